This is an optimization exercise on Yosys and OpenROAD, whose aim is small area, not a production implementation. The RTL was checked by simulation tests, not by an equivalence proof against the original design. Order is by start time. A run may have started before the one above it ended, and the first run may already hold edits. The series may have gaps, and a smaller design here may also do less where the tests do not look. The flow treats the clock pin as an ideal source, which a real chip does not have. Power figures rest on the tool's default switching activity, not on a simulated workload.

==> design/flow/design.v <==
module timelogger
 (
  rst,
  clk,
  sw,
  rw,
  rs,
  en,
  data,
  key1,key2,key3,key4,
  HEX0,HEX1,HEX2,HEX3,
  Led_out,
  Led_Out1,
  RST_CLK1,RST_CLK2,
  SW2,SW3,
  HEX4,HEX5,HEX6,HEX7
 );
 input clk,rst,sw;
 input key1,key2,key3,key4;
 output rs,en,rw;
 output [7:0] data;
 output [6:0] HEX0;
 output [6:0] HEX1;
 output [6:0] HEX2;
 output [6:0] HEX3;
 output Led_out,Led_Out1;
 input RST_CLK1,RST_CLK2;
 input SW2,SW3;
 output [6:0] HEX4;
 output [6:0] HEX5;
 output [6:0] HEX6;
 output [6:0] HEX7;
 reg [8:0] cnt;
 wire cnt_wrap = cnt[8] & cnt[7] & (&cnt[3:0]);               
 always @(posedge clk or negedge rst)
  if (!rst) cnt <= 9'd0;
  else cnt <= cnt_wrap ? 9'd0 : cnt + 9'd1;
 wire lcd_tick = ~cnt[1] & cnt[0];                             
 wire key_ph   = (cnt[2:0] == 3'd1);                           
 wire smp_ph   = (cnt[2:0] == 3'd7);                           
 wire dtick    = (cnt[8:3] == 6'd25) & (cnt[2:0] == 3'd0);
 reg [6:0] cnt2;
 always @(posedge clk or negedge rst)
  if (!rst) cnt2 <= 7'd0;
  else cnt2 <= (cnt2[6] & cnt2[4]) ? 7'd0 : cnt2 + 7'd1;
 wire scan_flag = cnt[0] ^ cnt2[0];
 wire scan_prev = ~cnt2[0] & (|cnt2[6:1]);
 reg k1_s, k2_s, k3_s, k1_e, k2_e, k3_e;
 always @(posedge clk or negedge rst)
  if (!rst) begin
   k1_s <= 1'b1; k2_s <= 1'b1; k3_s <= 1'b1;
   k1_e <= 1'b0; k2_e <= 1'b0; k3_e <= 1'b0;
  end else if (smp_ph) begin
   k1_s <= key1; k2_s <= key2; k3_s <= key3;
   k1_e <= k1_s & ~key1; k2_e <= k2_s & ~key2; k3_e <= k3_s & ~key3;
  end
 wire p1 = key_ph & k1_e;
 wire p2 = key_ph & k2_e;
 wire p3 = key_ph & k3_e;
 reg [3:0] flag;
 always @(posedge clk or negedge rst)
  if (!rst) flag <= 4'd0;
  else if (p1) flag <= flag[3] ? 4'd0 : flag + 4'd1;
 wire m0 = (flag == 4'd0);
 wire m2 = (flag == 4'd2);
 wire m3 = (flag == 4'd3);
 wire m4 = (flag == 4'd4);
 wire m5 = (flag == 4'd5);
 wire m6 = (flag == 4'd6);
 wire m7 = (flag == 4'd7);
 wire m8 = (flag == 4'd8);
 reg [5:0] c1hi;
 reg c1off;
 wire c1lo7 = c1off ? (cnt[2:0] == 3'd1) : (cnt[2:0] == 3'd7);
 wire c1hi49 = (c1hi[5] & c1hi[4] & c1hi[0]);                 
 always @(posedge clk or negedge rst)
  if (!rst) begin
   c1hi <= 6'd0; c1off <= 1'b0;
  end else if (!m0) begin
   c1hi <= 6'd0; c1off <= 1'b1;
  end else if (c1lo7)
   c1hi <= c1hi49 ? 6'd0 : c1hi + 6'd1;
 wire sec = m0 & c1lo7 & c1hi49;
 reg [2:0] st_; reg [3:0] su;    
 reg [2:0] ft; reg [3:0] fu;     
 reg [1:0] ht; reg [3:0] hu;     
 wire s59 = (st_ == 3'd5) & (su == 4'd9);
 wire f59 = (ft == 3'd5) & (fu == 4'd9);
 wire h23 = (ht == 2'd2) & (hu == 4'd3);
 wire s00 = (st_ == 3'd0) & (su == 4'd0);
 wire f00 = (ft == 3'd0) & (fu == 4'd0);
 wire h00 = (ht == 2'd0) & (hu == 4'd0);
 wire [6:0] s_inc = s59 ? 7'd0 : (su == 4'd9) ? {st_ + 3'd1, 4'd0} : {st_, su + 4'd1};
 wire [6:0] s_dec = s00 ? {3'd5, 4'd9} : (su == 4'd0) ? {st_ - 3'd1, 4'd9} : {st_, su - 4'd1};
 wire [6:0] f_inc = f59 ? 7'd0 : (fu == 4'd9) ? {ft + 3'd1, 4'd0} : {ft, fu + 4'd1};
 wire [6:0] f_dec = f00 ? {3'd5, 4'd9} : (fu == 4'd0) ? {ft - 3'd1, 4'd9} : {ft, fu - 4'd1};
 wire [5:0] h_inc = h23 ? 6'd0 : (hu == 4'd9) ? {ht + 2'd1, 4'd0} : {ht, hu + 4'd1};
 wire [5:0] h_dec = h00 ? {2'd2, 4'd3} : (hu == 4'd0) ? {ht - 2'd1, 4'd9} : {ht, hu - 4'd1};
 wire up = p2 & ~p3;
 wire s_up = sec | (m8 & up);
 wire s_dn = m8 & p3;
 wire f_up = (sec & s59) | (m7 & up);
 wire f_dn = m7 & p3;
 wire h_up = (sec & s59 & f59) | (m6 & up);
 wire h_dn = m6 & p3;
 wire day = sec & s59 & f59 & h23;
 always @(posedge clk or negedge rst)
  if (!rst) begin
   st_ <= 3'd0; su <= 4'd0; ft <= 3'd0; fu <= 4'd0; ht <= 2'd0; hu <= 4'd0;
  end else begin
   if (s_dn) {st_, su} <= s_dec; else if (s_up) {st_, su} <= s_inc;
   if (f_dn) {ft, fu} <= f_dec; else if (f_up) {ft, fu} <= f_inc;
   if (h_dn) {ht, hu} <= h_dec; else if (h_up) {ht, hu} <= h_inc;
  end
 reg [4:0] dt; reg [3:0] du;     
 reg [3:0] month;                
 reg [3:0] y3, y2, y1, y0;       
 reg [3:0] week;
 wire leap4   = ~y0[0] & ~(y0[1] ^ y1[0]);
 wire y00     = (y1 == 4'd0) & (y0 == 4'd0);
 wire leap400 = ~y2[0] & ~(y2[1] ^ y3[0]);
 wire leap    = y00 ? leap400 : leap4;
 wire mon30   = (month == 4'd4) | (month == 4'd6) | (month == 4'd9) | (month == 4'd11);
 wire mon2    = (month == 4'd2);
 wire [4:0] dft = 5'd2 | {4'd0, ~mon2};                       
 wire [3:0] dfu = mon2 ? (leap ? 4'd8 : 4'd7) : (mon30 ? 4'd0 : 4'd1);
 wire d_eq = (dt == dft) & (du == dfu);
 wire d00  = (dt == 5'd0) & (du == 4'd0);
 wire [8:0] d_inc = ((dt == 5'd25) & (du == 4'd5)) ? 9'd0 :
                    (du == 4'd9) ? {dt + 5'd1, 4'd0} : {dt, du + 4'd1};
 wire [8:0] d_dec = (du == 4'd0) ? {dt - 5'd1, 4'd9} : {dt, du - 4'd1};
 wire m12 = (month == 4'd12);
 wire mon_roll = day & d_eq;
 wire [3:0] mon_inc = month + 4'd1;
 wire [3:0] y0i = (y0 == 4'd9) ? 4'd0 : y0 + 4'd1;
 wire [3:0] y1i = (y1 == 4'd9) ? 4'd0 : y1 + 4'd1;
 wire [3:0] y2i = (y2 == 4'd9) ? 4'd0 : y2 + 4'd1;
 wire [3:0] y3i = (y3 == 4'd9) ? 4'd0 : y3 + 4'd1;
 wire c0 = (y0 == 4'd9), c1 = c0 & (y1 == 4'd9), c2 = c1 & (y2 == 4'd9);
 wire [3:0] y0d = (y0 == 4'd0) ? 4'd9 : y0 - 4'd1;
 wire [3:0] y1d = (y1 == 4'd0) ? 4'd9 : y1 - 4'd1;
 wire [3:0] y2d = (y2 == 4'd0) ? 4'd9 : y2 - 4'd1;
 wire [3:0] y3d = (y3 == 4'd0) ? 4'd9 : y3 - 4'd1;
 wire b0 = (y0 == 4'd0), b1 = b0 & (y1 == 4'd0), b2 = b1 & (y2 == 4'd0);
 wire y_up = (mon_roll & m12) | (m2 & up);
 wire y_dn = m2 & p3;
 always @(posedge clk or negedge rst)
  if (!rst) begin
   dt <= 5'd1; du <= 4'd1; month <= 4'd7;
   y3 <= 4'd2; y2 <= 4'd0; y1 <= 4'd2; y0 <= 4'd0;
   week <= 4'd5;
  end else begin
   if (day) {dt, du} <= d_eq ? 9'd1 : d_inc;
   else if (m4 & p3) {dt, du} <= d00 ? {dft, dfu} : d_dec;
   else if (m4 & p2) {dt, du} <= d_eq ? 9'd0 : d_inc;
   if (day) week <= (week == 4'd6) ? 4'd1 : week + 4'd1;
   else if (m5 & p3) week <= (week == 4'd0) ? 4'd7 : week - 4'd1;
   else if (m5 & p2) week <= (week == 4'd6) ? 4'd0 : week + 4'd1;
   if (mon_roll) month <= m12 ? 4'd1 : mon_inc;
   else if (m3 & p3) month <= (month == 4'd0) ? 4'd12 : month - 4'd1;
   else if (m3 & p2) month <= m12 ? 4'd0 : mon_inc;
   if (y_dn) begin
    y0 <= y0d;
    if (b0) y1 <= y1d;
    if (b1) y2 <= y2d;
    if (b2) y3 <= y3d;
   end else if (y_up) begin
    y0 <= y0i;
    if (c0) y1 <= y1i;
    if (c1) y2 <= y2i;
    if (c2) y3 <= y3i;
   end
  end
 reg wk_blank;
 wire wk_named = ~week[3] & ~(week[2] & week[1] & week[0]);
 always @(posedge clk)
  wk_blank <= (m5 & ~scan_flag) | (~wk_named & wk_blank);
 reg [5:0] lst;
 reg [7:0] data;
 wire lD = lst[4];
 wire lL = lst[5];
 wire [3:0] lp = lst[3:0];
 assign rs = lD ? (|lp) : lp[3];
 always @(posedge clk or negedge rst)
  if (!rst) lst <= 6'd0;
  else if (lcd_tick) begin
   if (lD)
    lst <= (&lp) ? {1'b1, 1'b0, 3'b100, lL} : lst + 6'd1;
   else if (lL)
    lst <= lp[0] ? 6'b001100 : 6'b110000;
   else if (lp[2])
    lst <= 6'b010000;
   else
    lst <= lst + 6'd1;
  end
 reg [4:0] dg;       
 reg       dgb;      
 always @* begin
  dg = 5'd0; dgb = 1'b0;
  case ({lL, lp})
   5'h00: begin dg = {1'b0, y3}; dgb = m2; end
   5'h01: begin dg = {1'b0, y2}; dgb = m2; end
   5'h02: begin dg = {1'b0, y1}; dgb = m2; end
   5'h03: begin dg = {1'b0, y0}; dgb = m2; end
   5'h05: begin dg = {4'd0, month[3] & (month[2] | month[1])}; dgb = m3; end
   5'h06: begin dg = (month[3] & (month[2] | month[1])) ? {3'd0, month[2], month[0]} : {1'b0, month}; dgb = m3; end
   5'h08: begin dg = dt; dgb = m4; end
   5'h09: begin dg = {1'b0, du}; dgb = m4; end
   5'h16: begin dg = {3'd0, ht}; dgb = m6; end
   5'h17: begin dg = {1'b0, hu}; dgb = m6; end
   5'h19: begin dg = {2'd0, ft}; dgb = m7; end
   5'h1a: begin dg = {1'b0, fu}; dgb = m7; end
   5'h1c: begin dg = {2'd0, st_}; dgb = m8; end
   5'h1d: begin dg = {1'b0, su}; dgb = m8; end
   default: ;
  endcase
 end
 wire [7:0] dchar = (dgb & ~scan_prev) ? 8'h14 : {1'b0, dg[4], ~dg[4], ~dg[4], dg[3:0]};
 wire [2:0] wn = wk_named ? week[2:0] : 3'd0;
 reg [7:0] n1, n2, n3;
 always @* begin
  case (wn)
   3'd0: begin n1 = "M"; n2 = "o"; n3 = "n"; end
   3'd1: begin n1 = "T"; n2 = "u"; n3 = "e"; end
   3'd2: begin n1 = "W"; n2 = "e"; n3 = "d"; end
   3'd3: begin n1 = "T"; n2 = "h"; n3 = "u"; end
   3'd4: begin n1 = "F"; n2 = "r"; n3 = "i"; end
   3'd5: begin n1 = "S"; n2 = "a"; n3 = "t"; end
   default: begin n1 = "S"; n2 = "u"; n3 = "n"; end
  endcase
 end
 reg [7:0] ch;
 always @* begin
  if (lD) begin
   case ({lL, lp})
    5'h04, 5'h07, 5'h18, 5'h1b: ch = "-";
    5'h0c: ch = wk_blank ? 8'h14 : n1;
    5'h0d: ch = wk_blank ? 8'h14 : n2;
    5'h0e: ch = wk_blank ? 8'h14 : n3;
    5'h0a, 5'h0b, 5'h0f, 5'h1e, 5'h1f: ch = " ";
    5'h10: ch = "C";
    5'h11: ch = "l";
    5'h12: ch = "o";
    5'h13: ch = "c";
    5'h14: ch = "k";
    5'h15: ch = ":";
    default: ch = dchar;
   endcase
  end else begin
   case ({lL, lp})
    5'h00: ch = 8'h38;
    5'h01: ch = 8'h0e;
    5'h02: ch = 8'h06;
    5'h03: ch = 8'h01;
    5'h10, 5'h11, 5'h18: ch = 8'hC0;
    default: ch = 8'h80;
   endcase
  end
 end
 always @(posedge clk or negedge rst)
  if (!rst) data <= 8'h00;
  else if (lcd_tick & ~(lL & ~lD & lp[0])) data <= ch;
 assign en = cnt[1];
 assign rw = 1'b0;
 reg Led_out;
 always @(posedge clk or negedge rst)
  if (!rst) Led_out <= 1'b0;
  else Led_out <= f00 & (st_ == 3'd0) & (su[3:2] == 2'd0) & ~(su[1] & su[0]);
 reg kd1, kd2;       
 reg swd;            
 reg st1;            
 reg [3:0] wsl, wml; reg [2:0] wsh, wmh;
 always @(posedge clk or negedge rst)
  if (!rst) begin kd1 <= 1'b1; kd2 <= 1'b1; end
  else begin kd1 <= key4; kd2 <= kd1; end
 always @(posedge clk) swd <= sw;
 wire w_s9 = (wsl == 4'd9), w_s59 = w_s9 & (wsh == 3'd5);
 wire w_m9 = (wml == 4'd9);
 always @(posedge clk or negedge rst)
  if (!rst) begin
   st1 <= 1'b0; wsl <= 4'd0; wsh <= 3'd0; wml <= 4'd0; wmh <= 3'd0;
  end else if (!swd) begin
   st1 <= 1'b0; wsl <= 4'd0; wsh <= 3'd0; wml <= 4'd0; wmh <= 3'd0;
  end else begin
   if (kd2 & ~kd1) st1 <= ~st1;
   if (dtick & ~st1) begin
    wsl <= w_s9 ? 4'd0 : wsl + 4'd1;
    if (w_s9) wsh <= (wsh == 3'd5) ? 3'd0 : wsh + 3'd1;
    if (w_s59) wml <= w_m9 ? 4'd0 : wml + 4'd1;
    if (w_s59 & w_m9) wmh <= (wmh == 3'd5) ? 3'd0 : wmh + 3'd1;
   end
  end
 reg r1d, r2d, s2d, s3d;
 always @(posedge clk) begin r1d <= RST_CLK1; r2d <= RST_CLK2; s2d <= SW2; s3d <= SW3; end
 reg [3:0] aml, ahl; reg [2:0] amh; reg [1:0] ahh;
 wire a_m9 = (aml == 4'd9);
 wire a_h9 = (ahl == 4'd9);
 wire a_h23 = (ahl == 4'd3) & (ahh == 2'd2);
 wire [3:0] aml_n = !r1d ? 4'd0 : (dtick & ~s2d) ? (a_m9 ? 4'd0 : aml + 4'd1) : aml;
 wire [2:0] amh_n = !r1d ? 3'd0 : (dtick & ~s2d & a_m9) ? ((amh == 3'd5) ? 3'd0 : amh + 3'd1) : amh;
 wire [3:0] ahl_n = !r2d ? 4'd0 : (dtick & ~s3d) ? ((a_h9 | a_h23) ? 4'd0 : ahl + 4'd1) : ahl;
 wire [1:0] ahh_n = !r2d ? 2'd0 : (dtick & ~s3d) ? (a_h9 ? ahh + 2'd1 : a_h23 ? 2'd0 : ahh) : ahh;
 always @(posedge clk or negedge rst)
  if (!rst) begin
   aml <= 4'd0; amh <= 3'd0; ahl <= 4'd0; ahh <= 2'd0;
  end else begin
   aml <= aml_n; amh <= amh_n; ahl <= ahl_n; ahh <= ahh_n;
  end
 reg Led_Out1;
 always @(posedge clk or negedge rst)
  if (!rst) Led_Out1 <= 1'b0;
  else Led_Out1 <= (aml_n == fu) & (amh_n == ft) & (ahl_n == hu) & (ahh_n == ht);
 function [6:0] seg;
  input [3:0] v;
  case (v)
   4'd0: seg = 7'b1000000;
   4'd1: seg = 7'b1111001;
   4'd2: seg = 7'b0100100;
   4'd3: seg = 7'b0110000;
   4'd4: seg = 7'b0011001;
   4'd5: seg = 7'b0010010;
   4'd6: seg = 7'b0000010;
   4'd7: seg = 7'b1111000;
   4'd8: seg = 7'b0000000;
   4'd9: seg = 7'b0010000;
   default: seg = 7'bxxxxxxx;
  endcase
 endfunction
 assign HEX0 = seg(wsl);
 assign HEX1 = seg({1'b0, wsh});
 assign HEX2 = seg(wml);
 assign HEX3 = seg({1'b0, wmh});
 assign HEX4 = seg(aml);
 assign HEX5 = seg({1'b0, amh});
 assign HEX6 = seg(ahl);
 assign HEX7 = seg({2'b0, ahh});
endmodule
==> design/flow/run.sh <==
#!/bin/bash
# synth_recipe.tcl (not shown) runs the flow's synth.tcl, then flattens the netlist and writes it again
# the make line also repeats each setting of config.mk as NAME=value (left out here)
make -C /OpenROAD-flow-scripts/flow DESIGN_CONFIG=/design/flow/config.mk WORK_HOME=/design/flow/orfs CLKGATE_MAP_FILE= SYNTH_SCRIPT=/design/flow/synth_recipe.tcl finish
==> design/flow/config.mk <==
export PLATFORM = sky130hd
export DESIGN_NAME = timelogger
export DESIGN_NICKNAME = timelogger
export VERILOG_FILES = /design/flow/design.v
export SDC_FILE = /design/flow/constraint.sdc
export NUM_CORES = 4
export LEC_CHECK = 0
export ABC_AREA = 1
export CAP_MARGIN = 20
export CORE_MARGIN = 2
export CORE_UTILIZATION = 40
export SLEW_MARGIN = 20
==> design/flow/constraint.sdc <==
create_clock -name core_clock -period 12.0 [get_ports {clk}]
set_input_delay 2.4000 -clock core_clock [delete_from_list [all_inputs] [get_ports {clk}]]
set_output_delay 2.4000 -clock core_clock [all_outputs]
set_load 0.01 [all_outputs]
==> results of run 1 <==
==> layer usage <==
| layer | GRT usage (%) | vias to the layer above | wire, um |
|---|---|---|---|
| li1 | - | 5442 | - |
| met3 | 3.125 | 30 | 1058 |
| met4 | 5.425 | 0 | 385 |
| met1 | 27.63 | 4804 | 13790 |
| met5 | 0 | - | 0 |
| met2 | 32.88 | 228 | 12690 |
==> cell type report <==
type / instances / area, um^2 / share of cell area [%]
Multi-Input combinational cell: 1189 / 6420 / 50.71
Sequential cell: 138 / 3441 / 27.18
Inverter: 256 / 962.2 / 7.600
Timing Repair Buffer: 79 / 787.0 / 6.216
Tap cell: 341 / 426.7 / 3.370
Clock buffer: 17 / 425.4 / 3.360
Clock inverter: 15 / 198.9 / 1.571
==> cells in the final DEF, fill, tap and decap left out, types with 3 or more instances in the layout <==
master           count
nor2_4               8
a21oi_1             75
o211ai_1            13
clkdlybuf4s50_1     76
a211oi_1             3
or2_2                7
nor2_1             174
nor4_1               9
clkinv_2             5
nand3_1            121
o221ai_1             5
ha_1                81
bufinv_16            4
clkinv_4             3
xor2_1              24
nand2_1            350
inv_1              244
clkbuf_16           17
nor3_2               3
nand2_2              4
dfxtp_1              6
o31ai_1             10
nand3_2              6
nor3_1              34
o21ai_0            149
o21ai_1              6
nor2_2               8
inv_2               10
dfstp_2             14
a31oi_1             15
o22ai_1             25
nand4_1             26
dfrtp_1            118
nor3b_1              3
xnor2_1              5
==> final timing paths <==
kind / startpoint / endpoint / slack (ns)
max: lst[0] / rs / 7.39
min: kd1 / kd2 / 0.37
max reg2reg: cnt[1] / y1[2] / 9.10
min reg2reg: kd1 / kd2 / 0.37
max in group asynchronous: rst / y0[0] / 8.71
min in group asynchronous: rst / aml[3] / 1.96
==> worst register-to-register path, cell delays in order (launching register included) <==
cell and delay [ns]:
dfrtp_1 0.40, inv_1 0.10, ha_1 0.35, nand2_2 0.21, nor2_4 0.07, nand2_1 0.33, clkinv_1 0.50, a21oi_1 0.51
nand2_1 0.19, nand2_1 0.09, nand2_1 0.05
==> power by group through the flow <==
stage,sequential [mW],combinational (mW),clock [mW]
final,0.511,0.229,0.570
after global routing,0.515,0.261,0.606
after CTS,0.511,0.232,0.584
after detailed placement,0.520,0.231,0
after global placement,0.519,0.229,0
after floorplan,0.512,0.139,0
==> flip-flops by register name, indices dropped and copies added, names as in the netlist, 5 cells and up <==
| register | count |
|---|---|
| data | 8 |
| cnt2 | 7 |
| cnt | 9 |
| lst | 6 |
| dt | 5 |
| c1hi | 6 |
==> cell families (layout without fill, tap and decap cells) <==
group / after synthesis / after routing
AO/OA/AOI/OAI: 319 / 319
XOR/XNOR: 29 / 29
adder cells (fa/ha/maj): 81 / 81
buffers and inverters: 287 / 367
flip-flops: 138 / 138
other: 1 / 2
AND/OR/NAND/NOR: 758 / 758
==> out/results.txt, run 1 <==
Syn Inst Count - 1613
Fin. Hold Viols - 0
share of cells above drive strength 1 - 6.021%
largest net degree at the start of global routing - 69
crit path launch type - register
crit-path leading delay family - buffers and inverters
DP HPWL - 21390 um
Die Area - 28770 um^2
Seq pwr share - 39.0%
crit-path cells - inv_1 -> ha_1 -> nand2_1 -> inv_1 -> a21oi_1 -> clkdlybuf4s50_1
Pwr Total - 1.311 mW
hold path depth - 0
slowest cell on the critical path - clkdlybuf4s50_1
final setup TNS - 0 ns
Post-Syn Area - 10970 um^2
clock root buffer master - clkbuf_16
mux cell area share after synthesis - 0%
WL final - 27930 um
diode count - 0
initial antenna violation count - 0
Final GP Congestion - 0.9238
fin crit share - 38.43%
Psw - 0.3768 mW
Via-to-Cell Ratio - 5.162
Setup Viol. Count Final - 0
Max Fclk - 216.8 MHz
CTS sink count - 138
Initial Util - 40.71%
CTS tree - done
Yosys warning count - 1
Worst path max stage delay - 0.57 ns
post-place setup slack - 7.857 ns
clock-pin slew on the worst setup and hold paths - 0.06 ns
Final min period - 4.612 ns
Skew-Pair Late Insertion Delay - 0.44 ns
post-DR wirelength/cell - 13.72 um
die height - 169.6 um
outcome - timing/DRC/antenna clean
Setup Buffers After CTS - 0
Clock Power Share - 43.5%
H-tree depth - 4
Internal - 0.9345 mW
# hold bufs at CTS - 0
Worst IR Drop VDD - 0.07700 mV
RSZ-0062 raised after global routing - false
Synth Area in Adders - 9.237%
crit-path most repeated cell - inv_1
worst setup slack after layout - 7.388 ns
total gr overflow - 0
Yosys top cell by area - dfrtp_1
# DRC - 0
Worst R2R Path Depth - 10
worst hold margin - 0.3659 ns
vias in the first global route - 9949
vias after detailed routing - 10500
Core Box Area - 26950 um^2
Post-DP Area - 12040 um^2
CTS Buf Count - 17
final instance area - 12660 um^2
first-pass GRT wire length - 47710 um
Port Buffer Count - 77
pwr/cell area - 103.6 nW/um^2
Post-synth EDFFs - 0
FP Rows - 60
gr usage total - 20.09%
Synth area leaders - dfrtp_1 27%, nand2_1 12%, ha_1 9.2%, inv_1 8.3%, o21ai_0 6.8%
Synth Area in XOR/XNOR - 2.315%
Die Wd - 169.6 um
compound-gate portion of the synthesized area - 16.43%
switching share of power - 28.73%
Seq/Total Area, Yosys - 31.36%
Non-Filler Instances - 2035
DR pass1 iterations - 5
synth cell count leaders - 350 x nand2_1, 244 x inv_1, 174 x nor2_1
largest family of logic cells by synthesized area - simple AND/OR/NAND/NOR gates
WP depth - 6
maximum root-to-sink buffer count - 2
IO Pins - 80
Post-synth top flop - dfrtp_1
antenna-violating nets left - 0
clock skew - 0.01091 ns
largest fanout on the critical path - 8
post-CTS sizing - 0
nets@finish - 1773
Pins Over Slew Limit - 0
final core occ - 46.98%
WP buf/inv - 3
Worst EP arrival - 2.21 ns
Async SR Flop Fraction - 95.65%
Worst slew margin - 41.28%
syn_area_per_cell - 6.802 um^2
Yosys cell types - 53
leakage - 6.210 nW
Worst Hold Class - reg2reg
drt first-iter violations - 759
placed insts - 2003
max-cap violations - 0
fillcell total - 2676
Synth Register Bits - 138
Crit Path Category - reg2out
Combinational Power Share - 17.5%
top-area cell type share of the netlist area - 26.91%
area grow syn2layout - 15.40%
Simple-Gate Fraction of Synth Area - 30.46%
Crit path required time - 9.60 ns
Setup crit end kind - output pin
worst-margin pin slew - 0.8808 ns
count leader, synth - nand2_1
==> run 2, diff against run 1 <==
--- a/design/flow/design.v
+++ b/design/flow/design.v
@@ -45,14 +45,14 @@
   else cnt2 <= (cnt2[6] & cnt2[4]) ? 7'd0 : cnt2 + 7'd1;
  wire scan_flag = cnt[0] ^ cnt2[0];
  wire scan_prev = ~cnt2[0] & (|cnt2[6:1]);
- reg k1_s, k2_s, k3_s, k1_e, k2_e, k3_e;
+ reg k1_sn, k2_sn, k3_sn, k1_e, k2_e, k3_e;
  always @(posedge clk or negedge rst)
   if (!rst) begin
-   k1_s <= 1'b1; k2_s <= 1'b1; k3_s <= 1'b1;
+   k1_sn <= 1'b0; k2_sn <= 1'b0; k3_sn <= 1'b0;
    k1_e <= 1'b0; k2_e <= 1'b0; k3_e <= 1'b0;
   end else if (smp_ph) begin
-   k1_s <= key1; k2_s <= key2; k3_s <= key3;
-   k1_e <= k1_s & ~key1; k2_e <= k2_s & ~key2; k3_e <= k3_s & ~key3;
+   k1_sn <= ~key1; k2_sn <= ~key2; k3_sn <= ~key3;
+   k1_e <= ~k1_sn & ~key1; k2_e <= ~k2_sn & ~key2; k3_e <= ~k3_sn & ~key3;
   end
  wire p1 = key_ph & k1_e;
  wire p2 = key_ph & k2_e;
@@ -112,10 +112,16 @@
    if (f_dn) {ft, fu} <= f_dec; else if (f_up) {ft, fu} <= f_inc;
    if (h_dn) {ht, hu} <= h_dec; else if (h_up) {ht, hu} <= h_inc;
   end
- reg [4:0] dt; reg [3:0] du;     
- reg [3:0] month;                
- reg [3:0] y3, y2, y1, y0;       
- reg [3:0] week;
+ reg [4:0] dt_q; reg [3:0] du_q;     
+ reg [3:0] month_q;                  
+ reg [3:0] y3_q, y2, y1_q, y0;       
+ reg [3:0] week_q;
+ wire [4:0] dt = dt_q ^ 5'd1;
+ wire [3:0] du = du_q ^ 4'd1;
+ wire [3:0] month = month_q ^ 4'd7;
+ wire [3:0] y3 = y3_q ^ 4'd2;
+ wire [3:0] y1 = y1_q ^ 4'd2;
+ wire [3:0] week = week_q ^ 4'd5;
  wire leap4   = ~y0[0] & ~(y0[1] ^ y1[0]);
  wire y00     = (y1 == 4'd0) & (y0 == 4'd0);
  wire leap400 = ~y2[0] & ~(y2[1] ^ y3[0]);
@@ -144,39 +150,47 @@
  wire b0 = (y0 == 4'd0), b1 = b0 & (y1 == 4'd0), b2 = b1 & (y2 == 4'd0);
  wire y_up = (mon_roll & m12) | (m2 & up);
  wire y_dn = m2 & p3;
+ reg [4:0] dt_n; reg [3:0] du_n, month_n, y3_n, y2_n, y1_n, y0_n, week_n;
+ always @* begin
+  {dt_n, du_n} = {dt, du}; week_n = week; month_n = month;
+  {y3_n, y2_n, y1_n, y0_n} = {y3, y2, y1, y0};
+  if (day) {dt_n, du_n} = d_eq ? 9'd1 : d_inc;
+  else if (m4 & p3) {dt_n, du_n} = d00 ? {dft, dfu} : d_dec;
+  else if (m4 & p2) {dt_n, du_n} = d_eq ? 9'd0 : d_inc;
+  if (day) week_n = (week == 4'd6) ? 4'd1 : week + 4'd1;
+  else if (m5 & p3) week_n = (week == 4'd0) ? 4'd7 : week - 4'd1;
+  else if (m5 & p2) week_n = (week == 4'd6) ? 4'd0 : week + 4'd1;
+  if (mon_roll) month_n = m12 ? 4'd1 : mon_inc;
+  else if (m3 & p3) month_n = (month == 4'd0) ? 4'd12 : month - 4'd1;
+  else if (m3 & p2) month_n = m12 ? 4'd0 : mon_inc;
+  if (y_dn) begin
+   y0_n = y0d;
+   if (b0) y1_n = y1d;
+   if (b1) y2_n = y2d;
+   if (b2) y3_n = y3d;
+  end else if (y_up) begin
+   y0_n = y0i;
+   if (c0) y1_n = y1i;
+   if (c1) y2_n = y2i;
+   if (c2) y3_n = y3i;
+  end
+ end
  always @(posedge clk or negedge rst)
   if (!rst) begin
-   dt <= 5'd1; du <= 4'd1; month <= 4'd7;
-   y3 <= 4'd2; y2 <= 4'd0; y1 <= 4'd2; y0 <= 4'd0;
-   week <= 4'd5;
+   dt_q <= 5'd0; du_q <= 4'd0; month_q <= 4'd0;
+   y3_q <= 4'd0; y2 <= 4'd0; y1_q <= 4'd0; y0 <= 4'd0;
+   week_q <= 4'd0;
   end else begin
-   if (day) {dt, du} <= d_eq ? 9'd1 : d_inc;
-   else if (m4 & p3) {dt, du} <= d00 ? {dft, dfu} : d_dec;
-   else if (m4 & p2) {dt, du} <= d_eq ? 9'd0 : d_inc;
-   if (day) week <= (week == 4'd6) ? 4'd1 : week + 4'd1;
-   else if (m5 & p3) week <= (week == 4'd0) ? 4'd7 : week - 4'd1;
-   else if (m5 & p2) week <= (week == 4'd6) ? 4'd0 : week + 4'd1;
-   if (mon_roll) month <= m12 ? 4'd1 : mon_inc;
-   else if (m3 & p3) month <= (month == 4'd0) ? 4'd12 : month - 4'd1;
-   else if (m3 & p2) month <= m12 ? 4'd0 : mon_inc;
-   if (y_dn) begin
-    y0 <= y0d;
-    if (b0) y1 <= y1d;
-    if (b1) y2 <= y2d;
-    if (b2) y3 <= y3d;
-   end else if (y_up) begin
-    y0 <= y0i;
-    if (c0) y1 <= y1i;
-    if (c1) y2 <= y2i;
-    if (c2) y3 <= y3i;
-   end
+   dt_q <= dt_n ^ 5'd1; du_q <= du_n ^ 4'd1; month_q <= month_n ^ 4'd7;
+   y3_q <= y3_n ^ 4'd2; y2 <= y2_n; y1_q <= y1_n ^ 4'd2; y0 <= y0_n;
+   week_q <= week_n ^ 4'd5;
   end
  reg wk_blank;
  wire wk_named = ~week[3] & ~(week[2] & week[1] & week[0]);
  always @(posedge clk)
   wk_blank <= (m5 & ~scan_flag) | (~wk_named & wk_blank);
  reg [5:0] lst;
- reg [7:0] data;
+ reg [6:0] data_q;    
  wire lD = lst[4];
  wire lL = lst[5];
  wire [3:0] lp = lst[3:0];
@@ -258,21 +272,22 @@
   end
  end
  always @(posedge clk or negedge rst)
-  if (!rst) data <= 8'h00;
-  else if (lcd_tick & ~(lL & ~lD & lp[0])) data <= ch;
+  if (!rst) data_q <= 7'h00;
+  else if (lcd_tick & ~(lL & ~lD & lp[0])) data_q <= ch[6:0];
+ assign data = {lD & (lp == 4'd0), data_q};
  assign en = cnt[1];
  assign rw = 1'b0;
  reg Led_out;
  always @(posedge clk or negedge rst)
   if (!rst) Led_out <= 1'b0;
   else Led_out <= f00 & (st_ == 3'd0) & (su[3:2] == 2'd0) & ~(su[1] & su[0]);
- reg kd1, kd2;       
+ reg kd1n, kd2n;     
  reg swd;            
  reg st1;            
  reg [3:0] wsl, wml; reg [2:0] wsh, wmh;
  always @(posedge clk or negedge rst)
-  if (!rst) begin kd1 <= 1'b1; kd2 <= 1'b1; end
-  else begin kd1 <= key4; kd2 <= kd1; end
+  if (!rst) begin kd1n <= 1'b0; kd2n <= 1'b0; end
+  else begin kd1n <= ~key4; kd2n <= kd1n; end
  always @(posedge clk) swd <= sw;
  wire w_s9 = (wsl == 4'd9), w_s59 = w_s9 & (wsh == 3'd5);
  wire w_m9 = (wml == 4'd9);
@@ -282,7 +297,7 @@
   end else if (!swd) begin
    st1 <= 1'b0; wsl <= 4'd0; wsh <= 3'd0; wml <= 4'd0; wmh <= 3'd0;
   end else begin
-   if (kd2 & ~kd1) st1 <= ~st1;
+   if (~kd2n & kd1n) st1 <= ~st1;
    if (dtick & ~st1) begin
     wsl <= w_s9 ? 4'd0 : wsl + 4'd1;
     if (w_s9) wsh <= (wsh == 3'd5) ? 3'd0 : wsh + 3'd1;
@@ -323,15 +338,28 @@
    4'd7: seg = 7'b1111000;
    4'd8: seg = 7'b0000000;
    4'd9: seg = 7'b0010000;
-   default: seg = 7'bxxxxxxx;
+   4'd10, 4'd12, 4'd14: seg = 7'b0000000;    
+   default: seg = 7'b0010000;                
+  endcase
+ endfunction
+ function [6:0] seg6;
+  input [2:0] v;
+  case (v)
+   3'd0: seg6 = 7'b1000000;
+   3'd1: seg6 = 7'b1111001;
+   3'd2: seg6 = 7'b0100100;
+   3'd3: seg6 = 7'b0110000;
+   3'd4: seg6 = 7'b0011001;
+   3'd5: seg6 = 7'b0010010;
+   default: seg6 = 7'b1000000;
   endcase
  endfunction
  assign HEX0 = seg(wsl);
- assign HEX1 = seg({1'b0, wsh});
+ assign HEX1 = seg6(wsh);
  assign HEX2 = seg(wml);
- assign HEX3 = seg({1'b0, wmh});
+ assign HEX3 = seg6(wmh);
  assign HEX4 = seg(aml);
- assign HEX5 = seg({1'b0, amh});
+ assign HEX5 = seg6(amh);
  assign HEX6 = seg(ahl);
  assign HEX7 = seg({2'b0, ahh});
 endmodule
==> design/flow/flow/run.sh (new file) <==
#!/bin/bash
# Own layout flow: the standard synthesis, then the combinational logic
# between the (unchanged) registers is re-mapped by ABC for area, then the
# standard ORFS layout from floorplan to finish.
set -euo pipefail
W=$(pwd)
FLOWDIR=$W/flow
RES=$W/orfs/results/${FLOW_PLATFORM}/timelogger/base
LIB=$FLOW_HOME/platforms/${FLOW_PLATFORM}/lib/sky130_fd_sc_hd__tt_025C_1v80.lib

# 1. standard synthesis
bash standard.sh synth > $W/log_1_standard_synth.log 2>&1

# 2. re-map the logic between the registers for area
cp $RES/1_2_yosys.v $W/std_synth.v
DU=$(sed -n '/DONT_USE_CELLS/,/^$/p' $FLOW_HOME/platforms/${FLOW_PLATFORM}/config.mk \
     | grep -o 'sky130_fd_sc_hd__[a-z0-9_]*' | sed 's/^/-dont_use /' | tr '\n' ' ')
cat > $W/reopt.ys <<EOY
read_liberty -ignore_miss_func $LIB
read_verilog $W/std_synth.v
hierarchy -top $FLOW_TOP
setattr -mod -set keep_hierarchy 1 sky130_fd_sc_hd__df*
flatten
hierarchy -top $FLOW_TOP
opt_clean -purge
tee -o $W/reopt_before.stat stat -liberty $LIB
abc -liberty $LIB $DU -script $FLOWDIR/area.abc
opt_clean -purge
hilomap -singleton -hicell sky130_fd_sc_hd__conb_1 HI -locell sky130_fd_sc_hd__conb_1 LO
splitnets
opt_clean -purge
read_liberty -overwrite -lib $LIB
hierarchy -top $FLOW_TOP
tee -o $W/reopt_after.stat stat -liberty $LIB
check -assert
write_verilog -noattr -noexpr -nohex -nodec $W/reopt.v
EOY
yosys -s $W/reopt.ys > $W/log_2_reopt_yosys.log 2>&1
cp $W/reopt.v $RES/1_2_yosys.v
rm -f $RES/1_synth.odb $RES/1_synth.sdc

# 3. standard layout from the new netlist
bash standard.sh > $W/log_3_standard_layout.log 2>&1
test -f $W/out/final.def
==> design/flow/flow/area.abc (new file) <==
strash; &get -n; &deepsyn -T 60; &put; balance -l; resub -K 6 -l; rewrite -l; resub -K 6 -N 2 -l; refactor -l; resub -K 8 -l; balance -l; resub -K 8 -N 2 -l; rewrite -l; resub -K 10 -l; rewrite -z -l; resub -K 10 -N 2 -l; balance -l; resub -K 12 -l; refactor -z -l; resub -K 12 -N 2 -l; rewrite -z -l; balance -l; dch -f; map -a; topo
==> design/flow/standard.sh (new file) <==
#!/bin/bash
# synth_recipe.tcl (not shown) runs the flow's synth.tcl, then flattens the netlist and writes it again
# the make line also repeats each setting of config.mk as NAME=value (left out here)
make -C /OpenROAD-flow-scripts/flow DESIGN_CONFIG=/design/flow/config.mk WORK_HOME=/design/flow/orfs CLKGATE_MAP_FILE= SYNTH_SCRIPT=/design/flow/synth_recipe.tcl "${@:-finish}"
removed: design/flow/run.sh
==> run 2 against run 1 <==
Highest routed layer unchanged. First-iteration DRC count shrank 17%. Still clean. Die area shrank 24%. Sequential cell count shrank 1.
==> out/results.txt, run 2 <==
H-tree depth - 4 (unchanged)
Yosys warning count - 1 (unchanged)
Pwr Total - 1.112 mW (was 1.311 mW)
commonest cells after routing, fill and taps aside - 230 x clkinv_1, 226 x nor2_1, 143 x nand2_1, 131 x dfrtp_1, 92 x a21oi_1 (was 350 x nand2_1, 244 x inv_1, 174 x nor2_1, 149 x o21ai_0, 121 x nand3_1)
maximum root-to-sink buffer count - 2 (unchanged)
Regs by FF count - cnt: 9 flops, cnt2: 7 flops, data_q: 7 flops (was cnt: 9 flops, data: 8 flops, cnt2: 7 flops)
Pins Over Slew Limit - 0 (unchanged)
# hold bufs at CTS - 0 (unchanged)
worst r2r dst - y3_q[2] (was y1[2])
switching share of power - 23.98% (was 28.73%)
Clock Power Share - 50.6% (was 43.5%)
Die Wd - 148.3 um (was 169.6 um)
max-cap violations - 0 (unchanged)
RSZ-0062 raised after global routing - false (unchanged)
Max Fclk - 181.1 MHz (was 216.8 MHz)
crit path launch type - register (unchanged)
fin crit share - 46.01% (was 38.43%)
Setup crit end kind - register (was output pin)
antenna-violating nets left - 0 (unchanged)
Initial Util - 41.01% (was 40.71%)
Met3 Routed Length - 1202 um (was 1058 um)
Seq pwr share - 43.5% (was 39.0%)
Worst IR Drop VDD - 0.09945 mV (was 0.07700 mV)
clock-pin slew on the worst setup and hold paths - 0.06 ns (about the same)
hold path depth - 0 (unchanged)
clock root buffer master - clkbuf_16 (unchanged)
leakage - 4.117 nW (was 6.210 nW)
CTS Buf Count - 17 (unchanged)
first-pass GRT wire length - 39000 um (was 47710 um)
Post-DP Area - 9442 um^2 (was 12040 um^2)
drt first-iter violations - 631 (was 759)
Setup Buffers After CTS - 0 (unchanged)
largest net degree at the start of global routing - 77 (was 69)
gr usage total - 21.87% (was 20.09%)
Internal - 0.8449 mW (was 0.9345 mW)
Post-Syn Area - 8324 um^2 (was 10970 um^2)
DP HPWL - 18090 um (was 21390 um)
crit-path leading delay family - simple AND/OR/NAND/NOR gates (was buffers and inverters)
initial antenna violation count - 0 (unchanged)
Final GP Congestion - 0.9586 (was 0.9238)
Syn Inst Count - 1187 (was 1613)
clock skew - 0.01569 ns (was 0.01091 ns)
largest fanout on the critical path - 7 (was 8)
Worst slew margin - 51.11% (was 41.28%)
Worst EP arrival - 5.82 ns (was 2.21 ns)
Min-Delay Startpoint - kd1n (was kd1)
share of cells above drive strength 1 - 3.547% (was 6.021%)
most common cell after layout, fill and taps aside - clkinv_1 (was nand2_1)
Via-to-Cell Ratio - 5.404 (was 5.162)
FP Rows - 52 (was 60)
Die Area - 21980 um^2 (was 28770 um^2)
reg2reg setup slack - 6.48 ns (was 9.10 ns)
Skew-Pair Late Insertion Delay - 0.44 ns (about the same)
syn_area_per_cell - 7.013 um^2 (was 6.802 um^2)
placed insts - 1535 (was 2003)
Hold Path Sink - kd2n (was kd2)
final core occ - 49.60% (was 46.98%)
slowest cell on the critical path - or4_2 (was clkdlybuf4s50_1)
Non-Filler Instances - 1567 (was 2035)
Crit Path Category - reg2reg (was reg2out)
final setup TNS - 0 ns (unchanged)
total gr overflow - 0 (unchanged)
outcome - timing/DRC/antenna clean (unchanged)
Worst R2R Path Depth - 25 (was 10)
worst-margin pin slew - 0.7333 ns (was 0.8808 ns)
final instance area - 10070 um^2 (was 12660 um^2)
fillcell total - 2066 (was 2676)
Worst path max stage delay - 0.60 ns (was 0.57 ns)
Psw - 0.2666 mW (was 0.3768 mW)
CTS sink count - 137 (was 138)
Post-Route M1 WL - 11030 um (was 13790 um)
vias after detailed routing - 8468 (was 10500)
Port Buffer Count - 77 (unchanged)
diode count - 0 (unchanged)
CTS tree - done (unchanged)
area grow syn2layout - 20.95% (was 15.40%)
WL final - 23470 um (was 27930 um)
metal2 WL - 10850 um (was 12690 um)
crit-path most repeated cell - clkinv_1 (was inv_1)
# DRC - 0 (unchanged)
r2r startpoint - cnt[0] (was cnt[1])
Crit path required time - 12.30 ns (was 9.60 ns)
post-CTS sizing - 0 (unchanged)
nets@finish - 1295 (was 1773)
DR top layer - met4 (unchanged)
die height - 148.3 um (was 169.6 um)
Final min period - 5.521 ns (was 4.612 ns)
IO Pins - 80 (unchanged)
Setup Viol. Count Final - 0 (unchanged)
Fin. Hold Viols - 0 (unchanged)
Worst Hold Class - reg2reg (unchanged)
Core Box Area - 20300 um^2 (was 26950 um^2)
max reg flops - 9 (unchanged)
Combinational Power Share - 5.9% (was 17.5%)
post-DR wirelength/cell - 14.98 um (was 13.72 um)
vias in the first global route - 7923 (was 9949)
pwr/cell area - 110.4 nW/um^2 (was 103.6 nW/um^2)
DR pass1 iterations - 6 (was 5)
WP buf/inv - 6 (was 3)
WP depth - 25 (was 6)
Biggest register - cnt (unchanged)
run 2: worst reg2reg max path: cells and delay by family (launching register included):
kind | cells | cell delay, ns
simple gates | 13 | 3.15
compound gates | 5 | 0.88
buf+inv | 6 | 0.84
flops | 1 | 0.37
xor+xnor | 1 | 0.17
run 2: worst max-delay path by stage:
stage,slack [ns],start,end
after global placement,6.76,cnt[0],y3_q[2]
after floorplan,7.48,cnt[0],y3_q[2]
after global routing,5.69,cnt[0],y3_q[2]
final,6.48,cnt[0],y3_q[2]
after detailed placement,6.58,cnt[0],y3_q[2]
after CTS,6.54,cnt[0],y3_q[2]
run 2: power groups by stage:
stage / Sequential [mW] / Clock [mW] / Combinational, mW
2_1_floorplan: 0.491 / 0 / 0.0346
3_5_place_dp: 0.492 / 0 / 0.0655
5_1_grt: 0.485 / 0.596 / 0.0738
3_3_place_gp: 0.493 / 0 / 0.0649
6_report: 0.484 / 0.563 / 0.0650
4_1_cts: 0.484 / 0.573 / 0.0658
run 2: cell type report:
class,count,area (um^2),share of cell area (%)
multi-input cells,820,4063,40.35
clock buffers,18,429.2,4.262
inverters,230,863.3,8.575
clock inverters,14,197.7,1.963
well taps,270,337.8,3.355
repair buffers,78,779.5,7.742
flip-flops and latches,137,3398,33.75
run 2: per-stage QoR:
stage	setup slack, ns	hold slack [ns]
2_1_floorplan	7.480	0.3669
3_3_place_gp	6.764	0.3787
3_5_place_dp	6.584	0.3778
4_1_cts	6.545	0.3935
5_1_grt	5.688	0.4072
6_report	6.479	0.3917
run 2: layer usage:
| metal | global-route usage [%] | up-vias |
|---|---|---|
| li1 | - | 4232 |
| met1 | 29.54 | 3936 |
| met2 | 36.23 | 262 |
| met3 | 4.141 | 38 |
| met4 | 5.810 | 0 |
| met5 | 0 | - |
==> run 3, diff against run 2 <==
--- a/design/flow/flow/run.sh
+++ b/design/flow/flow/run.sh
@@ -39,6 +39,10 @@
 cp $W/reopt.v $RES/1_2_yosys.v
 rm -f $RES/1_synth.odb $RES/1_synth.sdc
 
-# 3. standard layout from the new netlist
-bash standard.sh > $W/log_3_standard_layout.log 2>&1
+# 3. standard layout from the new netlist, with the ports buffered by the
+#    smallest buffer and a clock tree of small buffers without dummy loads
+bash standard.sh \
+  "BUFFER_PORTS_ARGS=-buffer_cell sky130_fd_sc_hd__buf_1" \
+  "CTS_ARGS=-sink_clustering_enable -repair_clock_nets -dont_use_dummy_load -buf_list sky130_fd_sc_hd__clkbuf_4" \
+  finish > $W/log_3_standard_layout.log 2>&1
 test -f $W/out/final.def
==> design/flow/flow/area.abc (replaced) <==
strash; &get -n; &deepsyn -J 100 -T 600; &put; balance -l; resub -K 6 -l; rewrite -l; resub -K 6 -N 2 -l; refactor -l; resub -K 8 -l; balance -l; resub -K 8 -N 2 -l; rewrite -l; resub -K 10 -l; rewrite -z -l; resub -K 10 -N 2 -l; balance -l; resub -K 12 -l; refactor -z -l; resub -K 12 -N 2 -l; rewrite -z -l; balance -l; dch -f; amap; strash; dch -f; amap; topo
--- a/design/flow/config.mk
+++ b/design/flow/config.mk
@@ -8,5 +8,6 @@
 export ABC_AREA = 1
 export CAP_MARGIN = 20
 export CORE_MARGIN = 2
-export CORE_UTILIZATION = 40
+export CORE_UTILIZATION = 65
+export PLACE_DENSITY = 0.8
 export SLEW_MARGIN = 20
==> run 3 against run 2 <==
Synthesized cell count decreased by 6.2%. First-iteration DRC count increased by 40%. Sequential cell count unchanged. Maximum frequency decreased by 4.3%. Sequential power about the same. Clock skew increased by 0.023 ns. Total power decreased by 32%. Cell area decreased by 13%. Setup slack got worse by 0.25 ns. Largest cell class unchanged.
==> out/results.txt, run 3 <==
Worst IR Drop VDD - 0.1126 mV (was 0.09945 mV)
RSZ-0062 raised after global routing - false (unchanged)
clock-pin slew on the worst setup and hold paths - 0.11 ns (was 0.06 ns)
Yosys warning count - 1 (unchanged)
commonest cells after routing, fill and taps aside - 233 x nor2_1, 178 x clkinv_1, 131 x dfrtp_1, 109 x nand2_1, 76 x buf_1 (was 230 x clkinv_1, 226 x nor2_1, 143 x nand2_1, 131 x dfrtp_1, 92 x a21oi_1)
first-pass GRT wire length - 34800 um (was 39000 um)
Port Buffer Count - 77 (unchanged)
Max Fclk - 173.4 MHz (was 181.1 MHz)
vias after detailed routing - 8347 (was 8468)
clock root buffer master - clkbuf_4 (was clkbuf_16)
antenna-violating nets left - 0 (unchanged)
Pins Over Slew Limit - 0 (unchanged)
metal2 WL - 9425 um (was 10850 um)
largest fanout on the critical path - 6 (was 7)
Post-Syn Area - 8132 um^2 (was 8324 um^2)
Initial Util - 67.14% (was 41.01%)
Worst Hold Class - reg2reg (unchanged)
area of the multi-input gates - 4065 um^2 (was 4063 um^2)
maximum root-to-sink buffer count - 2 (unchanged)
clock skew - 0.03896 ns (was 0.01569 ns)
Setup crit end kind - register (unchanged)
post-DR wirelength/cell - 15.24 um (was 14.98 um)
area grow syn2layout - 7.940% (was 20.95%)
Regs by FF count - cnt: 9 flops, cnt2: 7 flops, data_q: 7 flops (unchanged)
crit path launch type - register (unchanged)
IO Pins - 80 (unchanged)
DP HPWL - 16060 um (was 18090 um)
diode count - 0 (unchanged)
Min-Delay Startpoint - kd1n (unchanged)
Biggest register - cnt (unchanged)
Setup Viol. Count Final - 0 (unchanged)
WL final - 20980 um (was 23470 um)
CTS sink count - 137 (unchanged)
post-CTS sizing - 0 (unchanged)
total gr overflow - 0 (unchanged)
Syn Inst Count - 1113 (was 1187)
largest net degree at the start of global routing - 67 (was 77)
outcome - timing/DRC/antenna clean (unchanged)
Reg area - 3398 um^2 (unchanged)
Setup Buffers After CTS - 0 (unchanged)
initial antenna violation count - 0 (unchanged)
Die Wd - 115.9 um (was 148.3 um)
Final min period - 5.768 ns (was 5.521 ns)
placed insts - 1360 (was 1535)
# hold bufs at CTS - 0 (unchanged)
CTS tree - done (unchanged)
most common cell after layout, fill and taps aside - nor2_1 (was clkinv_1)
nets@finish - 1222 (was 1295)
FP Rows - 40 (was 52)
worst-margin pin slew - 0.8993 ns (was 0.7333 ns)
Die Area - 13420 um^2 (was 21980 um^2)
Core Box Area - 12110 um^2 (was 20300 um^2)
drt first-iter violations - 885 (was 631)
# DRC - 0 (unchanged)
die height - 115.9 um (was 148.3 um)
DR pass1 iterations - 5 (was 6)
final setup TNS - 0 ns (unchanged)
H-tree depth - 4 (unchanged)
Crit Path Category - reg2reg (unchanged)
CTS Buf Count - 17 (unchanged)
Skew-Pair Late Insertion Delay - 0.55 ns (was 0.44 ns)
gr usage total - 32.60% (was 21.87%)
Crit path required time - 12.41 ns (was 12.30 ns)
pwr/cell area - 85.72 nW/um^2 (was 110.4 nW/um^2)
Met3 Routed Length - 1827 um (was 1202 um)
max reg flops - 9 (unchanged)
Post-Route M1 WL - 9083 um (was 11030 um)
leakage - 3.457 nW (was 4.117 nW)
Fin. Hold Viols - 0 (unchanged)
r2r startpoint - cnt[0] (unchanged)
fillcell total - 1028 (was 2066)
share of cells above drive strength 1 - 1.654% (was 3.547%)
Worst EP arrival - 6.18 ns (was 5.82 ns)
syn_area_per_cell - 7.306 um^2 (was 7.013 um^2)
Via-to-Cell Ratio - 6.062 (was 5.404)
Non-Filler Instances - 1377 (was 1567)
fin crit share - 48.06% (was 46.01%)
Worst Setup SP - cnt[0] (unchanged)
Worst slew margin - 40.05% (was 51.11%)
vias in the first global route - 7524 (was 7923)
DR top layer - met4 (unchanged)
Final GP Congestion - 0.9927 (was 0.9586)
max-cap violations - 0 (unchanged)
## run 3: final cells by class
cell class                      count  area share, %
Clock buffer                       17          1.454
Inverter                          178          7.612
Sequential cell                   137          38.72
Multi-Input combinational cell    798          46.32
Timing Repair Buffer               79          3.507
Tap cell                          168          2.395
## run 3: final timing paths
check	endpoint	slack (ns)	cells past startpoint
max	y3_q[2]	6.23	26
min	kd2n	0.35	0
max reg2reg	y3_q[2]	6.23	26
min reg2reg	kd2n	0.35	0
max in group asynchronous	amh[0]	8.65	2
min in group asynchronous	cnt[8]	1.98	1
## run 3: where the power goes
part	internal (mW)	total, mW	switching [mW]
combinational	0.0191	0.0639	0.0448
sequential	0.472	0.483	0.0106
clock	0.0646	0.205	0.141
total	0.556	0.752	0.196
## run 3: layer usage
metal	GRT usage [%]	vias up
li1	-	4106
met4	11.27	0
met3	8.525	61
met5	0	-
met2	51.85	370
met1	43.69	3810
## run 3: metrics by stage
stage / area (um^2) / hold slack, ns / power (mW) / utilization [%] / worst slack [ns]
after floorplan: 8135 / 0.3465 / 0.5293 / - / 7.329
after global placement: 8650 / 0.3585 / 0.5540 / 71.42 / 6.685
after detailed placement: 8650 / 0.3542 / 0.5553 / 71.42 / 6.465
after CTS: 8777 / 0.3506 / 0.7570 / 72.47 / 6.392
after global routing: 8777 / 0.3717 / 0.7909 / 72.47 / 5.703
final: 8777 / 0.3470 / 0.7524 / 72.47 / 6.232
## run 3: critical path, stage by stage, from the launching register on
cell,delay [ns]
dfrtp_1,0.39
clkinv_1,0.12
nor2_1,0.25
clkinv_1,0.23
or2_0,0.32
nand2_1,0.10
o21ai_0,0.10
nor2_1,0.22
nand2_1,0.13
or4_1,0.43
nand3b_1,0.19
or2_0,0.29
nor2b_1,0.36
a32oi_1,0.25
or3_1,0.41
nor4_1,0.41
clkinv_1,0.19
nor2_1,0.17
nand4_1,0.20
nor2_1,0.13
nor2_1,0.06
nor2_1,0.13
a21oi_1,0.06
a31oi_1,0.20
a21oi_1,0.12
nor2_1,0.11
a21oi_1,0.05
==> run 4, diff against run 3 <==
--- a/design/flow/flow/run.sh
+++ b/design/flow/flow/run.sh
@@ -43,6 +43,6 @@
 #    smallest buffer and a clock tree of small buffers without dummy loads
 bash standard.sh \
   "BUFFER_PORTS_ARGS=-buffer_cell sky130_fd_sc_hd__buf_1" \
-  "CTS_ARGS=-sink_clustering_enable -repair_clock_nets -dont_use_dummy_load -buf_list sky130_fd_sc_hd__clkbuf_4" \
+  "CTS_ARGS=-sink_clustering_enable -repair_clock_nets -dont_use_dummy_load -buf_list sky130_fd_sc_hd__clkbuf_4 -sink_clustering_size 10" \
   finish > $W/log_3_standard_layout.log 2>&1
 test -f $W/out/final.def
==> run 4 against run 3 <==
Register-to-register slack about the same. Clock skew is the same. Wire length unchanged. Critical endpoint unchanged.
==> out/results.txt, run 4 <==
Pins Over Slew Limit - 0 (unchanged)
worst hold margin - 0.3470 ns (unchanged)
IO Pins - 80 (unchanged)
Crit Path Category - reg2reg (unchanged)
gr usage total - 32.60% (unchanged)
Core Box Area - 12110 um^2 (unchanged)
CTS tree - done (unchanged)
FP Rows - 40 (unchanged)
vias after detailed routing - 8347 (unchanged)
reg2reg setup slack - 6.23 ns (about the same)
Syn Inst Count - 1113 (unchanged)
Final min period - 5.768 ns (unchanged)
Max Fclk - 173.4 MHz (unchanged)
CTS sink count - 137 (unchanged)
clock-pin slew on the worst setup and hold paths - 0.11 ns (about the same)
Biggest register - cnt (unchanged)
# DRC - 0 (unchanged)
CTS Buf Count - 17 (unchanged)
antenna-violating nets left - 0 (unchanged)
Fin. Hold Viols - 0 (unchanged)
Die Wd - 115.9 um (unchanged)
DP HPWL - 16060 um (unchanged)
WL final - 20980 um (unchanged)
post-place setup slack - 6.465 ns (unchanged)
pwr/cell area - 85.72 nW/um^2 (unchanged)
nets@finish - 1222 (unchanged)
vias in the first global route - 7524 (unchanged)
max-cap violations - 0 (unchanged)
initial antenna violation count - 0 (unchanged)
Port Buffer Count - 77 (unchanged)
post-DR wirelength/cell - 15.24 um (unchanged)
Min-Delay Startpoint - kd1n (unchanged)
syn_area_per_cell - 7.306 um^2 (unchanged)
Worst EP arrival - 6.18 ns (about the same)
r2r startpoint - cnt[0] (unchanged)
largest fanout on the critical path - 6 (unchanged)
Die Area - 13420 um^2 (unchanged)
area grow syn2layout - 7.940% (unchanged)
Worst Hold Class - reg2reg (unchanged)
worst-margin pin slew - 0.8993 ns (unchanged)
Regs by FF count - cnt: 9 flops, cnt2: 7 flops, data_q: 7 flops (unchanged)
Setup crit end kind - register (unchanged)
Skew-Pair Late Insertion Delay - 0.55 ns (about the same)
share of cells above drive strength 1 - 1.654% (unchanged)
H-tree depth - 4 (unchanged)
total gr overflow - 0 (unchanged)
outcome - timing/DRC/antenna clean (unchanged)
DR pass1 iterations - 5 (unchanged)
crit-path leading delay family - simple AND/OR/NAND/NOR gates (unchanged)
Worst slew margin - 40.05% (unchanged)
largest net degree at the start of global routing - 67 (unchanged)
max reg flops - 9 (unchanged)
die height - 115.9 um (unchanged)
hold path depth - 0 (unchanged)
leakage - 3.457 nW (unchanged)
slowest cell on the critical path - or4_1 (unchanged)
fillcell total - 1028 (unchanged)
Crit path required time - 12.41 ns (about the same)
maximum root-to-sink buffer count - 2 (unchanged)
Yosys warning count - 1 (unchanged)
Hold Path Sink - kd2n (unchanged)
Final GP Congestion - 0.9927 (unchanged)
clock root buffer master - clkbuf_4 (unchanged)
Post-Syn Area - 8132 um^2 (unchanged)
crit-path most repeated cell - nor2_1 (unchanged)
Worst IR Drop VDD - 0.1126 mV (unchanged)
# hold bufs at CTS - 0 (unchanged)
worst setup slack after layout - 6.232 ns (unchanged)
fin crit share - 48.06% (unchanged)
clock skew - 0.03896 ns (unchanged)
first-pass GRT wire length - 34800 um (unchanged)
worst r2r dst - y3_q[2] (unchanged)
Setup Viol. Count Final - 0 (unchanged)
Pwr Total - 0.7524 mW (unchanged)
crit path launch type - register (unchanged)
post-CTS sizing - 0 (unchanged)
Initial Util - 67.14% (unchanged)
most common cell after layout, fill and taps aside - nor2_1 (unchanged)
final setup TNS - 0 ns (unchanged)
Worst R2R Path Depth - 26 (unchanged)
RSZ-0062 raised after global routing - false (unchanged)
WP buf/inv - 3 (unchanged)
Worst path max stage delay - 0.43 ns (about the same)
Via-to-Cell Ratio - 6.062 (unchanged)
commonest cells after routing, fill and taps aside - 233 x nor2_1, 178 x clkinv_1, 131 x dfrtp_1, 109 x nand2_1, 76 x buf_1 (unchanged)
Setup Buffers After CTS - 0 (unchanged)
drt first-iter violations - 885 (unchanged)
diode count - 0 (unchanged)
run 4: worst max-delay path by stage:
stage | startpoint | to | slack [ns] | depth (start not counted)
6_report | cnt[0] | y3_q[2] | 6.23 | 26
3_3_place_gp | cnt[0] | y3_q[2] | 6.68 | 26
5_1_grt | y2[1] | y3_q[2] | 5.70 | 27
3_5_place_dp | cnt[0] | y3_q[2] | 6.47 | 26
2_1_floorplan | cnt[0] | y3_q[2] | 7.33 | 26
4_1_cts | cnt[0] | y3_q[2] | 6.39 | 26
run 4: metal layers:
metal	share of wire [%]	wire (um)	vias to the layer above	track usage, %
met5	0	0	-	0
li1	-	-	4106	-
met4	3.1	648	0	11.27
met1	43	9083	3810	43.69
met3	8.7	1827	61	8.525
met2	45	9425	370	51.85
run 4: metrics by stage:
stage,cell area [um^2],util (%),instances
floorplan,8135,-,1114
global placement,8650,71.42,1360
detailed placement,8650,71.42,1360
CTS,8777,72.47,1377
global route,8777,72.47,1377
finish,8777,72.47,1377
run 4: report_power, final:
part           total [mW]  leakage (nW)  internal [mW]  switching (mW)
sequential          0.483          1.77          0.472          0.0106
combinational      0.0639          1.61         0.0191          0.0448
clock               0.205        0.0782         0.0646           0.141
run 4: final cells by class:
type	count	area [um^2]	share of cell area [%]
Multi-Input combinational cell	798	4065	46.32
Sequential cell	137	3398	38.72
Inverter	178	668.1	7.612
Timing Repair Buffer	79	307.8	3.507
Tap cell	168	210.2	2.395
Clock buffer	17	127.6	1.454
==> run 5, diff against run 4 <==
--- a/design/flow/flow/run.sh
+++ b/design/flow/flow/run.sh
@@ -43,6 +43,6 @@
 #    smallest buffer and a clock tree of small buffers without dummy loads
 bash standard.sh \
   "BUFFER_PORTS_ARGS=-buffer_cell sky130_fd_sc_hd__buf_1" \
-  "CTS_ARGS=-sink_clustering_enable -repair_clock_nets -dont_use_dummy_load -buf_list sky130_fd_sc_hd__clkbuf_4 -sink_clustering_size 10" \
+  "CTS_ARGS=-sink_clustering_enable -repair_clock_nets -dont_use_dummy_load -buf_list sky130_fd_sc_hd__clkbuf_4 -root_buf sky130_fd_sc_hd__clkbuf_8" \
   finish > $W/log_3_standard_layout.log 2>&1
 test -f $W/out/final.def
==> run 5 against run 4 <==
Clock skew is 0.0013 ns lower. Global-route usage stayed put. Largest cell class unchanged. Sequential power hardly changed. Cell area hardly changed. Highest routed layer unchanged. Clock power is 2% higher. Total power is 0.46% higher. Still clean. Hold slack hardly changed. Cell count stayed put. Non-clock buffer count stayed put.
==> out/results.txt, run 5 <==
Die Wd - 115.9 um (unchanged)
Regs by FF count - cnt: 9 flops, cnt2: 7 flops, data_q: 7 flops (unchanged)
worst hold margin - 0.3472 ns (was 0.3470 ns)
post-CTS sizing - 0 (unchanged)
Via-to-Cell Ratio - 6.090 (was 6.062)
Worst IR Drop VDD - 0.1129 mV (was 0.1126 mV)
Setup crit end kind - register (unchanged)
Post-Syn Area - 8132 um^2 (unchanged)
crit path launch type - register (unchanged)
syn_area_per_cell - 7.306 um^2 (unchanged)
Setup Viol. Count Final - 0 (unchanged)
initial antenna violation count - 0 (unchanged)
Non-Filler Instances - 1377 (unchanged)
clock-pin slew on the worst setup and hold paths - 0.11 ns (about the same)
share of cells above drive strength 1 - 1.654% (unchanged)
maximum root-to-sink buffer count - 2 (unchanged)
vias after detailed routing - 8386 (was 8347)
Fin. Hold Viols - 0 (unchanged)
outcome - timing/DRC/antenna clean (unchanged)
final instance area - 8783 um^2 (was 8777 um^2)
placed insts - 1360 (unchanged)
die height - 115.9 um (unchanged)
fin crit share - 47.91% (was 48.06%)
Core Box Area - 12110 um^2 (unchanged)
drt first-iter violations - 897 (was 885)
IO Pins - 80 (unchanged)
hold path depth - 0 (unchanged)
clock skew - 0.03766 ns (was 0.03896 ns)
Initial Util - 67.14% (unchanged)
Port Buffer Count - 77 (unchanged)
Worst Hold Class - reg2reg (unchanged)
largest fanout on the critical path - 6 (unchanged)
CTS tree - done (unchanged)
WL final - 20910 um (was 20980 um)
Worst Setup SP - cnt[0] (unchanged)
Worst EP arrival - 6.04 ns (was 6.18 ns)
RSZ-0062 raised after global routing - false (unchanged)
first-pass GRT wire length - 34800 um (about the same)
Yosys warning count - 1 (unchanged)
reg2reg setup slack - 6.25 ns (was 6.23 ns)
DR pass1 iterations - 5 (unchanged)
pwr/cell area - 86.05 nW/um^2 (was 85.72 nW/um^2)
leakage - 3.460 nW (was 3.457 nW)
post-DR wirelength/cell - 15.18 um (was 15.24 um)
vias in the first global route - 7522 (was 7524)
CTS sink count - 137 (unchanged)
met3 GRT Util - 8.525% (unchanged)
Final min period - 5.750 ns (was 5.768 ns)
# DRC - 0 (unchanged)
Post-DP Area - 8650 um^2 (unchanged)
Skew-Pair Late Insertion Delay - 0.43 ns (was 0.55 ns)
total gr overflow - 0 (unchanged)
largest net degree at the start of global routing - 67 (unchanged)
Biggest register - cnt (unchanged)
DP HPWL - 16060 um (unchanged)
GR peak layer - met2 (unchanged)
clock root buffer master - clkbuf_8 (was clkbuf_4)
Setup Buffers After CTS - 0 (unchanged)
# hold bufs at CTS - 0 (unchanged)
Syn Inst Count - 1113 (unchanged)
most common cell after layout, fill and taps aside - nor2_1 (unchanged)
Die Area - 13420 um^2 (unchanged)
Worst slew margin - 40.41% (was 40.05%)
area grow syn2layout - 8.017% (was 7.940%)
commonest cells after routing, fill and taps aside - 233 x nor2_1, 178 x clkinv_1, 131 x dfrtp_1, 109 x nand2_1, 76 x buf_1 (unchanged)
CTS Buf Count - 17 (unchanged)
final core occ - 72.52% (was 72.47%)
Worst R2R Path Depth - 26 (unchanged)
global routing usage on met1 - 43.69% (unchanged)
gr usage total - 32.60% (unchanged)
Worst Setup EP - y3_q[2] (unchanged)
H-tree depth - 4 (unchanged)
Crit Path Category - reg2reg (unchanged)
Final GP Congestion - 0.9927 (unchanged)
worst r2r dst - y3_q[2] (unchanged)
worst-margin pin slew - 0.8939 ns (was 0.8993 ns)
nets@finish - 1222 (unchanged)
max reg flops - 9 (unchanged)
r2r startpoint - cnt[0] (unchanged)
Pins Over Slew Limit - 0 (unchanged)
final setup TNS - 0 ns (unchanged)
FP Rows - 40 (unchanged)
max-cap violations - 0 (unchanged)
diode count - 0 (unchanged)
Max Fclk - 173.9 MHz (was 173.4 MHz)
Crit path required time - 12.29 ns (was 12.41 ns)
met2 Usage GRT - 51.85% (unchanged)
antenna-violating nets left - 0 (unchanged)
-- run 5: cell types whose count changed in the layout (fill, tap and decap cells not counted) --
cell / previous run / this run
clkbuf_4: 18 / 17
clkbuf_8: 0 / 1
-- run 5: per-stage QoR --
stage	setup slack [ns]	power (mW)
floorplan	7.329	0.5293
CTS	6.392	0.7618
finish	6.250	0.7558
detailed placement	6.465	0.5553
global route	5.703	0.7957
global placement	6.685	0.5540
-- run 5: layout make-up --
| class | instances | area [um^2] |
|---|---|---|
| clock buffer | 17 | 133.9 |
| timing repair buffer | 79 | 307.8 |
| tap | 168 | 210.2 |
| fill | 1029 | 3328 |
| multi-input combinational | 798 | 4065 |
| sequential | 137 | 3398 |
| inverter | 178 | 668.1 |
-- run 5: per-layer routing --
layer	up-vias	share of wire, %
met4	0	3.1
met2	377	45
met3	55	8.2
li1	4111	-
met5	-	0
met1	3843	43
-- run 5: worst min path at each step --
stage | to | start | slack [ns]
after floorplan | kd2n | kd1n | 0.35
after global placement | kd2n | kd1n | 0.36
after CTS | kd2n | kd1n | 0.35
after global routing | kd2n | kd1n | 0.37
after detailed placement | kd2n | kd1n | 0.35
final | kd2n | kd1n | 0.35
-- run 5: report_power, final --
part           total, mW  internal, mW  switching [mW]  leakage (nW)
clock              0.209        0.0695           0.139        0.0808
sequential         0.483         0.472          0.0105          1.77
combinational     0.0640        0.0191          0.0449          1.61
-- run 5: worst max-delay path, stage by stage, from the launching register on --
cell and delay (ns):
dfrtp_1 0.39, clkinv_1 0.13, nor2_1 0.25, clkinv_1 0.23
or2_0 0.32, nand2_1 0.10, o21ai_0 0.10, nor2_1 0.23
nand2_1 0.13, or4_1 0.43, nand3b_1 0.19, or2_0 0.29
nor2b_1 0.36, a32oi_1 0.25, or3_1 0.41, nor4_1 0.41
clkinv_1 0.19, nor2_1 0.17, nand4_1 0.20, nor2_1 0.13
nor2_1 0.06, nor2_1 0.14, a21oi_1 0.06, a31oi_1 0.20
a21oi_1 0.12, nor2_1 0.11, a21oi_1 0.05
==> run 6, diff against run 5 <==
==> design/flow/flow/run.sh (replaced) <==
#!/bin/bash
# Own layout flow: the standard synthesis, then the combinational logic
# between the (unchanged) registers is re-mapped by ABC for area (several
# seeds of ABC's &deepsyn, the smallest result kept), then the standard ORFS
# layout from floorplan to finish, with the ports buffered by the smallest
# buffer and a clock tree of small buffers.
set -euo pipefail
W=$(pwd)
FLOWDIR=$W/flow
RES=$W/orfs/results/${FLOW_PLATFORM}/timelogger/base
LIB=$FLOW_HOME/platforms/${FLOW_PLATFORM}/lib/sky130_fd_sc_hd__tt_025C_1v80.lib

# 1. standard synthesis
bash standard.sh synth > $W/log_1_standard_synth.log 2>&1

# 2. re-map the logic between the registers for area
cp $RES/1_2_yosys.v $W/std_synth.v
DU=$(sed -n '/DONT_USE_CELLS/,/^$/p' $FLOW_HOME/platforms/${FLOW_PLATFORM}/config.mk \
     | grep -o 'sky130_fd_sc_hd__[a-z0-9_]*' | sed 's/^/-dont_use /' | tr '\n' ' ')
C2="balance -l; resub -K 6 -l; rewrite -l; resub -K 6 -N 2 -l; refactor -l; resub -K 8 -l; balance -l; resub -K 8 -N 2 -l; rewrite -l; resub -K 10 -l; rewrite -z -l; resub -K 10 -N 2 -l; balance -l; resub -K 12 -l; refactor -z -l; resub -K 12 -N 2 -l; rewrite -z -l; balance -l"
reopt() {
  local S=$1
  echo "strash; &get -n; &deepsyn -J 100 -T 900 -S $S; &put; $C2; dch -f; amap; strash; dch -f; amap; topo" > $W/area_$S.abc
  cat > $W/reopt_$S.ys <<EOY
read_liberty -ignore_miss_func $LIB
read_verilog $W/std_synth.v
hierarchy -top $FLOW_TOP
setattr -mod -set keep_hierarchy 1 sky130_fd_sc_hd__df*
flatten
hierarchy -top $FLOW_TOP
opt_clean -purge
abc -liberty $LIB $DU -script $W/area_$S.abc
opt_clean -purge
hilomap -singleton -hicell sky130_fd_sc_hd__conb_1 HI -locell sky130_fd_sc_hd__conb_1 LO
splitnets
opt_clean -purge
read_liberty -overwrite -lib $LIB
hierarchy -top $FLOW_TOP
tee -o $W/reopt_$S.stat stat -liberty $LIB
check -assert
write_verilog -noattr -noexpr -nohex -nodec $W/reopt_$S.v
EOY
  yosys -s $W/reopt_$S.ys > $W/log_2_reopt_yosys_$S.log 2>&1 || true
}
SEEDS="0 7 13 21 34 55 77 99"
n=0
for S in $SEEDS; do
  reopt $S &
  n=$((n+1))
  if (( n % ${NUM_CORES:-4} == 0 )); then wait; fi
done
wait
best=""; besta=""
for S in $SEEDS; do
  [[ -s $W/reopt_$S.v && -s $W/reopt_$S.stat ]] || continue
  a=$(grep -m1 "Chip area for module" $W/reopt_$S.stat | grep -o '[0-9.]*$')
  echo "seed $S area $a" >> $W/log_2_reopt_choice.log
  if [[ -z "$besta" ]] || awk "BEGIN{exit !($a < $besta)}"; then best=$S; besta=$a; fi
done
echo "chosen seed $best area $besta" >> $W/log_2_reopt_choice.log
cp $W/reopt_$best.v $W/reopt.v
cp $W/reopt.v $RES/1_2_yosys.v
rm -f $RES/1_synth.odb $RES/1_synth.sdc

# 3. standard layout from the new netlist
bash standard.sh \
  "BUFFER_PORTS_ARGS=-buffer_cell sky130_fd_sc_hd__buf_1" \
  "CTS_ARGS=-sink_clustering_enable -repair_clock_nets -dont_use_dummy_load -buf_list sky130_fd_sc_hd__clkbuf_4" \
  "POST_CTS_TCL=$FLOWDIR/post_cts.tcl" \
  finish > $W/log_3_standard_layout.log 2>&1
test -f $W/out/final.def
==> design/flow/flow/post_cts.tcl (new file) <==
estimate_parasitics -placement
set upsized 0
foreach inst [get_cells -filter "ref_name == sky130_fd_sc_hd__clkbuf_4"] {
  if {![string match "clkbuf_*" [get_full_name $inst]]} { continue }
  set out [get_pins -of_objects $inst -filter "direction == output"]
  set net [get_nets -of_objects $out]
  set worst 0
  foreach p [get_pins -of_objects $net -filter "direction == input"] {
    set s [get_property $p slew_max_rise]
    if {$s > $worst} { set worst $s }
  }
  if {$worst > 0.100} {
    puts "post_cts: [get_full_name $inst] sink slew $worst -> clkbuf_8"
    replace_cell $inst sky130_fd_sc_hd__clkbuf_8
    incr upsized
  }
}
puts "post_cts: upsized $upsized clock buffers"
if {$upsized > 0} {
  detailed_placement
  check_placement -verbose
  estimate_parasitics -placement
}
removed: design/flow/flow/area.abc
==> run 6 against run 5 <==
Clock-buffer cell count unchanged. Critical path depth decreased by 2. Non-clock buffer count decreased by 1. Sequential cell count unchanged.
==> out/results.txt, run 6 <==
Port Buffer Count - 77 (unchanged)
Setup crit end kind - register (unchanged)
vias in the first global route - 7298 (was 7522)
largest fanout on the critical path - 7 (was 6)
clock skew - 0.02907 ns (was 0.03766 ns)
CTS sink count - 137 (unchanged)
leakage - 3.421 nW (was 3.460 nW)
Reg area - 3398 um^2 (unchanged)
die height - 115.2 um (was 115.9 um)
Final GP Congestion - 0.9930 (was 0.9927)
Crit path required time - 12.32 ns (was 12.29 ns)
Post-Syn Area - 8038 um^2 (was 8132 um^2)
max reg flops - 9 (unchanged)
DR pass1 iterations - 5 (unchanged)
clock-pin slew on the worst setup and hold paths - 0.09 ns (was 0.11 ns)
Combinational Power Share - 11.3% (was 8.5%)
Skew-Pair Late Insertion Delay - 0.45 ns (was 0.43 ns)
Clock Power Share - 28.2% (was 27.6%)
antenna-violating nets left - 0 (unchanged)
outcome - timing/DRC/antenna clean (unchanged)
IO Pins - 80 (unchanged)
# DRC - 0 (unchanged)
Worst path max stage delay - 0.56 ns (was 0.43 ns)
post-DR wirelength/cell - 15.43 um (was 15.18 um)
crit path launch type - register (unchanged)
fin crit share - 49.69% (was 47.91%)
Via-to-Cell Ratio - 6.164 (was 6.090)
Max Fclk - 167.7 MHz (was 173.9 MHz)
final setup TNS - 0 ns (unchanged)
hold path depth - 0 (unchanged)
crit-path cells - clkinv_1 -> nor2_1 -> clkinv_1 -> or2_0 -> a21oi_1 -> nand4_1 -> nand4b_1 -> or4_1 -> nor4_1 -> nand2_1 -> o32ai_1 -> nand4_1 -> nor4_1 -> clkinv_1 -> nor3_1 -> nand2_1 -> nor4_1 -> clkinv_1 -> nor2_1 -> a221oi_1 -> nor2_1 -> a21oi_1 -> nand2_1 -> o21ai_0
gr usage total - 32.64% (was 32.60%)
r2r startpoint - cnt[0] (unchanged)
nets@finish - 1186 (was 1222)
area of the multi-input gates - 4009 um^2 (was 4065 um^2)
CTS tree - done (unchanged)
drt first-iter violations - 787 (was 897)
worst-margin pin slew - 0.9455 ns (was 0.8939 ns)
largest net degree at the start of global routing - 77 (was 67)
slowest cell on the critical path - nor4_1 (was or4_1)
initial antenna violation count - 0 (unchanged)
share of cells above drive strength 1 - 1.620% (was 1.654%)
most common cell after layout, fill and taps aside - nor2_1 (unchanged)
final core occ - 72.24% (was 72.52%)
switching share of power - 27.87% (was 25.77%)
Setup Viol. Count Final - 0 (unchanged)
syn_area_per_cell - 7.456 um^2 (was 7.306 um^2)
Min-Delay Startpoint - kd1n (unchanged)
Worst Hold Class - reg2reg (unchanged)
Pins Over Slew Limit - 0 (unchanged)
RSZ-0062 raised after global routing - false (unchanged)
reg2reg setup slack - 6.04 ns (was 6.25 ns)
Biggest register - cnt (unchanged)
commonest cells after routing, fill and taps aside - 223 x nor2_1, 168 x clkinv_1, 131 x dfrtp_1, 112 x nand2_1, 78 x o21ai_0 (was 233 x nor2_1, 178 x clkinv_1, 131 x dfrtp_1, 109 x nand2_1, 76 x buf_1)
Worst R2R Path Depth - 24 (was 26)
Syn Inst Count - 1078 (was 1113)
Crit Path Category - reg2reg (unchanged)
Die Area - 13270 um^2 (was 13420 um^2)
worst r2r dst - y3_q[2] (unchanged)
Worst Setup SP - cnt[0] (unchanged)
Worst slew margin - 36.97% (was 40.41%)
WL final - 20690 um (was 20910 um)
DP HPWL - 15840 um (was 16060 um)
FP Rows - 40 (unchanged)
diode count - 0 (unchanged)
Yosys warning count - 1 (unchanged)
crit-path most repeated cell - clkinv_1 (was nor2_1)
total gr overflow - 0 (unchanged)
pwr/cell area - 94.33 nW/um^2 (was 86.05 nW/um^2)
Regs by FF count - cnt: 9 flops, cnt2: 7 flops, data_q: 7 flops (unchanged)
Psw - 0.2291 mW (was 0.1947 mW)
Die Wd - 115.2 um (was 115.9 um)
Final min period - 5.963 ns (was 5.750 ns)
Initial Util - 66.64% (was 67.14%)
Seq pwr share - 60.5% (was 63.9%)
fillcell total - 1000 (was 1029)
area grow syn2layout - 8.406% (was 8.017%)
first-pass GRT wire length - 34090 um (was 34800 um)
Core Box Area - 12060 um^2 (was 12110 um^2)
max-cap violations - 0 (unchanged)
Worst IR Drop VDD - 0.09046 mV (was 0.1129 mV)
Hold Path Sink - kd2n (unchanged)
vias after detailed routing - 8266 (was 8386)
Internal - 0.5928 mW (was 0.5610 mW)
Fin. Hold Viols - 0 (unchanged)
Worst EP arrival - 6.29 ns (was 6.04 ns)
==> run 6: worst max-delay path by stage <==
| stage | slack (ns) | to |
|---|---|---|
| after floorplan | 7.27 | y3_q[2] |
| after global placement | 6.39 | y3_q[2] |
| after detailed placement | 6.11 | y3_q[2] |
| after global routing | 5.35 | y3_q[2] |
| final | 6.04 | y3_q[2] |
==> run 6: per-stage QoR <==
step           hold slack [ns]  setup slack [ns]  cell area (um^2)  power [mW]  cells
2_1_floorplan           0.3465             7.271              8041      0.5635   1079
3_3_place_gp            0.3514             6.393              8548      0.5954   1324
3_5_place_dp            0.3529             6.106              8548      0.5968   1324
5_1_grt                 0.3941             5.347              8713      0.8587   1341
6_report                0.3717             6.037              8713      0.8219   1341
==> run 6: final cells by class <==
type                       count  area share, %
multi-input combinational    773          46.01
sequential                   137          39.00
inverter                     168          7.237
timing repair buffer          78          3.446
tap                          168          2.412
clock buffer                  17          1.895
==> run 6: power groups by stage <==
stage                     Combinational, mW  Sequential (mW)  Clock, mW
after floorplan                      0.0595            0.504          0
after global placement               0.0899            0.505          0
after detailed placement             0.0909            0.506          0
after global routing                  0.104            0.500      0.255
final                                0.0926            0.497      0.232
==> run 6: metal layers <==
metal | global-route usage, % | vias up | share of wire, %
li1 | - | 4042 | -
met1 | 43.03 | 3804 | 43
met2 | 53.02 | 361 | 47
met3 | 6.589 | 59 | 6.9
met4 | 13.65 | 0 | 3.3
met5 | 0 | - | 0
==> run 6: critical path: cells and delay by family (launching register included) <==
kind / cells / cell delay, ns
AO/OA/AOI/OAI: 5 / 0.78
buffers and inverters: 4 / 0.73
flip-flops: 1 / 0.36
AND/OR/NAND/NOR: 15 / 3.97
==> run 7, diff against run 6 <==
--- a/design/flow/flow/run.sh
+++ b/design/flow/flow/run.sh
@@ -42,7 +42,7 @@
 EOY
   yosys -s $W/reopt_$S.ys > $W/log_2_reopt_yosys_$S.log 2>&1 || true
 }
-SEEDS="0 7 13 21 34 55 77 99"
+SEEDS="0 7 13 21 34 55 77 99 3 11 42 63 70 85 91 100"
 n=0
 for S in $SEEDS; do
   reopt $S &
--- a/design/flow/flow/post_cts.tcl
+++ b/design/flow/flow/post_cts.tcl
@@ -9,7 +9,7 @@
     set s [get_property $p slew_max_rise]
     if {$s > $worst} { set worst $s }
   }
-  if {$worst > 0.100} {
+  if {$worst > 0.110} {
     puts "post_cts: [get_full_name $inst] sink slew $worst -> clkbuf_8"
     replace_cell $inst sky130_fd_sc_hd__clkbuf_8
     incr upsized
==> run 7 against run 6 <==
Clock power shrank 8%. Via count is 1.3% lower. Hold slack improved by 0.013 ns. Die area is 0.30% lower. Cell count fell by 1.6%. Global-route usage shrank 1.2 points. Critical endpoint is now y3_q[3]. Largest power group unchanged. Highest routed layer unchanged.
==> out/results.txt, run 7 <==
Crit path required time - 12.32 ns (about the same)
final setup TNS - 0 ns (unchanged)
Pins Over Slew Limit - 0 (unchanged)
WL final - 20150 um (was 20690 um)
Worst IR Drop VDD - 0.07412 mV (was 0.09046 mV)
Syn Inst Count - 1077 (was 1078)
total gr overflow - 0 (unchanged)
IO Pins - 80 (unchanged)
area grow syn2layout - 7.839% (was 8.406%)
Biggest register - cnt (unchanged)
Yosys warning count - 1 (unchanged)
crit path launch type - register (unchanged)
fillcell total - 1040 (was 1000)
hold path depth - 0 (unchanged)
max-cap violations - 0 (unchanged)
share of cells above drive strength 1 - 1.621% (was 1.620%)
CTS tree - done (unchanged)
first-pass GRT wire length - 32920 um (was 34090 um)
CTS sink count - 137 (unchanged)
Worst slew margin - 33.90% (was 36.97%)
Min-Delay Startpoint - kd1n (unchanged)
DR pass1 iterations - 7 (was 5)
Final GP Congestion - 0.9777 (was 0.9930)
largest net degree at the start of global routing - 82 (was 77)
Regs by FF count - cnt: 9 flops, cnt2: 7 flops, data_q: 7 flops (unchanged)
area of the multi-input gates - 3935 um^2 (was 4009 um^2)
Skew-Pair Late Insertion Delay - 0.44 ns (was 0.45 ns)
clock skew - 0.04223 ns (was 0.02907 ns)
FP Rows - 40 (unchanged)
worst hold margin - 0.3851 ns (was 0.3717 ns)
worst r2r dst - y3_q[3] (was y3_q[2])
outcome - timing/DRC/antenna clean (unchanged)
max reg flops - 9 (unchanged)
reg2reg setup slack - 6.28 ns (was 6.04 ns)
Non-Filler Instances - 1319 (was 1341)
Reg area - 3398 um^2 (unchanged)
most common cell after layout, fill and taps aside - nor2_1 (unchanged)
drt first-iter violations - 676 (was 787)
post-DR wirelength/cell - 15.28 um (was 15.43 um)
nets@finish - 1185 (was 1186)
gr usage total - 31.39% (was 32.64%)
vias in the first global route - 7079 (was 7298)
syn_area_per_cell - 7.440 um^2 (was 7.456 um^2)
DP HPWL - 15350 um (was 15840 um)
Crit Path Category - reg2reg (unchanged)
clock-pin slew on the worst setup and hold paths - 0.10 ns (was 0.09 ns)
Worst R2R Path Depth - 27 (was 24)
fin crit share - 47.66% (was 49.69%)
worst-margin pin slew - 0.9879 ns (was 0.9455 ns)
antenna-violating nets left - 0 (unchanged)
vias after detailed routing - 8155 (was 8266)
initial antenna violation count - 0 (unchanged)
Core Box Area - 12010 um^2 (was 12060 um^2)
r2r startpoint - cnt[0] (unchanged)
Worst EP arrival - 6.04 ns (was 6.29 ns)
post-place setup slack - 6.373 ns (was 6.106 ns)
pwr/cell area - 90.69 nW/um^2 (was 94.33 nW/um^2)
largest fanout on the critical path - 8 (was 7)
Pwr Total - 0.7837 mW (was 0.8219 mW)
worst setup slack after layout - 6.281 ns (was 6.037 ns)
Max Fclk - 174.9 MHz (was 167.7 MHz)
Port Buffer Count - 77 (unchanged)
Setup crit end kind - register (unchanged)
Via-to-Cell Ratio - 6.183 (was 6.164)
Hold Path Sink - kd2n (unchanged)
Initial Util - 66.71% (was 66.64%)
placed insts - 1302 (was 1324)
Worst Hold Class - reg2reg (unchanged)
Final min period - 5.719 ns (was 5.963 ns)
Die Area - 13230 um^2 (was 13270 um^2)
Die Wd - 115.0 um (was 115.2 um)
Fin. Hold Viols - 0 (unchanged)
# DRC - 0 (unchanged)
diode count - 0 (unchanged)
Setup Viol. Count Final - 0 (unchanged)
commonest cells after routing, fill and taps aside - 225 x nor2_1, 181 x clkinv_1, 131 x dfrtp_1, 97 x nand2_1, 87 x o21ai_0 (was 223 x nor2_1, 168 x clkinv_1, 131 x dfrtp_1, 112 x nand2_1, 78 x o21ai_0)
leakage - 3.397 nW (was 3.421 nW)
die height - 115.0 um (was 115.2 um)
Post-Syn Area - 8013 um^2 (was 8038 um^2)
RSZ-0062 raised after global routing - false (unchanged)
-- run 7: per-layer routing --
metal / track usage (%) / routed length (um)
met2: 49.37 / 9024
met5: 0 / 0
met3: 9.172 / 1671
met1: 42.11 / 8959
met4: 10.52 / 498
-- run 7: cell type report --
cell class	instances	area share (%)
inverters	181	7.863
clock buffers	17	1.622
flip-flops and latches	137	39.33
well taps	147	2.129
multi-input cells	759	45.54
repair buffers	78	3.519
-- run 7: worst max-delay path, cell delays in order, from the launching register on --
cell and delay (ns):
dfrtp_1 0.39, clkinv_1 0.13, nor2_1 0.20, clkinv_1 0.24, or2_0 0.33, nand2_1 0.09, o21ai_0 0.10, nor2_1 0.15
nand2_1 0.10, or4_1 0.45, or3_1 0.37, nor3_1 0.40, nand2_1 0.18, o32ai_1 0.34, nand2_1 0.19, nor3_1 0.22
nand2_1 0.16, clkinv_1 0.09, nand2_1 0.09, nor3_1 0.22, nand2_1 0.11, clkinv_1 0.10, nand2_1 0.07, nor3_1 0.38
and3_1 0.25, a21o_1 0.11, nor2_1 0.05, o32a_1 0.14
-- run 7: worst max path at each step --
stage | to | slack (ns) | start | cells after the start
2_1_floorplan | y3_q[3] | 7.25 | cnt[0] | 27
3_3_place_gp | y3_q[3] | 6.64 | cnt[0] | 27
3_5_place_dp | y3_q[3] | 6.37 | cnt[0] | 27
5_1_grt | y3_q[3] | 5.65 | cnt[0] | 27
6_report | y3_q[3] | 6.28 | cnt[0] | 27
-- run 7: stage by stage --
stage               util (%)  cell area, um^2
finish                 71.94             8641
global route           71.94             8641
detailed placement     70.74             8497
global placement       70.74             8497
floorplan                  -             8016
-- run 7: power breakdown --
part,internal [mW],leakage (nW),switching [mW]
sequential,0.475,1.77,0.0139
combinational,0.0262,1.55,0.0562
clock,0.0728,0.0834,0.140
total,0.574,3.40,0.210
==> run 8, diff against run 7 <==
--- a/design/flow/design.v
+++ b/design/flow/design.v
@@ -116,12 +116,12 @@
  reg [3:0] month_q;                  
  reg [3:0] y3_q, y2, y1_q, y0;       
  reg [3:0] week_q;
- wire [4:0] dt = dt_q ^ 5'd1;
- wire [3:0] du = du_q ^ 4'd1;
- wire [3:0] month = month_q ^ 4'd7;
- wire [3:0] y3 = y3_q ^ 4'd2;
- wire [3:0] y1 = y1_q ^ 4'd2;
- wire [3:0] week = week_q ^ 4'd5;
+ wire [4:0] dt = dt_q;
+ wire [3:0] du = du_q;
+ wire [3:0] month = month_q;
+ wire [3:0] y3 = y3_q;
+ wire [3:0] y1 = y1_q;
+ wire [3:0] week = week_q;
  wire leap4   = ~y0[0] & ~(y0[1] ^ y1[0]);
  wire y00     = (y1 == 4'd0) & (y0 == 4'd0);
  wire leap400 = ~y2[0] & ~(y2[1] ^ y3[0]);
@@ -177,13 +177,13 @@
  end
  always @(posedge clk or negedge rst)
   if (!rst) begin
-   dt_q <= 5'd0; du_q <= 4'd0; month_q <= 4'd0;
-   y3_q <= 4'd0; y2 <= 4'd0; y1_q <= 4'd0; y0 <= 4'd0;
-   week_q <= 4'd0;
+   dt_q <= 5'd1; du_q <= 4'd1; month_q <= 4'd7;
+   y3_q <= 4'd2; y2 <= 4'd0; y1_q <= 4'd2; y0 <= 4'd0;
+   week_q <= 4'd5;
   end else begin
-   dt_q <= dt_n ^ 5'd1; du_q <= du_n ^ 4'd1; month_q <= month_n ^ 4'd7;
-   y3_q <= y3_n ^ 4'd2; y2 <= y2_n; y1_q <= y1_n ^ 4'd2; y0 <= y0_n;
-   week_q <= week_n ^ 4'd5;
+   dt_q <= dt_n; du_q <= du_n; month_q <= month_n;
+   y3_q <= y3_n; y2 <= y2_n; y1_q <= y1_n; y0 <= y0_n;
+   week_q <= week_n;
   end
  reg wk_blank;
  wire wk_named = ~week[3] & ~(week[2] & week[1] & week[0]);
==> run 8 against run 7 <==
Clock skew down 0.0052 ns. Clock power about the same. Sequential share of layout area up 0.39 points. Synthesized area down 0.81%. Non-clock buffer count up 1. Via count down 1.9%. Utilization down 0.17 points. Wire length down 0.64%. Cell count down 1.4%. Clock-buffer cell count unchanged. Combinational power down 32%.
==> out/results.txt, run 8 <==
Initial Util - 66.44% (was 66.71%)
antenna-violating nets left - 0 (unchanged)
outcome - timing/DRC/antenna clean (unchanged)
Worst IR Drop VDD - 0.09324 mV (was 0.07412 mV)
vias in the first global route - 7023 (was 7079)
most common cell after layout, fill and taps aside - nor2_1 (unchanged)
Final GP Congestion - 0.9927 (was 0.9777)
Via-to-Cell Ratio - 6.151 (was 6.183)
Worst Hold Class - reg2reg (unchanged)
fillcell total - 1020 (was 1040)
final setup TNS - 0 ns (unchanged)
Biggest register - cnt (unchanged)
Worst slew margin - 33.21% (was 33.90%)
# DRC - 0 (unchanged)
first-pass GRT wire length - 33070 um (was 32920 um)
crit-path most repeated cell - clkinv_1 (was nand2_1)
Setup crit end kind - register (unchanged)
leakage - 3.302 nW (was 3.397 nW)
clock-pin slew on the worst setup and hold paths - 0.11 ns (was 0.10 ns)
worst setup slack after layout - 5.451 ns (was 6.281 ns)
clock skew - 0.03708 ns (was 0.04223 ns)
Final min period - 6.549 ns (was 5.719 ns)
Die Area - 13130 um^2 (was 13230 um^2)
CTS sink count - 137 (unchanged)
die height - 114.6 um (was 115.0 um)
Syn Inst Count - 1058 (was 1077)
Setup Viol. Count Final - 0 (unchanged)
Skew-Pair Late Insertion Delay - 0.45 ns (was 0.44 ns)
gr usage total - 31.79% (was 31.39%)
Regs by FF count - cnt: 9 flops, cnt2: 7 flops, data_q: 7 flops (unchanged)
initial antenna violation count - 0 (unchanged)
DR pass1 iterations - 5 (was 7)
Crit path required time - 12.35 ns (was 12.32 ns)
area grow syn2layout - 8.013% (was 7.839%)
diode count - 0 (unchanged)
IO Pins - 80 (unchanged)
CTS tree - done (unchanged)
Pins Over Slew Limit - 0 (unchanged)
Fin. Hold Viols - 0 (unchanged)
crit-path leading delay family - compound AO/OA/AOI/OAI gates (was simple AND/OR/NAND/NOR gates)
commonest cells after routing, fill and taps aside - 213 x nor2_1, 183 x clkinv_1, 122 x dfrtp_1, 91 x o21ai_0, 85 x nand2_1 (was 225 x nor2_1, 181 x clkinv_1, 131 x dfrtp_1, 97 x nand2_1, 87 x o21ai_0)
post-place setup slack - 5.611 ns (was 6.373 ns)
max-cap violations - 0 (unchanged)
crit path launch type - register (unchanged)
FP Rows - 40 (unchanged)
post-DR wirelength/cell - 15.39 um (was 15.28 um)
WL final - 20030 um (was 20150 um)
crit-path cells - clkinv_1 -> nand2_1 -> o21ai_0 -> nor3_1 -> o211ai_1 -> a21oi_1 -> o22ai_1 -> a2111oi_0 -> nand2_1 -> o22ai_1 -> o221ai_1 -> clkinv_1 -> o21ai_0 -> nor2_1 -> clkinv_1 -> nor3_1 -> clkinv_1 -> o32ai_1 -> clkinv_1 -> a2111oi_0 -> o221ai_1 -> a221oi_1 -> nand3_1 -> o21ai_0
Reg area - 3410 um^2 (was 3398 um^2)
fin crit share - 54.58% (was 47.66%)
Worst EP arrival - 6.90 ns (was 6.04 ns)
Port Buffer Count - 77 (unchanged)
drt first-iter violations - 821 (was 676)
RSZ-0062 raised after global routing - false (unchanged)
nets@finish - 1167 (was 1185)
max reg flops - 9 (unchanged)
Yosys warning count - 1 (unchanged)
Post-Syn Area - 7948 um^2 (was 8013 um^2)
syn_area_per_cell - 7.512 um^2 (was 7.440 um^2)
WP buf/inv - 5 (was 4)
slowest cell on the critical path - a2111oi_0 (was or4_1)
share of cells above drive strength 1 - 2.513% (was 1.621%)
pwr/cell area - 87.44 nW/um^2 (was 90.69 nW/um^2)
Crit Path Category - reg2reg (unchanged)
DP HPWL - 15250 um (was 15350 um)
area of the multi-input gates - 3852 um^2 (was 3935 um^2)
Die Wd - 114.6 um (was 115.0 um)
Worst path max stage delay - 0.71 ns (was 0.45 ns)
worst-margin pin slew - 0.9981 ns (was 0.9879 ns)
Core Box Area - 11960 um^2 (was 12010 um^2)
largest fanout on the critical path - 5 (was 8)
vias after detailed routing - 8002 (was 8155)
Pwr Total - 0.7506 mW (was 0.7837 mW)
largest net degree at the start of global routing - 82 (unchanged)
total gr overflow - 0 (unchanged)
Max Fclk - 152.7 MHz (was 174.9 MHz)
final core occ - 71.77% (was 71.94%)
## run 8: cell types whose count changed in the layout (fill, tap and decap cells not counted), moves of 5 or more
cell	change
or2_0	+5
a21oi_1	+22
o22ai_1	-11
dfrtp_1	-9
nand2_1	-12
dfstp_2	+9
nor3_1	-14
nor2_1	-12
## run 8: metal layers
metal / track usage [%] / vias up / routed length [um]
li1: - / 3950 / -
met1: 44.91 / 3597 / 9179
met2: 48.84 / 380 / 8815
met3: 5.982 / 75 / 1449
met4: 12.36 / 0 / 581
met5: 0 / - / 0
## run 8: through the flow
step                      cell area, um^2  hold WS [ns]  std cells
after floorplan                      7951        0.3465       1059
after global placement               8439        0.3612       1284
after detailed placement             8439        0.3827       1284
after global routing                 8584        0.3833       1301
final                                8584        0.3604       1301
## run 8: final cells by class
cell class | count | share of cell area (%)
clock buffers | 17 | 1.632
inverters | 183 | 8.002
repair buffers | 79 | 3.629
multi-input cells | 738 | 44.88
flip-flops and latches | 137 | 39.72
well taps | 147 | 2.143
## run 8: worst paths after layout
path                            start       to  slack (ns)  cells past startpoint
max                        month_q[2]  y3_q[2]        5.45                     24
min                              kd1n     kd2n        0.36                      0
max reg2reg                month_q[2]  y3_q[2]        5.45                     24
min reg2reg                      kd1n     kd2n        0.36                      0
max in group asynchronous         rst  dt_q[3]        8.84                      2
min in group asynchronous         rst  cnt2[4]        2.00                      1
## run 8: power by group
| group | switching [mW] | leakage (nW) | internal [mW] | total, mW |
|---|---|---|---|---|
| registers | 0.0105 | 1.75 | 0.472 | 0.483 |
| logic | 0.0407 | 1.46 | 0.0156 | 0.0564 |
| clock network | 0.139 | 0.0834 | 0.0727 | 0.212 |
==> run 9, diff against run 8 <==
--- a/design/flow/flow/run.sh
+++ b/design/flow/flow/run.sh
@@ -20,7 +20,12 @@
 C2="balance -l; resub -K 6 -l; rewrite -l; resub -K 6 -N 2 -l; refactor -l; resub -K 8 -l; balance -l; resub -K 8 -N 2 -l; rewrite -l; resub -K 10 -l; rewrite -z -l; resub -K 10 -N 2 -l; balance -l; resub -K 12 -l; refactor -z -l; resub -K 12 -N 2 -l; rewrite -z -l; balance -l"
 reopt() {
   local S=$1
-  echo "strash; &get -n; &deepsyn -J 100 -T 900 -S $S; &put; $C2; dch -f; amap; strash; dch -f; amap; topo" > $W/area_$S.abc
+  # seeds above 100 use a dc2 pass before &deepsyn (seed S-100)
+  if (( S > 100 )); then
+    echo "strash; dc2; &get -n; &deepsyn -J 100 -T 900 -S $((S-100)); &put; $C2; dch -f; amap; strash; dch -f; amap; topo" > $W/area_$S.abc
+  else
+    echo "strash; &get -n; &deepsyn -J 100 -T 900 -S $S; &put; $C2; dch -f; amap; strash; dch -f; amap; topo" > $W/area_$S.abc
+  fi
   cat > $W/reopt_$S.ys <<EOY
 read_liberty -ignore_miss_func $LIB
 read_verilog $W/std_synth.v
@@ -42,7 +47,7 @@
 EOY
   yosys -s $W/reopt_$S.ys > $W/log_2_reopt_yosys_$S.log 2>&1 || true
 }
-SEEDS="0 7 13 21 34 55 77 99 3 11 42 63 70 85 91 100"
+SEEDS="0 7 13 21 34 55 77 99 3 11 42 63 70 85 91 100 101 107 113 121 134 155 177 199"
 n=0
 for S in $SEEDS; do
   reopt $S &
==> run 9 against run 8 <==
Utilization is 0.31 points lower. Die area is 0.49% lower. Clock-buffer cell count stayed put. Critical endpoint unchanged. Sequential power is 1% lower.
==> out/results.txt, run 9 <==
Port Buffer Count - 77 (unchanged)
vias in the first global route - 7187 (was 7023)
Biggest register - cnt (unchanged)
Worst IR Drop VDD - 0.07813 mV (was 0.09324 mV)
leakage - 3.350 nW (was 3.302 nW)
Psw - 0.1841 mW (was 0.1902 mW)
Combinational Power Share - 6.4% (was 7.5%)
FP Rows - 40 (unchanged)
Pins Over Slew Limit - 0 (unchanged)
final setup TNS - 0 ns (unchanged)
Yosys warning count - 1 (unchanged)
worst setup slack after layout - 6.116 ns (was 5.451 ns)
Worst EP arrival - 6.21 ns (was 6.90 ns)
WL final - 20400 um (was 20030 um)
first-pass GRT wire length - 33890 um (was 33070 um)
Syn Inst Count - 1032 (was 1058)
Pwr Total - 0.7390 mW (was 0.7506 mW)
worst-margin pin slew - 0.9027 ns (was 0.9981 ns)
largest fanout on the critical path - 6 (was 5)
Setup crit end kind - register (unchanged)
DR pass1 iterations - 8 (was 5)
# DRC - 0 (unchanged)
gr usage total - 32.72% (was 31.79%)
pwr/cell area - 86.46 nW/um^2 (was 87.44 nW/um^2)
Crit Path Category - reg2reg (unchanged)
max-cap violations - 0 (unchanged)
diode count - 0 (unchanged)
fillcell total - 1017 (was 1020)
global routing usage on met1 - 44.52% (was 44.91%)
outcome - timing/DRC/antenna clean (unchanged)
area grow syn2layout - 8.085% (was 8.013%)
Final GP Congestion - 1.012 (was 0.9927)
clock skew - 0.02882 ns (was 0.03708 ns)
drt first-iter violations - 647 (was 821)
die height - 114.3 um (was 114.6 um)
Regs by FF count - cnt: 9 flops, cnt2: 7 flops, data_q: 7 flops (unchanged)
total gr overflow - 0 (unchanged)
Final min period - 5.884 ns (was 6.549 ns)
initial antenna violation count - 0 (unchanged)
Fin. Hold Viols - 0 (unchanged)
Die Area - 13060 um^2 (was 13130 um^2)
antenna-violating nets left - 0 (unchanged)
Post-Syn Area - 7908 um^2 (was 7948 um^2)
clock-pin slew on the worst setup and hold paths - 0.11 ns (about the same)
max reg flops - 9 (unchanged)
Internal - 0.5548 mW (was 0.5604 mW)
Initial Util - 66.11% (was 66.44%)
crit path launch type - register (unchanged)
Worst path max stage delay - 0.43 ns (was 0.71 ns)
Seq pwr share - 64.4% (was 64.3%)
post-place setup slack - 6.242 ns (was 5.611 ns)
GR peak layer - met2 (unchanged)
met3 GRT Util - 7.094% (was 5.982%)
post-DR wirelength/cell - 15.99 um (was 15.39 um)
largest net degree at the start of global routing - 69 (was 82)
Max Fclk - 170.0 MHz (was 152.7 MHz)
share of cells above drive strength 1 - 2.657% (was 2.513%)
Crit path required time - 12.33 ns (was 12.35 ns)
crit-path most repeated cell - nor2_1 (was clkinv_1)
Worst Hold Class - reg2reg (unchanged)
Core Box Area - 11960 um^2 (unchanged)
Skew-Pair Late Insertion Delay - 0.44 ns (was 0.45 ns)
Die Wd - 114.3 um (was 114.6 um)
RSZ-0062 raised after global routing - false (unchanged)
CTS sink count - 137 (unchanged)
DP HPWL - 15620 um (was 15250 um)
commonest cells after routing, fill and taps aside - 214 x nor2_1, 167 x clkinv_1, 122 x dfrtp_1, 76 x o21ai_0, 76 x buf_1 (was 213 x nor2_1, 183 x clkinv_1, 122 x dfrtp_1, 91 x o21ai_0, 85 x nand2_1)
IO Pins - 80 (unchanged)
Clock Power Share - 29.2% (was 28.2%)
slowest cell on the critical path - dfrtp_1 (was a2111oi_0)
crit-path leading delay family - simple AND/OR/NAND/NOR gates (was compound AO/OA/AOI/OAI gates)
most common cell after layout, fill and taps aside - nor2_1 (unchanged)
CTS tree - done (unchanged)
Via-to-Cell Ratio - 6.230 (was 6.151)
reg2reg setup slack - 6.12 ns (was 5.45 ns)
nets@finish - 1142 (was 1167)
WP buf/inv - 4 (was 5)
worst hold margin - 0.3803 ns (was 0.3604 ns)
met2 Usage GRT - 50.99% (was 48.84%)
vias after detailed routing - 7950 (was 8002)
syn_area_per_cell - 7.662 um^2 (was 7.512 um^2)
Setup Viol. Count Final - 0 (unchanged)
Worst slew margin - 39.82% (was 33.21%)
fin crit share - 49.03% (was 54.58%)
switching share of power - 24.92% (was 25.34%)
-- run 9: final timing paths --
path / startpoint / end / cells past startpoint
min: kd1n / kd2n / 0
max in group asynchronous: rst / y0[2] / 2
max reg2reg: cnt[0] / y3_q[2] / 26
max: cnt[0] / y3_q[2] / 26
min reg2reg: kd1n / kd2n / 0
min in group asynchronous: rst / cnt[0] / 1
-- run 9: metrics by stage --
step | area [um^2] | util [%] | cells
2_1_floorplan | 7911 | - | 1033
3_5_place_dp | 8407 | 70.28 | 1259
3_3_place_gp | 8407 | 70.28 | 1259
6_report | 8547 | 71.45 | 1276
5_1_grt | 8547 | 71.45 | 1276
-- run 9: per-layer routing --
layer	vias up	part of all wire [%]	routed length [um]
li1	3902	-	-
met1	3626	44	8935
met2	360	44	9050
met3	62	8.1	1644
met4	0	3.8	772
met5	-	0	0
-- run 9: area by class of cell --
| cell class | count | area, um^2 | area share (%) |
|---|---|---|---|
| sequential | 137 | 3410 | 39.89 |
| multi-input combinational | 728 | 3871 | 45.29 |
| inverter | 167 | 626.9 | 7.334 |
| tap | 147 | 183.9 | 2.152 |
| clock buffer | 17 | 140.1 | 1.640 |
| timing repair buffer | 80 | 315.3 | 3.689 |
-- run 9: worst reg2reg max path: stages, from the launching register on --
cell and delay, ns:
dfrtp_1 0.43, clkinv_1 0.15, nor2_1 0.20, clkinv_1 0.21
nor2_1 0.16, nand2_1 0.06, o21ai_0 0.11, nand4_1 0.18
nor4_1 0.35, nand4_1 0.16, or4_1 0.42, nand4b_1 0.28
nor2_1 0.21, clkinv_1 0.12, o22ai_1 0.29, o221ai_1 0.30
nor2_1 0.25, o221ai_1 0.17, clkinv_1 0.11, nand2_1 0.07
nor2_1 0.16, o221ai_1 0.23, nor2_1 0.30, o221ai_1 0.25
nor3_1 0.25, a21oi_1 0.09, o32ai_1 0.26
-- run 9: power by group through the flow --
stage / registers [mW] / logic (mW) / clock network [mW]
2_1_floorplan: 0.484 / 0.0269 / 0
3_3_place_gp: 0.484 / 0.0468 / 0
3_5_place_dp: 0.485 / 0.0470 / 0
5_1_grt: 0.477 / 0.0540 / 0.238
6_report: 0.476 / 0.0471 / 0.216

static timing again, ports no longer ideal:
The results above use ideal ports. As a check the final layouts listed here were re-extracted and re-timed, cells and wires unchanged.
Step 1: set_driving_cell puts a clkbuf_16 on clk and a buf_2 on each other input, an assumption about the parent block.
Step 2 adds t to the input delays and takes it off the output delays; t is the mean of the earliest and latest rising clock arrival at the registers after step 1. Input paths then give back, and output paths get back, about the clock's delay inside the block.
Slacks: ideal / step 1 / step 2; pairs: ideal / step 1.
run	t (ns)	slack for setup (ns)	hold WS [ns]	worst slew at a driven data input, ns	cell pins on the clock port's net
run 1	0.480	7.388 / 7.338 / 7.818	0.366 / 0.366 / 0.366	0.04	1
run 2	0.475	6.479 / 6.479 / 6.479	0.392 / 0.392 / 0.392	0.04	1
run 3	0.566	6.232 / 6.232 / 6.232	0.347 / 0.347 / 0.347	0.03	1
run 4	0.566	6.232 / 6.232 / 6.232	0.347 / 0.347 / 0.347	0.03	1
run 5	0.448	6.250 / 6.250 / 6.250	0.347 / 0.347 / 0.347	0.03	1
run 6	0.474	6.037 / 6.037 / 6.037	0.372 / 0.372 / 0.372	0.04	1
run 7	0.462	6.281 / 6.281 / 6.281	0.385 / 0.385 / 0.385	0.03	1
run 8	0.468	5.451 / 5.451 / 5.451	0.360 / 0.360 / 0.360	0.04	1
run 9	0.465	6.116 / 6.116 / 6.116	0.380 / 0.380 / 0.380	0.03	1
After both steps setup and hold are still met in every run listed.
